From an optimization exercise on the open Yosys and OpenROAD flow, aimed at small area; shortcuts taken in it are not production practice.
In this exercise RTL edits were held to simulation tests only and were not proved equivalent to the original.
Order is by start time. A run may have started before the one above it ended, and the first run may already hold edits.
Not every run is shown, and edits may drop behaviour that the tests do not exercise.
The clock port is modelled as an ideal driver, which makes a skipped or thinned clock tree look cheaper than it is; a real chip needs a root buffer or a tree.

$ cat flow/design.v
`timescale 1ns / 1ps
module clock_divider(clk, rst, clk_div);
parameter n=25;
input clk;
input rst;
output clk_div;
reg [n-1:0] num;
wire [n-1:0] next_num;
always @(posedge clk, posedge rst) begin
    if (rst)
        num <= 0;
    else
        num <= next_num;
    end
assign next_num = num+1;
assign clk_div = num[n-1];
endmodule
`timescale 1ns / 1ps
module lab3_3(clk, rst, en, speed ,led);
input clk;
input rst;
input en;
input speed;
output [15:0] led;
reg [15:0] ledM1A;
reg [15:0] ledM1B;
reg [15:0] ledM3;
reg [15:0] led_nextM1A;
reg [15:0] led_nextM1B;
reg [15:0] led_nextM3 ;
reg flag, n_flag;
reg dirA,n_dirA, n_dirB, dirB, dirC, n_dirC;
wire clk_div23;                     
wire clk_div25;
wire tmp_clock1, tmp_clock2;
clock_divider #(12) clkdiv1(.clk(clk), .rst(rst), .clk_div(clk_div25));
clock_divider #(10) clkdiv2(.clk(clk), .rst(rst), .clk_div(clk_div23));
assign tmp_clock1 = (speed == 0)? clk_div25: clk_div23;
assign tmp_clock2 = (speed == 0)? clk_div23: clk_div25;
reg tmp_clock1_q, tmp_clock2_q;
wire tick1 = tmp_clock1 & ~tmp_clock1_q;
wire tick2 = tmp_clock2 & ~tmp_clock2_q;
always @(posedge clk, posedge rst) begin
            if(rst) begin
                tmp_clock1_q <= 0;
                tmp_clock2_q <= 0;
            end
            else begin
                tmp_clock1_q <= tmp_clock1;
                tmp_clock2_q <= tmp_clock2;
            end
end
always @(posedge clk, posedge rst) begin
            if(rst) begin
                ledM3 <= 16'b0000111000000000;
                dirC <= 0;
            end
            else if(tick1) begin
                ledM3 <= led_nextM3;
                dirC <= n_dirC;
            end
end
always @(posedge clk, posedge rst) begin
            if(rst) begin
                ledM1A <= 16'b1000000000000000;
                dirA <=1;
            end
            else if(tick2) begin
                ledM1A <= led_nextM1A;
                dirA <= n_dirA;
            end
end
always @(posedge clk, posedge rst) begin
             if(rst) begin
                ledM1B <= 16'b0000000000000001;
                dirB <=0;
            end
            else if(tick2) begin
                ledM1B <= led_nextM1B;
                  dirB <= n_dirB;
            end
end
always@(*) begin
        led_nextM3 = ledM3;
        led_nextM1A = ledM1A;
        led_nextM1B = ledM1B;
        n_dirC = dirC;
        n_dirB = dirB;
        n_dirA = dirA;
    if(en ==1 ) begin
      if(dirA == 0)begin
         if(ledM1A == 16'b1000_0000_0000_0000) begin
                led_nextM1A =  ledM1A>> 1;
                n_dirA = 1;
            end
        else if(ledM1A != 16'b1000000000000000 ) begin
                 led_nextM1A =  ledM1A << 1;
                 n_dirA = dirA;
           end
     end
    else if(dirA == 1) begin
      if(ledM1A + ledM3 == 16'b0001111000000000 || ((ledM1A & ledM3) != 0) || ledM1A + ledM3 == 16'b0000111100000000 ||  ledM1A + ledM3 == 16'b0000111100000000 || ledM1A + ledM3 == 16'b0000001111000000  || ledM1A + ledM3 == 16'b0000000111100000 || ledM1A + ledM3 == 16'b0000000011110000) begin
               led_nextM1A =    ledM1A << 1;
               n_dirA = 0;
               end
      else begin
                 led_nextM1A =   ledM1A >> 1;  
                  n_dirA = dirA;
                 end
       end
      if(dirB == 1)begin
        if(ledM1B == 16'b0000000000000001) begin
            led_nextM1B =  ledM1B<< 1;
            n_dirB = 0;
            end
        else if(ledM1B != 16'b0000000000000001 ) begin
              led_nextM1B = ledM1B >> 1;
               n_dirB = dirB;
              end
      end
     else if(dirB == 0) begin
      if(ledM1B + ledM3 == 16'b0000000001111000 || ((ledM1B & ledM3) != 0) || ledM1B + ledM3 == 16'b0000111100000000 ||  ledM1B + ledM3 == 16'b0000011110000000 || ledM1B + ledM3 == 16'b0000001111000000  || ledM1B + ledM3 == 16'b0000000111100000 || ledM1B + ledM3 == 16'b0000000011110000) begin
               led_nextM1B =    ledM1B >> 1;
               n_dirB = 1;
               end
      else begin
                 led_nextM1B =   ledM1B << 1;  
                 n_dirB = dirB;
                 end
            end
           if(dirC == 0)begin
            if(ledM3 == 16'b0000111000000000) begin
                 led_nextM3 =  ledM3 >> 1;
                 n_dirC =1;
            end
            else if(ledM3 != 16'b0000111000000000) begin
                 led_nextM3 =  ledM3 << 1;
                 n_dirC = dirC;
            end
        end
       else if(dirC == 1)begin
            if(ledM3 == 16'b0000000001110000) begin
                 led_nextM3 =  ledM3 << 1;
                n_dirC = 0;
            end
        else if(ledM3 != 16'b0000000001110000) begin
              led_nextM3 =  ledM3 >> 1;
              n_dirC = dirC;
         end
        end
        end
end
assign led = ledM1A | ledM1B | ledM3;
endmodule
$ cat flow/run.sh
#!/bin/bash
# synth_recipe.tcl (not shown) runs the flow's synth.tcl, then flattens the netlist and writes it again
# the make line also repeats each setting of config.mk as NAME=value (left out here)
make -C /OpenROAD-flow-scripts/flow DESIGN_CONFIG=/design/flow/config.mk WORK_HOME=/design/flow/orfs CLKGATE_MAP_FILE= SYNTH_SCRIPT=/design/flow/synth_recipe.tcl finish
$ cat flow/config.mk
export PLATFORM = sky130hd
export DESIGN_NAME = lab3_3
export DESIGN_NICKNAME = lab3_3
export VERILOG_FILES = /design/flow/design.v
export SDC_FILE = /design/flow/constraint.sdc
export NUM_CORES = 4
export LEC_CHECK = 0
export CAP_MARGIN = 20
export CORE_MARGIN = 2
export CORE_UTILIZATION = 40
export SLEW_MARGIN = 20
$ cat flow/constraint.sdc
create_clock -name core_clock -period 5.0 [get_ports {clk}]
set_input_delay 1.0000 -clock core_clock [delete_from_list [all_inputs] [get_ports {clk}]]
set_output_delay 1.0000 -clock core_clock [all_outputs]
set_load 0.01 [all_outputs]
==> impl_metrics.ini, run 1 <==
[clock_network]
cts_setup_buffers = 0
insertion_delay_ns = 0.34
cts.hold.buffers_added = 0
cts_root_buf = clkbuf_16
clk_pin_slew_ns = 0.06
tritoncts = yes
cts.path.max_buffers = 2
cts_resized = 0
cts_max_level = 3
numClockSinks = 75
cts_buffers = 9

[place]
place_area_um2 = 5850
port_buffers = 19
place_hpwl_um = 10100
gp_congestion = 0.854

[routing]
first_pass_iters = 5
wl_per_cell_um = 17.3
drtIter0Drc = 309
wl_um = 13700
drc_errors = 0
vias_per_cell = 5.77
via_count = 4591
ant_nets = 0

[global_routing]
grt.busiest_layer = met2
overflow = 0
grt_use_met2 = 0.311
grt_max_degree = 49
track_usage = 0.199
grtUsageMet1 = 0.285
grt_pass1_wl_um = 23400
first_global_vias = 4479
met3_usage = 0.0398
antenna_found_initial = 0

[sta]
min_period_ns = 4.24
setup_viol = 0
fin_tns_setup_ns = 0
slew_violations = 0
rsz0062_at_grt = no
fin_crit_sh = 0.848
final_hold_viol_count = 0
worst_pin_slew_ns = 0.861
max_freq_ghz = 0.236
skew_ns = 0.00963
relSlewSlack = 0.422

[synth]
synth_top_flop_cell = dfrtp_1
synth_fa_ha_area_frac = 0.0835
synth_mux_area_frac = 0.0810
synth_compound_area_frac = 0.180
synth-edff-count = 0
synthSimpleGateAreaFrac = 0.197
synth-async-reset-ratio = 1.00
ys_ff_latch = 75
yosysWarnings = 3
ys_types = 77
syn_inst = 596
yosys-top-cells-area = dfrtp_1, ha_1, mux2i_1, xnor2_1, nand2_1
syn-num-nets = 636
yosysTopAreaCell = dfrtp_1
syn-cell-area_um2 = 5580
synth_top_area_frac = 0.310
postSynthAreaPerCell_um2 = 9.36
ys_seq_area_frac = 0.338
synthXorXnorAreaFrac = 0.0731
synth_top_family_by_area = simple AND/OR/NAND/NOR gates

[hold_path]
hold_path.class = reg2reg

[worst_setup_path]
crit_path_end_kind = flop
cpPeakStageDelay_ns = 0.56
cpLargestDelayFamily = compound AO/OA/AOI/OAI gates
critPathKind = reg2reg
worstPathArrival_ns = 4.43
cp_cell_sequence = ha_1, fa_1, a21o_2, a221o_1, or4b_4, nand4b_4, mux2_4, a2111oi_4, a22oi_2, o21ai_4, mux2i_1, a21oi_1
worst_path_max_delay_cell = o21ai_4
required_ns = 5.20
cp_max_fo = 17
crit_path_start_kind = flop
path_buf_inv = 0

[floorplanning]
ios = 20
die_height_um = 122
num_rows = 43
coreArea_um2 = 13800
start_util = 0.405
dieArea_um2 = 14900
die_w_um = 122

[cells_and_area]
final_cell_area_um2 = 6200
area.sequential_um2 = 1880
diodes = 0
syn_to_final_growth_pct = 11.2
nets = 651
drive_above_1_share = 0.0909
multi_input_area_um2 = 3430
nFillCells = 1341

[outcome]
status = no timing/DRC/antenna violations

[run]
cap_violations = 0
==> path summary, 6_finish.rpt <==
path | from | cells past startpoint | endpoint | slack (ns)
setup / recovery | ledM1A[0] | 12 | ledM1A[5] | 0.76
hold / removal | clkdiv1.num[8] | 1 | clkdiv1.num[8] | 0.47
setup reg to reg | ledM1A[0] | 12 | ledM1A[5] | 0.76
hold reg to reg | clkdiv1.num[8] | 1 | clkdiv1.num[8] | 0.47
max in group asynchronous | rst | 3 | dirA | 3.20
min in group asynchronous | rst | 2 | clkdiv2.num[8] | 1.00
==> registers in the layout (all words and copies together) (netlist names), 10 cells and up <==
signal / count
clkdiv2.num: 10
ledM1A: 16
clkdiv1.num: 12
ledM3: 16
ledM1B: 16
==> per-layer routing <==
metal / share of wire / vias to the layer above
li1: - / 2234
met1: 0.50 / 2248
met2: 0.46 / 98
met3: 0.036 / 11
met4: 0.011 / 0
met5: 0 / -
==> cells in the mapped netlist (6+ instances only) <==
cell type  number
ha_1           34
or3_1          18
a21oi_1        37
dfrtp_1        69
o21ai_1         9
a31oi_1         9
inv_1          23
nand2_1        55
xnor2_1        27
nor4_1         11
nand3_1        21
nor2_1         35
nor3_1         10
nand4_1        10
o21ai_0        30
a21o_1          6
o21a_1          8
and3_1          8
o31ai_1         6
xor2_1         17
dfstp_2         6
mux2i_1        38
clkbuf_1       12
==> metrics by stage <==
step           hold WS [ns]  utilization  instances  setup slack [ns]
2_1_floorplan         0.434            -        596              1.18
3_3_place_gp          0.452        0.425        777             0.890
3_5_place_dp          0.452        0.425        777             0.795
4_1_cts               0.468        0.447        793             0.774
5_1_grt               0.487        0.450        796             0.553
6_report              0.467        0.450        796             0.762
==> cell families after synthesis <==
group	after synthesis
compound gates	145
mux	44
simple gates	205
fa+ha+maj	36
buf+inv	46
flops	75
xor+xnor	45
==> cells in the final DEF, fill, tap and decap left out, types with 9 or more instances in the layout <==
| master | instances |
|---|---|
| dfrtp_1 | 69 |
| nand2_1 | 55 |
| mux2i_1 | 38 |
| a21oi_1 | 37 |
| nor2_1 | 35 |
| ha_1 | 34 |
| o21ai_0 | 30 |
| xnor2_1 | 27 |
| inv_1 | 22 |
| nand3_1 | 21 |
| clkdlybuf4s50_1 | 19 |
| or3_1 | 18 |
| xor2_1 | 17 |
| nor4_1 | 11 |
| nand4_1 | 10 |
| nor3_1 | 10 |
| a31oi_1 | 9 |
| o21ai_1 | 9 |
| clkbuf_16 | 9 |
==> final cells by class <==
type                       count  area share
multi-input combinational    475       0.552
sequential                    75       0.304
timing repair buffer          27      0.0442
clock buffer                   9      0.0363
tap                          180      0.0363
inverter                      23      0.0139
clock inverter                 7      0.0131
Power of run 1 is not shown: the default activity estimate is doubtful for this run.
==> run 2, diff against run 1 <==
==> flow/design.v (replaced) <==
module clock_divider(clk, rst, cnt);
parameter n=12;
input clk;
input rst;
output reg [n-1:0] cnt;
always @(posedge clk, posedge rst) begin
    if (rst)
        cnt <= 0;
    else
        cnt <= cnt + 1'b1;
end
endmodule
module lab3_3(clk, rst, en, speed, led);
input clk;
input rst;
input en;
input speed;
output [15:0] led;
wire [11:0] S;
clock_divider #(12) clkdiv(.clk(clk), .rst(rst), .cnt(S));
wire sel1 = speed ? S[9]  : S[11];
wire sel2 = speed ? S[11] : S[9];
reg p1, p2;
always @(posedge clk) begin
    p1 <= sel1;
    p2 <= sel2;
end
wire step3 = sel1 & ~p1 & en;
wire step1 = sel2 & ~p2 & en;
reg [2:0] m;      
reg dirC;         
wire m_p4 = ~m[0] & ~m[2];
wire m_p9 = ~m[1] &  m[2];
wire [15:0] M3;
assign M3[3:0]   = 4'b0;
assign M3[4]     = m_p4;
assign M3[5]     = ~m[1] & ~m[2];
assign M3[6]     = ~m[2];
assign M3[7]     =  m[0];
assign M3[8]     =  m[1];
assign M3[9]     =  m[2];
assign M3[10]    = ~m[0] & m[2];
assign M3[11]    = m_p9;
assign M3[15:12] = 4'b0;
wire [9:4] P;
assign P[4] = m_p4;
assign P[5] =  m[0] & ~m[1];
assign P[6] =  m[1] & ~m[2];
assign P[7] =  m[0] &  m[2];
assign P[8] = ~m[0] &  m[1];
assign P[9] = m_p9;
wire m_up = dirC ? m_p4 : ~m_p9;
always @(posedge clk, posedge rst) begin
    if (rst) begin
        m <= 3'b100;    
        dirC <= 1'b0;
    end else if (step3) begin
        m <= m_up ? {m[1], m[0], ~m[2]} : {~m[0], m[2], m[1]};
        dirC <= dirC ? ~m_p4 : m_p9;
    end
end
reg [3:0] a;
reg dirA;        
reg aliveA;
wire [15:0] A1 = aliveA ? (16'd1 << a) : 16'd0;
wire collA = ((A1 & M3) != 0)
           | (P[9] & (A1[12] | A1[8]))
           | (P[8] & A1[11])
           | (P[7] & A1[6])
           | (P[6] & (A1[9] | A1[5]))
           | (P[5] & (A1[8] | A1[4]))
           | (P[4] & A1[7]);
wire a_up = dirA ? collA : (a != 4'd15);
always @(posedge clk, posedge rst) begin
    if (rst) begin
        a <= 4'd15;
        dirA <= 1'b1;
        aliveA <= 1'b1;
    end else if (step1 & aliveA) begin
        if (dirA & ~collA & (a == 4'd0))
            aliveA <= 1'b0;
        else begin
            a <= a_up ? a + 1'b1 : a - 1'b1;
            dirA <= ~a_up;
        end
    end
end
reg [3:0] b;
reg dirB;        
reg aliveB;
wire [15:0] B1 = aliveB ? (16'd1 << b) : 16'd0;
wire collB = ((B1 & M3) != 0)
           | (P[4] & (B1[3] | B1[7]))
           | (P[9] & B1[8])
           | (P[8] & (B1[11] | B1[7]))
           | (P[7] & (B1[10] | B1[6]))
           | (P[6] & (B1[9] | B1[5]))
           | (P[5] & (B1[8] | B1[4]));
wire b_up = dirB ? (b == 4'd0) : ~collB;
always @(posedge clk, posedge rst) begin
    if (rst) begin
        b <= 4'd0;
        dirB <= 1'b0;
        aliveB <= 1'b1;
    end else if (step1 & aliveB) begin
        if (~dirB & ~collB & (b == 4'd15))
            aliveB <= 1'b0;
        else begin
            b <= b_up ? b + 1'b1 : b - 1'b1;
            dirB <= ~b_up;
        end
    end
end
assign led = A1 | B1 | M3;
endmodule
==> run 2 against run 1 <==
Clock skew shrank 0.0010 ns. Utilization increased by 2.6 points. Clock-buffer cell count down 2. Setup slack better by 1.0 ns. Register-to-register slack improved by 1.3 ns. Global-route usage shrank 2.7 points. Die area fell by 61%. Critical path type is now reg2out. Highest routed layer unchanged.
==> impl_metrics.ini, run 2 <==
[synth]
synth_top_area_frac = 0.240
postSynthAreaPerCell_um2 = 8.85
syn-num-nets = 247
ys_seq_area_frac = 0.359
synthTopCellsByCount = nand2_1, dfrtp_1, inv_1, nor2_1, o21ai_0
synth-edff-count = 0
synth_top_flop_cell = dfrtp_1
syn_inst = 236
synth.most_common_cell = nand2_1
ys_types = 60
ys_ff_latch = 30
syn-cell-area_um2 = 2090
yosysTopAreaCell = dfrtp_1
yosysWarnings = 2
synth-async-reset-ratio = 0.933
yosys-top-cells-area = dfrtp_1, dfstp_2, xnor2_1, nand2_1, o21ai_0

[clock_network]
cts_buffers = 5
cts_root_buf = clkbuf_8
cts_resized = 0
cts_max_level = 2
numClockSinks = 30
cts.path.max_buffers = 2
cts_setup_buffers = 0
insertion_delay_ns = 0.28
tritoncts = yes
cts.hold.buffers_added = 0
clk_pin_slew_ns = 0.06

[floorplanning]
die_w_um = 76.3
die_height_um = 76.3
dieArea_um2 = 5810
coreArea_um2 = 5070
num_rows = 26
ios = 20
start_util = 0.411

[cells_and_area]
top_regs = clkdiv.cnt (12), a (4), b (4)
largest_register_ffs = 12
post-route-util = 0.477
diodes = 0
drive_above_1_share = 0.0956
largest_register = clkdiv.cnt
syn_to_final_growth_pct = 15.8
mostFrequentLayoutCell = nand2_1
layout_common_cells = nand2_1, dfrtp_1, clkdlybuf4s50_1
nFillCells = 514
nets = 261

[routing]
drtIter0Drc = 166
vias_per_cell = 5.44
via_count = 1745
wl_um = 4640
drc_errors = 0
ant_nets = 0
wl_per_cell_um = 14.5
first_pass_iters = 4

[global_routing]
met3_usage = 0.0332
first_global_vias = 1676
track_usage = 0.173
grtUsageMet1 = 0.255
grt_pass1_wl_um = 8250
grt_max_degree = 29
antenna_found_initial = 0
grt.busiest_layer = met1
overflow = 0
grt_use_met2 = 0.247

[worst_setup_path]
worstPathArrival_ns = 2.23
cp_max_fo = 16
crit_path_start_kind = flop
crit_path_end_kind = output pin
critPathKind = reg2out
required_ns = 4.00

[sta]
fin_tns_setup_ns = 0
fin_crit_sh = 0.645
min_period_ns = 3.23
rsz0062_at_grt = no
worst_pin_slew_ns = 0.449
setup_viol = 0
max_freq_ghz = 0.310
relSlewSlack = 0.699
final_hold_viol_count = 0
slew_violations = 0
skew_ns = 0.00860

[outcome]
status = no timing/DRC/antenna violations

[place]
place_hpwl_um = 3310
gp_congestion = 0.844
port_buffers = 19

[run]
cap_violations = 0

[hold_path]
hold_path.class = reg2reg
[run 2: cell types whose count changed after synthesis, moves of 17 or more]
cell     change
a21oi_1     -29
nor2_1      -21
mux2i_1     -38
or3_1       -17
dfrtp_1     -49
ha_1        -29
nand2_1     -31
[run 2: cell type report]
type / instances / area [um2] / share of cell area
well taps: 70 / 87.6 / 0.0362
repair buffers: 20 / 198 / 0.0817
clock buffers: 7 / 76.3 / 0.0316
inverters: 14 / 52.6 / 0.0217
flip-flops and latches: 30 / 751 / 0.310
clock inverters: 1 / 30.0 / 0.0124
multi-input cells: 179 / 1220 / 0.506
[run 2: path summary, 6_finish.rpt]
path                                     from            end  slack [ns]  cells after the start
worst max-delay path                     a[1]        led[10]        1.77                      4
worst min-delay path            clkdiv.cnt[8]  clkdiv.cnt[8]        0.46                      1
worst max register to register           a[1]           a[3]        2.03                     11
worst min register to register  clkdiv.cnt[8]  clkdiv.cnt[8]        0.46                      1
max in group asynchronous                 rst           a[0]        3.60                      3
min in group asynchronous                 rst           dirB        1.08                      3
[run 2: critical path, stage by stage (launching register included)]
cell	delay, ns
dfstp_2	0.73
nand3_2	0.17
or3_1	0.37
o211ai_1	0.11
clkdlybuf4s50_1	0.56
[run 2: metal layers]
| layer | vias to the layer above | wire [um] |
|---|---|---|
| met5 | - | 0 |
| met4 | 0 | 43 |
| met3 | 4 | 230 |
| met2 | 44 | 1950 |
| met1 | 812 | 2420 |
| li1 | 885 | - |
[run 2: metrics by stage]
| stage | hold slack [ns] | std cells | cell area, um2 | setup slack (ns) |
|---|---|---|---|---|
| 2_1_floorplan | 0.434 | 236 | 2090 | 2.23 |
| 3_3_place_gp | 0.449 | 313 | 2310 | 2.03 |
| 3_5_place_dp | 0.450 | 313 | 2310 | 2.05 |
| 4_1_cts | 0.463 | 321 | 2420 | 1.78 |
| 5_1_grt | 0.473 | 321 | 2420 | 1.65 |
| 6_report | 0.459 | 321 | 2420 | 1.77 |
[run 2: logic make-up after synthesis]
group / after synthesis / synth area share
buf+inv: 27 / 0.0545
simple gates: 84 / 0.219
compound gates: 68 / 0.226
xor+xnor: 14 / 0.0587
mux: 6 / 0.0324
flops: 30 / 0.359
fa+ha+maj: 7 / 0.0491
Power of run 2 is not shown: the default activity estimate is doubtful for this run.
==> run 3, diff against run 2 <==
==> flow/design.v (replaced) <==
module clock_divider(clk, rst, cnt);
input clk;
input rst;
output reg [2:0] cnt;
reg [8:0] lo;
wire lo_z8 = (lo[7:0] == 8'd0);
wire wrap = lo[8] & lo_z8;       
always @(posedge clk, posedge rst) begin
    if (rst) begin
        lo <= 9'd0;
        cnt <= 3'd0;
    end else begin
        lo <= {lo[7:0], lo[8] ^ lo[4] ^ lo_z8};
        if (wrap)
            cnt <= cnt + 1'b1;
    end
end
endmodule
module lab3_3(clk, rst, en, speed, led);
input clk;
input rst;
input en;
input speed;
output [15:0] led;
wire [2:0] S;    
clock_divider clkdiv(.clk(clk), .rst(rst), .cnt(S));
wire sel1 = speed ? S[0] : S[2];
wire sel2 = speed ? S[2] : S[0];
reg p1, p2;
always @(posedge clk) begin
    p1 <= sel1;
    p2 <= sel2;
end
wire step3 = sel1 & ~p1 & en;
wire step1 = sel2 & ~p2 & en;
reg [2:0] m;
reg dirC;         
wire [9:4] P;     
assign P[4] = ~m[0] & ~m[2];
assign P[5] =  m[0] & ~m[1];
assign P[6] =  m[1] & ~m[2];
assign P[7] =  m[0] &  m[2];
assign P[8] = ~m[0] &  m[1];
assign P[9] = ~m[1] &  m[2];
wire [15:0] M3;
assign M3[3:0]   = 4'b0;
assign M3[4]     = P[4];
assign M3[5]     = ~m[1] & ~m[2];
assign M3[6]     = ~m[2];
assign M3[7]     =  m[0];
assign M3[8]     =  m[1];
assign M3[9]     =  m[2];
assign M3[10]    = ~m[0] & m[2];
assign M3[11]    = P[9];
assign M3[15:12] = 4'b0;
wire m_up = dirC ? P[4] : ~P[9];
always @(posedge clk, posedge rst) begin
    if (rst) begin
        m <= 3'b100;
        dirC <= 1'b0;
    end else if (step3) begin
        m <= m_up ? {m[1], m[0], ~m[2]} : {~m[0], m[2], m[1]};
        dirC <= ~m_up;
    end
end
reg [3:0] a;
reg dirA;         
wire a0 = (a == 4'd0);
wire a15 = (a == 4'd15);
wire collA = P[4] & (a >= 4'd4) & (a <= 4'd7)
           | P[5] & (a >= 4'd4) & (a <= 4'd8)
           | P[6] & (a >= 4'd5) & (a <= 4'd9)
           | P[7] & (a >= 4'd6) & (a <= 4'd9)
           | P[8] & (a >= 4'd8) & (a <= 4'd11)
           | P[9] & (a >= 4'd8) & (a <= 4'd12);
wire a_up = dirA ? collA : ~a15;
wire a_hold = ~dirA & a0;            
wire a_die = dirA & ~collA & a0;     
always @(posedge clk, posedge rst) begin
    if (rst) begin
        a <= 4'd15;
        dirA <= 1'b1;
    end else if (step1 & ~a_hold) begin
        if (a_die)
            dirA <= 1'b0;
        else begin
            a <= a_up ? a + 1'b1 : a - 1'b1;
            dirA <= ~a_up;
        end
    end
end
wire [15:0] A1 = {(16'd1 << a)} & {15'h7fff, dirA};
reg [3:0] b;
reg dirB;         
wire b0 = (b == 4'd0);
wire b15 = (b == 4'd15);
wire collB = P[4] & (b >= 4'd3) & (b <= 4'd7)
           | P[5] & (b >= 4'd4) & (b <= 4'd8)
           | P[6] & (b >= 4'd5) & (b <= 4'd9)
           | P[7] & (b >= 4'd6) & (b <= 4'd10)
           | P[8] & (b >= 4'd7) & (b <= 4'd11)
           | P[9] & (b >= 4'd8) & (b <= 4'd11);
wire b_up = dirB ? b0 : ~collB;
wire b_hold = dirB & b15;            
wire b_die = ~dirB & ~collB & b15;   
always @(posedge clk, posedge rst) begin
    if (rst) begin
        b <= 4'd0;
        dirB <= 1'b0;
    end else if (step1 & ~b_hold) begin
        if (b_die)
            dirB <= 1'b1;
        else begin
            b <= b_up ? b + 1'b1 : b - 1'b1;
            dirB <= ~b_up;
        end
    end
end
wire [15:0] B1 = {(16'd1 << b)} & {~dirB, 15'h7fff};
assign led = A1 | B1 | M3;
endmodule
==> run 3 against run 2 <==
Still clean. Sequential share of layout area is 4.2 points higher. First-iteration DRC count is 16% higher. Clock-buffer cell count is 4 lower. Synthesized cell count is 25% lower. Register-to-register slack better by 0.30 ns. Non-clock buffer count is 1 lower. Critical path type unchanged.
==> impl_metrics.ini, run 3 <==
[sta]
final_hold_viol_count = 0
min_period_ns = 3.49
worst_pin_slew_ns = 0.898
skew_ns = 0.0165
relSlewSlack = 0.398
whs_ns = 0.372
rsz0062_at_grt = no
fin_tns_setup_ns = 0
setup_viol = 0
slew_violations = 0
max_freq_ghz = 0.287
fin_crit_sh = 0.697

[synth]
syn-num-nets = 187
synth_top_family_by_area = compound AO/OA/AOI/OAI gates
synth_top_flop_cell = dfrtp_1
synthXorXnorAreaFrac = 0.0455
synth_fa_ha_area_frac = 0.0404
synth_compound_area_frac = 0.221
yosysWarnings = 2
synth_mux_area_frac = 0.0397
synthSimpleGateAreaFrac = 0.181
synth_top_area_frac = 0.289
synth-edff-count = 0
synth-async-reset-ratio = 0.929
ys_types = 55
ys_ff_latch = 28
syn_inst = 178
syn-cell-area_um2 = 1730
ys_seq_area_frac = 0.403
postSynthAreaPerCell_um2 = 9.74
synthTopCellsByCount = dfrtp_1, o21ai_0, nand2_1, nor2_1, inv_1
synth.most_common_cell = dfrtp_1
yosysTopAreaCell = dfrtp_1
yosys-top-cells-area = dfrtp_1, dfstp_2, o21ai_0, xnor2_1, buf_6

[clock_network]
insertion_delay_ns = 0.28
clk_pin_slew_ns = 0.11
cts_resized = 0
cts.hold.buffers_added = 0
cts_max_level = 1
cts_root_buf = clkbuf_8
cts_setup_buffers = 0
tritoncts = yes
numClockSinks = 28
cts.path.max_buffers = 2
cts_buffers = 3

[global_routing]
grt_max_degree = 27
grt_pass1_wl_um = 6600
track_usage = 0.164
first_global_vias = 1398
antenna_found_initial = 0
overflow = 0

[cells_and_area]
largest_register = clkdiv.lo
syn_to_final_growth_pct = 14.3
drive_above_1_share = 0.156
largest_register_ffs = 9
instances_no_fill = 242
mostFrequentLayoutCell = dfrtp_1
nets = 202
final_cell_area_um2 = 1980
diodes = 0
top_regs = clkdiv.lo (9), a (4), b (4)
layout_common_cells = dfrtp_1, clkdlybuf4s50_1, o21ai_0

[worst_setup_path]
crit_path_end_kind = output pin
required_ns = 4.00
worstPathArrival_ns = 2.49
crit_path_start_kind = flop
critPathKind = reg2out
cp_max_fo = 8

[floorplanning]
die_w_um = 69.8
start_util = 0.424
die_height_um = 69.8
ios = 20
dieArea_um2 = 4870
num_rows = 23
coreArea_um2 = 4090

[hold_path]
hold_path.class = reg2reg

[place]
place_hpwl_um = 2800
dpl.cell_count = 238
port_buffers = 19
gp_congestion = 0.931
place_area_um2 = 1910

[routing]
drc_errors = 0
drtIter0Drc = 192
via_count = 1383
wl_um = 3800
vias_per_cell = 5.71
first_pass_iters = 4
ant_nets = 0
wl_per_cell_um = 15.7

[outcome]
status = no timing/DRC/antenna violations

[run]
cap_violations = 0
-- run 3: cell types whose count changed in the layout (fill, tap and decap cells not counted), moves of 3 or more --
cell,change
and3_1,-4
nand3_1,-5
a31oi_1,-6
nand2_1,-12
and2_1,-3
mux2_1,-3
inv_1,-5
xnor2_1,-4
nand4_1,-3
a21o_1,-3
-- run 3: path summary, 6_finish.rpt --
path	from	end	slack, ns	cells after the start
max in group asynchronous	rst	clkdiv.lo[1]	3.48	2
worst min register to register	clkdiv.lo[3]	clkdiv.lo[4]	0.37	0
worst max register to register	m[2]	b[3]	2.33	10
worst max-delay path	a[3]	led[0]	1.51	7
worst min-delay path	clkdiv.lo[3]	clkdiv.lo[4]	0.37	0
min in group asynchronous	rst	clkdiv.cnt[0]	1.09	2
-- run 3: cells by family after synthesis --
group / count (synthesis)
AND/OR/NAND/NOR: 56
AO/OA/AOI/OAI: 53
flip-flops: 28
buffers and inverters: 21
XOR/XNOR: 9
multiplexers: 6
adder cells (fa/ha/maj): 5
-- run 3: through the flow --
step | util | worst slack, ns
6_report | 0.485 | 1.51
5_1_grt | 0.485 | 1.32
3_3_place_gp | 0.467 | 1.89
2_1_floorplan | - | 2.42
3_5_place_dp | 0.467 | 1.83
4_1_cts | 0.485 | 1.51
-- run 3: critical path, stage by stage, from the launching register on --
cell and delay, ns:
dfstp_2 0.60, nand2b_1 0.27, o22a_1 0.20, o221ai_1 0.12, a21oi_2 0.24, inv_1 0.06
o21ai_0 0.14, clkdlybuf4s50_1 0.56
-- run 3: cell type report --
cell class	count	area [um2]
Fill cell	396	2110
Clock inverter	1	30.0
Clock buffer	3	41.3
Multi-Input combinational cell	129	913
Tap cell	50	62.6
Timing Repair Buffer	19	190
Sequential cell	28	698
Inverter	12	45.0
-- run 3: metal layers --
metal | share of wire | up-vias | global-route usage
li1 | - | 666 | -
met1 | 0.46 | 664 | 0.224
met2 | 0.46 | 49 | 0.258
met3 | 0.066 | 4 | 0.0436
met4 | 0.010 | 0 | 0.0449
met5 | 0 | - | 0
Power of run 3 is not shown: the default activity estimate is doubtful for this run.
==> run 4, diff against run 3 <==
==> flow/flow/run.sh (new file) <==
#!/bin/bash
# Own layout flow: the standard synthesis, then its combinational logic
# re-mapped for area (flip-flops untouched), then the standard ORFS layout
# steps with 1x port buffers and a single-level clock tree.
set -euo pipefail
W=$PWD
R=$W/orfs/results/$FLOW_PLATFORM/lab3_3/base
export LIB_FILE=$FLOW_HOME/platforms/$FLOW_PLATFORM/lib/sky130_fd_sc_hd__tt_025C_1v80.lib
export DONT_USE_CELLS="$(sed -n '/^export DONT_USE_CELLS/,/^$/p' $FLOW_HOME/platforms/$FLOW_PLATFORM/config.mk | tr -d '\\' | sed 's/export DONT_USE_CELLS += //' | tr -s ' \n' ' ')"
export TOP=$FLOW_TOP

# 1. standard synthesis (netlist only)
bash standard.sh $R/1_2_yosys.v > $W/synth_standard.log 2>&1
cp $R/1_2_yosys.v $W/netlist_standard.v

# 2. re-map the logic with a few ABC area scripts, keep the smallest
best=""; best_area=""
for s in $W/flow/abc_*.script; do
  n=$(basename $s .script)
  if IN_V=$W/netlist_standard.v OUT_V=$W/netlist_$n.v ABC_SCRIPT=$s \
       yosys -c $W/flow/remap.tcl > $W/remap_$n.log 2>&1; then
    a=$(sed -n "s/.*Chip area for top module.*: *//p" $W/netlist_$n.v.stat)
    echo "$n $a" >> $W/remap_areas.txt
    if [[ -z "$best" ]] || awk "BEGIN{exit !($a < $best_area)}"; then best=$n; best_area=$a; fi
  fi
done
a0=$(grep -h "Chip area" $W/orfs/reports/$FLOW_PLATFORM/lab3_3/base/synth_stat.txt | head -1 | sed 's/.*: *//')
echo "standard $a0 best $best $best_area" >> $W/remap_areas.txt
if [[ -n "$best" ]] && awk "BEGIN{exit !($best_area < $a0)}"; then
  cp $W/netlist_$best.v $R/1_2_yosys.v
fi

# 3. layout
bash standard.sh finish \
  "BUFFER_PORTS_ARGS=-buffer_cell sky130_fd_sc_hd__buf_1" \
  > $W/layout_standard.log 2>&1
==> flow/flow/abc_a.script (new file) <==
strash
dch -f
amap
topo
==> flow/flow/abc_b.script (new file) <==
&get -n
&st
&dch -f
&nf -R 1000
&put
==> flow/flow/abc_c.script (new file) <==
strash
dch -f
map -a -B 0
topo
==> flow/flow/remap.tcl (new file) <==
# Re-map the combinational logic of the standard synthesis netlist for area.
# The flip-flops (and tie cells) are kept as they are, with their names and
# cell types; only the logic between them is re-synthesised by ABC.
yosys -import
set lib $::env(LIB_FILE)
read_liberty -ignore_miss_func $lib
read_verilog $::env(IN_V)
hierarchy -top $::env(TOP)
setattr -mod -set keep_hierarchy 1 sky130_fd_sc_hd__df* sky130_fd_sc_hd__conb*
flatten
opt_clean -purge
set du {}
foreach c $::env(DONT_USE_CELLS) { lappend du -dont_use $c }
abc -liberty $lib -script $::env(ABC_SCRIPT) {*}$du
opt_clean -purge
hilomap -singleton -hicell sky130_fd_sc_hd__conb_1 HI -locell sky130_fd_sc_hd__conb_1 LO
tee -o $::env(OUT_V).stat stat -liberty $lib
blackbox sky130_fd_sc_hd__*
write_verilog -noattr -nohex -nodec $::env(OUT_V)
==> flow/standard.sh (new file) <==
#!/bin/bash
# synth_recipe.tcl (not shown) runs the flow's synth.tcl, then flattens the netlist and writes it again
# the make line also repeats each setting of config.mk as NAME=value (left out here)
make -C /OpenROAD-flow-scripts/flow DESIGN_CONFIG=/design/flow/config.mk WORK_HOME=/design/flow/orfs CLKGATE_MAP_FILE= SYNTH_SCRIPT=/design/flow/synth_recipe.tcl "${@:-finish}"
--- a/flow/config.mk
+++ b/flow/config.mk
@@ -8,4 +8,6 @@
 export CAP_MARGIN = 20
 export CORE_MARGIN = 2
 export CORE_UTILIZATION = 40
+export CTS_CLUSTER_DIAMETER = 500
+export CTS_CLUSTER_SIZE = 40
 export SLEW_MARGIN = 20
removed: flow/run.sh
==> run 4 against run 3 <==
Non-clock buffer count grew 1. Cell count is 8.3% higher. Synthesized cell count increased by 6.7%. Area after synthesis down 13%. Global-route usage is 1.1 points higher. Critical endpoint unchanged.
==> impl_metrics.ini, run 4 <==
[routing]
wl_per_cell_um = 13.5
drc_errors = 0
ant_nets = 0
first_pass_iters = 6
drtIter0Drc = 221
wl_um = 3530
vias_per_cell = 5.66
via_count = 1484

[sta]
fin_tns_setup_ns = 0
worst_pin_slew_ns = 0.916
relSlewSlack = 0.385
min_period_ns = 3.25
rsz0062_at_grt = no
slew_violations = 0
final_hold_viol_count = 0
fin_crit_sh = 0.650
skew_ns = 0.00600
max_freq_ghz = 0.308
setup_ws_ns = 1.75
setup_viol = 0

[global_routing]
antenna_found_initial = 0
first_global_vias = 1344
track_usage = 0.175
overflow = 0
grt_max_degree = 27
grt_pass1_wl_um = 5890

[worst_setup_path]
cp_max_fo = 8
critPathKind = reg2out
cpPeakStageDelay_ns = 0.58
worst_path_max_delay_cell = dfstp_2
worstPathArrival_ns = 2.25
crit_path_end_kind = output pin
cp_cell_sequence = clkinv_1, nand2_1, a211oi_1, nor4_1, o31ai_1, o32ai_1, buf_1
required_ns = 4.00
crit_path_start_kind = flop

[floorplanning]
ios = 20
dieArea_um2 = 4280
coreArea_um2 = 3630
num_rows = 22
die_w_um = 65.4
die_height_um = 65.4
start_util = 0.415

[clock_network]
numClockSinks = 28
cts_root_buf = clkbuf_8
tritoncts = yes
cts_resized = 0
clk_pin_slew_ns = 0.10
cts_buffers = 3
cts_setup_buffers = 0
cts.hold.buffers_added = 0
cts_max_level = 1
insertion_delay_ns = 0.28
cts.path.max_buffers = 2

[synth]
syn-num-nets = 194
yosysWarnings = 2
syn-cell-area_um2 = 1510
syn_inst = 190
postSynthAreaPerCell_um2 = 7.94

[cells_and_area]
layout_common_cells = nor2_1, clkinv_1, dfrtp_1
largest_register_ffs = 9
nets = 219
mostFrequentLayoutCell = nor2_1
largest_register = clkdiv.lo
syn_to_final_growth_pct = 13.6
drive_above_1_share = 0.0514
top_regs = clkdiv.lo (9), a (4), b (4)
diodes = 0

[run]
cap_violations = 0

[place]
place_ws_ns = 2.10
port_buffers = 19
place_hpwl_um = 2700
gp_congestion = 0.941

[outcome]
status = no timing/DRC/antenna violations

[hold_path]
hold_path.class = reg2reg
-- run 4: final timing paths --
check | cells past startpoint | endpoint | slack (ns) | from
min reg2reg | 0 | clkdiv.lo[1] | 0.38 | clkdiv.lo[0]
max reg2reg | 12 | a[2] | 2.16 | a[3]
max in group asynchronous | 2 | clkdiv.lo[3] | 3.80 | rst
max | 7 | led[0] | 1.75 | a[0]
min | 0 | clkdiv.lo[1] | 0.38 | clkdiv.lo[0]
min in group asynchronous | 2 | clkdiv.cnt[1] | 0.77 | rst
-- run 4: through the flow --
step	util	instance area (um2)	instances	hold WS [ns]
after CTS	0.471	1710	262	0.384
after global placement	0.453	1650	258	0.362
after global routing	0.471	1710	262	0.395
after floorplan	-	1510	190	0.346
final	0.471	1710	262	0.379
after detailed placement	0.453	1650	258	0.365
-- run 4: worst max-delay path: cells and delay by family, from the launching register on --
family / cells / cell delay, ns
buffers and inverters: 2 / 0.32
AO/OA/AOI/OAI: 3 / 0.56
AND/OR/NAND/NOR: 2 / 0.52
flip-flops: 1 / 0.58
-- run 4: layout make-up --
cell class	instances	area, um2
fillers	389	1920
flip-flops and latches	28	698
multi-input cells	129	686
inverters	33	124
repair buffers	20	78.8
clock buffers	4	66.3
well taps	48	60.1
-- run 4: routing by layer --
| metal | vias to the layer above | track usage | share of wire | wire, um |
|---|---|---|---|---|
| met5 | - | 0 | 0 | 0 |
| met2 | 58 | 0.297 | 0.46 | 1640 |
| met3 | 8 | 0.0325 | 0.061 | 215 |
| met4 | 0 | 0.0781 | 0.018 | 65 |
| met1 | 691 | 0.216 | 0.46 | 1620 |
| li1 | 727 | - | - | - |
Power of run 4 is not shown: the default activity estimate is doubtful for this run.
==> run 5, diff against run 4 <==
--- a/flow/flow/run.sh
+++ b/flow/flow/run.sh
@@ -17,12 +17,17 @@
 best=""; best_area=""
 for s in $W/flow/abc_*.script; do
   n=$(basename $s .script)
-  if IN_V=$W/netlist_standard.v OUT_V=$W/netlist_$n.v ABC_SCRIPT=$s \
-       yosys -c $W/flow/remap.tcl > $W/remap_$n.log 2>&1; then
-    a=$(sed -n "s/.*Chip area for top module.*: *//p" $W/netlist_$n.v.stat)
-    echo "$n $a" >> $W/remap_areas.txt
-    if [[ -z "$best" ]] || awk "BEGIN{exit !($a < $best_area)}"; then best=$n; best_area=$a; fi
-  fi
+  IN_V=$W/netlist_standard.v OUT_V=$W/netlist_$n.v ABC_SCRIPT=$s \
+    yosys -c $W/flow/remap.tcl > $W/remap_$n.log 2>&1 &
+done
+wait
+for s in $W/flow/abc_*.script; do
+  n=$(basename $s .script)
+  [[ -s $W/netlist_$n.v.stat ]] || continue
+  a=$(sed -n "s/.*Chip area for top module.*: *//p" $W/netlist_$n.v.stat)
+  [[ -n "$a" ]] || continue
+  echo "$n $a" >> $W/remap_areas.txt
+  if [[ -z "$best" ]] || awk "BEGIN{exit !($a < $best_area)}"; then best=$n; best_area=$a; fi
 done
 a0=$(grep -h "Chip area" $W/orfs/reports/$FLOW_PLATFORM/lab3_3/base/synth_stat.txt | head -1 | sed 's/.*: *//')
 echo "standard $a0 best $best $best_area" >> $W/remap_areas.txt
@@ -33,4 +38,5 @@
 # 3. layout
 bash standard.sh finish \
   "BUFFER_PORTS_ARGS=-buffer_cell sky130_fd_sc_hd__buf_1" \
+  "CTS_ARGS=-sink_clustering_enable -repair_clock_nets -dont_use_dummy_load -sink_clustering_size 64 -sink_clustering_max_diameter 500 -buf_list sky130_fd_sc_hd__clkbuf_8 -root_buf sky130_fd_sc_hd__clkbuf_8" \
   > $W/layout_standard.log 2>&1
==> flow/flow/abc_d1.script (new file) <==
strash
&get -n
&deepsyn -T 15 -S 1
&put
dch -f
amap
==> flow/flow/abc_d2.script (new file) <==
strash
&get -n
&deepsyn -T 15 -S 2
&put
dch -f
amap
==> flow/flow/abc_d3.script (new file) <==
strash
&get -n
&deepsyn -T 15 -S 3
&put
dch -f
amap
==> flow/flow/abc_d4.script (new file) <==
strash
&get -n
&deepsyn -T 15 -S 4
&put
dch -f
amap
==> flow/flow/abc_s01.script (new file) <==
strash
dch -f
amap
==> flow/flow/abc_s21.script (new file) <==
strash
dch -f
amap
strash
dch -f
amap
strash
dch -f
amap
--- a/flow/config.mk
+++ b/flow/config.mk
@@ -8,6 +8,4 @@
 export CAP_MARGIN = 20
 export CORE_MARGIN = 2
 export CORE_UTILIZATION = 40
-export CTS_CLUSTER_DIAMETER = 500
-export CTS_CLUSTER_SIZE = 40
 export SLEW_MARGIN = 20
removed: flow/flow/abc_a.script
removed: flow/flow/abc_b.script
removed: flow/flow/abc_c.script
==> run 5 against run 4 <==
Setup slack better by 0.17 ns. Hold slack worse by 0.0094 ns. Sequential cell count stayed put. Area after synthesis is 6.6% lower. Register-to-register slack better by 0.47 ns.
==> impl_metrics.ini, run 5 <==
[clock_network]
cts_setup_buffers = 0
cts_buffers = 3
insertion_delay_ns = 0.28
clk_pin_slew_ns = 0.10
cts_root_buf = clkbuf_8
cts_max_level = 1
tritoncts = yes
cts.path.max_buffers = 2
numClockSinks = 28
cts_resized = 0
cts.hold.buffers_added = 0

[synth]
syn-num-nets = 175
postSynthAreaPerCell_um2 = 8.23
yosysWarnings = 2
syn-cell-area_um2 = 1410
syn_inst = 171

[hold_path]
holdPathStages = 0
hold_path.startpoint = clkdiv.lo[2]
hold_path.class = reg2reg

[cells_and_area]
drive_above_1_share = 0.0466
largest_register_ffs = 9
layout_common_cells = nor2_1, clkinv_1, nand2_1
diodes = 0
syn_to_final_growth_pct = 12.1
top_regs = clkdiv.lo (9), a (4), b (4)
nets = 199
mostFrequentLayoutCell = nor2_1
largest_register = clkdiv.lo

[sta]
fin_tns_setup_ns = 0
setup_viol = 0
worst_pin_slew_ns = 0.891
max_freq_ghz = 0.325
whs_ns = 0.370
final_hold_viol_count = 0
skew_ns = 0.0181
rsz0062_at_grt = no
slew_violations = 0
min_period_ns = 3.08
relSlewSlack = 0.402
fin_crit_sh = 0.616

[global_routing]
track_usage = 0.176
antenna_found_initial = 0
grt_max_degree = 27
overflow = 0
first_global_vias = 1261
grt_pass1_wl_um = 5640

[routing]
first_pass_iters = 5
via_count = 1363
wl_um = 3290
drc_errors = 0
drtIter0Drc = 178
ant_nets = 0
wl_per_cell_um = 13.8
vias_per_cell = 5.70

[floorplanning]
die_w_um = 63.3
start_util = 0.419
dieArea_um2 = 4010
ios = 20
coreArea_um2 = 3360
die_height_um = 63.3
num_rows = 21

[worst_setup_path]
crit_path_start_kind = flop
worstPathArrival_ns = 2.08
timing.rr.start = m[2]
critPathKind = reg2out
worstRegToRegCells = 11
crit_path_end_kind = output pin
startpoint = m[2]
required_ns = 4.00
cp_max_fo = 9

[place]
port_buffers = 19
place_hpwl_um = 2560
gp_congestion = 1.07

[outcome]
status = no timing/DRC/antenna violations

[run]
cap_violations = 0
[run 5: cell count changes in the layout (fill, tap and decap cells not counted), moves of 3 or more]
| cell | previous run | this run |
|---|---|---|
| nor2_1 | 38 | 28 |
| clkinv_1 | 33 | 25 |
| a21oi_1 | 12 | 6 |
| nand2_1 | 18 | 24 |
| o21ai_0 | 15 | 18 |
| o32ai_1 | 5 | 2 |
[run 5: area by class of cell]
type | count | area (um2)
tap | 46 | 57.6
fill | 348 | 1790
clock buffer | 3 | 41.3
timing repair buffer | 19 | 71.3
sequential | 28 | 698
multi-input combinational | 118 | 616
inverter | 25 | 93.8
[run 5: worst max-delay path, stage by stage (launching register included)]
cell and delay [ns]:
dfstp_2 0.63, clkinv_1 0.15, nand2_1 0.15, nor2_1 0.06, nor3_1 0.18, o21ai_0 0.10, a31oi_1 0.23, nand2_1 0.09
nand2_1 0.07, buf_1 0.15
[run 5: layer usage]
layer,global-route usage,share of wire,vias up
li1,-,-,649
met5,0,0,-
met3,0.0393,0.085,8
met4,0.0842,0.012,0
met1,0.223,0.45,636
met2,0.283,0.46,70
[run 5: path summary, 6_finish.rpt]
path                            slack [ns]           end
worst max register to register        2.63          a[2]
worst max-delay path                  1.92        led[0]
max in group asynchronous             3.80          b[3]
worst min register to register        0.37  clkdiv.lo[3]
min in group asynchronous             0.77  clkdiv.lo[3]
worst min-delay path                  0.37  clkdiv.lo[3]
[run 5: through the flow]
| step | util | cells | setup WS [ns] | instance area [um2] |
|---|---|---|---|---|
| 6_report | 0.469 | 239 | 1.92 | 1580 |
| 3_3_place_gp | 0.457 | 236 | 2.33 | 1540 |
| 4_1_cts | 0.469 | 239 | 1.96 | 1580 |
| 3_5_place_dp | 0.457 | 236 | 2.28 | 1540 |
| 2_1_floorplan | - | 171 | 2.56 | 1410 |
| 5_1_grt | 0.469 | 239 | 1.68 | 1580 |
Power of run 5 is not shown: the default activity estimate is doubtful for this run.
==> run 6, diff against run 5 <==
--- a/flow/design.v
+++ b/flow/design.v
@@ -33,7 +33,8 @@
 end
 wire step3 = sel1 & ~p1 & en;
 wire step1 = sel2 & ~p2 & en;
-reg [2:0] m;
+reg [2:0] mr;      
+wire [2:0] m = mr ^ 3'b100;
 reg dirC;         
 wire [9:4] P;     
 assign P[4] = ~m[0] & ~m[2];
@@ -56,15 +57,17 @@
 wire m_up = dirC ? P[4] : ~P[9];
 always @(posedge clk, posedge rst) begin
     if (rst) begin
-        m <= 3'b100;
+        mr <= 3'b000;
         dirC <= 1'b0;
     end else if (step3) begin
-        m <= m_up ? {m[1], m[0], ~m[2]} : {~m[0], m[2], m[1]};
+        mr <= (m_up ? {m[1], m[0], ~m[2]} : {~m[0], m[2], m[1]}) ^ 3'b100;
         dirC <= ~m_up;
     end
 end
-reg [3:0] a;
-reg dirA;         
+reg [3:0] na;     
+reg ndirA;        
+wire [3:0] a = ~na;
+wire dirA = ~ndirA;   
 wire a0 = (a == 4'd0);
 wire a15 = (a == 4'd15);
 wire collA = P[4] & (a >= 4'd4) & (a <= 4'd7)
@@ -78,14 +81,14 @@
 wire a_die = dirA & ~collA & a0;     
 always @(posedge clk, posedge rst) begin
     if (rst) begin
-        a <= 4'd15;
-        dirA <= 1'b1;
+        na <= 4'd0;
+        ndirA <= 1'b0;
     end else if (step1 & ~a_hold) begin
         if (a_die)
-            dirA <= 1'b0;
+            ndirA <= 1'b1;
         else begin
-            a <= a_up ? a + 1'b1 : a - 1'b1;
-            dirA <= ~a_up;
+            na <= ~(a_up ? a + 1'b1 : a - 1'b1);
+            ndirA <= a_up;
         end
     end
 end
==> run 6 against run 5 <==
Still clean. Register-to-register slack got worse by 0.80 ns. Critical path depth increased by 5. Non-clock buffer count increased by 1. Cell count decreased by 1.7%. Synthesized cell count decreased by 2.9%. Clock-buffer cell count unchanged.
==> impl_metrics.ini, run 6 <==
[routing]
vias_per_cell = 5.58
wl_um = 3330
wl_per_cell_um = 14.2
first_pass_iters = 4
drc_errors = 0
drtIter0Drc = 94
via_count = 1312
ant_nets = 0

[hold_path]
holdPathStages = 0
hold_path.class = reg2reg
hold_path.startpoint = clkdiv.lo[3]
min_to = clkdiv.lo[4]

[floorplanning]
ios = 20
start_util = 0.417
die_height_um = 63.0
dieArea_um2 = 3960
die_w_um = 63.0
coreArea_um2 = 3340
num_rows = 21

[place]
gp_congestion = 0.925
place_hpwl_um = 2570
port_buffers = 19

[worst_setup_path]
cp_cell_sequence = buf_1, clkinv_1, o22ai_1, nor3_1, clkinv_1, a31oi_1, o21ai_0, a2111oi_0, nor2_1, a21oi_1, a21oi_1, nand2_1, nor2_1, o21ai_0
worstRegToRegCells = 12
r2r_setup_slack_ns = 1.83
worst_path_max_delay_cell = a2111oi_0
rr_endpoint = b[3]
path_buf_inv = 3
crit_path_start_kind = input port
cpPeakStageDelay_ns = 0.81
required_ns = 5.21
crit_path_end_kind = flop
critPathKind = in2reg
cpLargestDelayFamily = compound AO/OA/AOI/OAI gates
worstPathArrival_ns = 3.80
cp_max_fo = 6
startpoint = speed
timing.rr.start = clkdiv.cnt[0]

[clock_network]
cts_buffers = 3
cts_resized = 0
cts_root_buf = clkbuf_8
tritoncts = yes
cts.hold.buffers_added = 0
cts_setup_buffers = 0
cts.path.max_buffers = 2
clk_pin_slew_ns = 0.10
cts_max_level = 1
numClockSinks = 28
insertion_delay_ns = 0.28

[outcome]
status = no timing/DRC/antenna violations

[sta]
worst_pin_slew_ns = 1.04
min_period_ns = 3.60
fin_crit_sh = 0.719
slew_violations = 0
rsz0062_at_grt = no
setup_viol = 0
fin_tns_setup_ns = 0
whs_ns = 0.369
max_freq_ghz = 0.278
relSlewSlack = 0.291
skew_ns = 0.0183
final_hold_viol_count = 0

[cells_and_area]
largest_register_ffs = 9
mostFrequentLayoutCell = dfrtp_1
layout_common_cells = dfrtp_1, clkinv_1, nor2_1
drive_above_1_share = 0.0212
diodes = 0
top_regs = clkdiv.lo (9), b (4), na (4)
nets = 195
largest_register = clkdiv.lo
syn_to_final_growth_pct = 13.3

[global_routing]
antenna_found_initial = 0
overflow = 0
grt_max_degree = 27
first_global_vias = 1305
grt_pass1_wl_um = 5930
track_usage = 0.186

[synth]
yosysWarnings = 2
syn-num-nets = 170
postSynthAreaPerCell_um2 = 8.37
syn-cell-area_um2 = 1390
syn_inst = 166

[run]
cap_violations = 0
-- run 6: changes by cell type in the layout (fill, tap and decap cells not counted), sizes merged, moves of 3 or more --
cell | previous run | this run
o21ai | 18 | 15
dfrtp | 20 | 26
nor2 | 28 | 23
dfstp | 6 | 0
-- run 6: how the worst max path moves through the flow --
stage	cells after the start	slack [ns]	to
2_1_floorplan	12	1.79	b[3]
3_3_place_gp	13	1.39	b[3]
3_5_place_dp	12	1.15	b[3]
4_1_cts	14	1.44	b[3]
5_1_grt	14	0.85	b[3]
6_report	14	1.40	b[3]
-- run 6: worst reg2reg max path, cell delays in order (launching register included) --
cell	delay [ns]
dfrtp_1	0.40
o22ai_1	0.13
nor3_1	0.52
clkinv_1	0.20
a31oi_1	0.22
o21ai_0	0.10
a2111oi_0	0.81
nor2_1	0.12
a21oi_1	0.25
a21oi_1	0.08
nand2_1	0.09
nor2_1	0.04
o21ai_0	0.14
-- run 6: stage by stage --
stage | std cells | utilization | setup slack [ns] | instance area [um2]
2_1_floorplan | 166 | - | 1.79 | 1390
3_3_place_gp | 231 | 0.455 | 1.39 | 1520
3_5_place_dp | 231 | 0.455 | 1.15 | 1520
4_1_cts | 234 | 0.468 | 1.44 | 1560
5_1_grt | 235 | 0.472 | 0.850 | 1580
6_report | 235 | 0.472 | 1.40 | 1580
-- run 6: final cells by class --
cell class / instances / area [um2]
Tap cell: 46 / 57.6
Fill cell: 356 / 1760
Inverter: 25 / 93.8
Clock buffer: 3 / 41.3
Multi-Input combinational cell: 113 / 606
Sequential cell: 28 / 691
Timing Repair Buffer: 20 / 86.3
-- run 6: routing by layer --
| metal | vias up | track usage | share of wire |
|---|---|---|---|
| met3 | 7 | 0.0324 | 0.053 |
| met2 | 38 | 0.295 | 0.46 |
| li1 | 649 | - | - |
| met1 | 618 | 0.247 | 0.47 |
| met5 | - | 0 | 0 |
| met4 | 0 | 0.0861 | 0.019 |
Power of run 6 is not shown: the default activity estimate is doubtful for this run.
==> run 7, diff against run 6 <==
--- a/flow/config.mk
+++ b/flow/config.mk
@@ -5,7 +5,7 @@
 export SDC_FILE = /design/flow/constraint.sdc
 export NUM_CORES = 4
 export LEC_CHECK = 0
-export CAP_MARGIN = 20
+export CAP_MARGIN = 0
 export CORE_MARGIN = 2
 export CORE_UTILIZATION = 40
-export SLEW_MARGIN = 20
+export SLEW_MARGIN = 0
==> run 7 against run 6 <==
Still clean on timing, DRC and antenna. Utilization decreased by 0.45 points. Die area unchanged. Non-clock buffer count decreased by 1. Synthesized cell count unchanged. Fmax increased by 0.70%. Setup slack improved by 0.025 ns. Critical path depth unchanged. Sequential cell count unchanged. Clock-buffer cell count unchanged. Register-to-register slack improved by 0.02 ns.
==> impl_metrics.ini, run 7 <==
[cells_and_area]
post-route-util = 0.468
layout_common_cells = dfrtp_1, clkinv_1, nor2_1
drive_above_1_share = 0.0160
largest_register_ffs = 9
nets = 194
top_regs = clkdiv.lo (9), b (4), na (4)
syn_to_final_growth_pct = 12.2
diodes = 0
largest_register = clkdiv.lo
mostFrequentLayoutCell = dfrtp_1
nFillCells = 358

[worst_setup_path]
required_ns = 5.21
cp_max_fo = 6
crit_path_end_kind = flop
worstPathArrival_ns = 3.78
critPathKind = in2reg
crit_path_start_kind = input port

[sta]
rsz0062_at_grt = no
fin_crit_sh = 0.714
relSlewSlack = 0.305
worst_pin_slew_ns = 1.02
slew_violations = 0
final_hold_viol_count = 0
setup_viol = 0
min_period_ns = 3.57
max_freq_ghz = 0.280
skew_ns = 0.0173
fin_tns_setup_ns = 0

[synth]
postSynthAreaPerCell_um2 = 8.37
syn-num-nets = 170
yosysWarnings = 2
syn-cell-area_um2 = 1390
syn_inst = 166

[global_routing]
grt_pass1_wl_um = 5930
track_usage = 0.186
first_global_vias = 1305
overflow = 0
antenna_found_initial = 0
grt_max_degree = 27

[clock_network]
cts_resized = 0
insertion_delay_ns = 0.28
cts.hold.buffers_added = 0
cts.path.max_buffers = 2
cts_max_level = 1
cts_root_buf = clkbuf_8
tritoncts = yes
cts_buffers = 3
clk_pin_slew_ns = 0.10
cts_setup_buffers = 0
numClockSinks = 28

[outcome]
status = no timing/DRC/antenna violations

[routing]
drtIter0Drc = 83
drc_errors = 0
wl_um = 3320
first_pass_iters = 4
via_count = 1332
vias_per_cell = 5.69
ant_nets = 0
wl_per_cell_um = 14.2

[floorplanning]
die_height_um = 63.0
die_w_um = 63.0
start_util = 0.417
dieArea_um2 = 3960
ios = 20
num_rows = 21
coreArea_um2 = 3340

[place]
place_hpwl_um = 2570
gp_congestion = 0.925
port_buffers = 19

[hold_path]
hold_path.class = reg2reg

[run]
cap_violations = 0
==> run 7: final cells by class <==
| cell class | instances | area, um2 | share of cell area |
|---|---|---|---|
| Sequential cell | 28 | 691 | 0.443 |
| Multi-Input combinational cell | 113 | 606 | 0.388 |
| Inverter | 25 | 93.8 | 0.0601 |
| Timing Repair Buffer | 19 | 71.3 | 0.0457 |
| Tap cell | 46 | 57.6 | 0.0369 |
| Clock buffer | 3 | 41.3 | 0.0265 |
==> run 7: path summary, 6_finish.rpt <==
kind	startpoint	to	slack (ns)	depth (start not counted)
min	clkdiv.lo[3]	clkdiv.lo[4]	0.37	0
max reg2reg	clkdiv.cnt[0]	b[3]	1.85	12
min reg2reg	clkdiv.lo[3]	clkdiv.lo[4]	0.37	0
max in group asynchronous	rst	clkdiv.lo[1]	3.79	2
min in group asynchronous	rst	clkdiv.lo[5]	0.77	2
max	speed	b[3]	1.43	14
==> run 7: per-layer routing <==
| metal | global-route usage | wire (um) |
|---|---|---|
| met5 | 0 | 0 |
| met3 | 0.0324 | 229 |
| met4 | 0.0861 | 70 |
| met2 | 0.295 | 1510 |
| met1 | 0.247 | 1520 |
==> run 7: stage by stage <==
step           hold slack, ns  cell area (um2)  setup slack, ns  cells
6_report                0.371             1560             1.43    234
5_1_grt                 0.381             1560            0.850    234
4_1_cts                 0.377             1560             1.44    234
3_5_place_dp            0.356             1520             1.15    231
3_3_place_gp            0.361             1520             1.39    231
2_1_floorplan           0.346             1390             1.79    166
==> run 7: critical path, cell delays in order <==
cell       delay, ns
buf_1           0.10
clkinv_1        0.06
o22ai_1         0.08
nor3_1          0.52
clkinv_1        0.20
a31oi_1         0.21
o21ai_0         0.10
a2111oi_0       0.79
nor2_1          0.12
a21oi_1         0.24
a21oi_1         0.08
nand2_1         0.09
nor2_1          0.04
o21ai_0         0.14
Power of run 7 is not shown: the default activity estimate is doubtful for this run.
==> run 8, diff against run 7 <==
==> flow/flow/run.sh (replaced) <==
#!/bin/bash
# Own layout flow: the standard synthesis, then its combinational logic
# re-mapped for area (flip-flops untouched), then the standard ORFS layout
# steps with 1x port buffers and a single-level clock tree.
set -euo pipefail
W=$PWD
R=$W/orfs/results/$FLOW_PLATFORM/lab3_3/base
export LIB_FILE=$FLOW_HOME/platforms/$FLOW_PLATFORM/lib/sky130_fd_sc_hd__tt_025C_1v80.lib
export DONT_USE_CELLS="$(sed -n '/^export DONT_USE_CELLS/,/^$/p' $FLOW_HOME/platforms/$FLOW_PLATFORM/config.mk | tr -d '\\' | sed 's/export DONT_USE_CELLS += //' | tr -s ' \n' ' ')"
export TOP=$FLOW_TOP

# 1. standard synthesis (netlist only)
bash standard.sh $R/1_2_yosys.v > $W/synth_standard.log 2>&1
cp $R/1_2_yosys.v $W/netlist_standard.v

a0=$(grep -h "Chip area" $W/orfs/reports/$FLOW_PLATFORM/lab3_3/base/synth_stat.txt | head -1 | sed 's/.*: *//')
best_v=$W/netlist_standard.v; best_area=$a0
echo "standard $a0" >> $W/remap_areas.txt
for round in 1 2 3; do
  src=$best_v; improved=0
  for s in $W/flow/abc_*.script; do
    n=r${round}_$(basename $s .script)
    IN_V=$src OUT_V=$W/netlist_$n.v ABC_SCRIPT=$s \
      yosys -c $W/flow/remap.tcl > $W/remap_$n.log 2>&1 &
  done
  wait
  for s in $W/flow/abc_*.script; do
    n=r${round}_$(basename $s .script)
    [[ -s $W/netlist_$n.v.stat ]] || continue
    a=$(sed -n "s/.*Chip area for top module.*: *//p" $W/netlist_$n.v.stat)
    [[ -n "$a" ]] || continue
    echo "$n $a" >> $W/remap_areas.txt
    if awk "BEGIN{exit !($a < $best_area)}"; then best_v=$W/netlist_$n.v; best_area=$a; improved=1; fi
  done
  [[ $improved == 1 ]] || break
done
echo "best $best_v $best_area" >> $W/remap_areas.txt
cp $best_v $R/1_2_yosys.v

# 3. layout
bash standard.sh finish \
  "BUFFER_PORTS_ARGS=-buffer_cell sky130_fd_sc_hd__buf_1" \
  "CTS_ARGS=-sink_clustering_enable -repair_clock_nets -dont_use_dummy_load -sink_clustering_size 64 -sink_clustering_max_diameter 500 -buf_list sky130_fd_sc_hd__clkbuf_8 -root_buf sky130_fd_sc_hd__clkbuf_8" \
  > $W/layout_standard.log 2>&1
==> flow/flow/abc_d5.script (new file) <==
strash
&get -n
&deepsyn -T 15 -S 5
&put
dch -f
amap
==> flow/flow/abc_d6.script (new file) <==
strash
&get -n
&deepsyn -T 15 -S 6
&put
dch -f
amap
==> run 8 against run 7 <==
First-iteration DRC count is 61% higher. Fmax is 23% higher. Final area is 0.96% lower. Register-to-register slack better by 0.66 ns. Largest cell class unchanged.
==> impl_metrics.ini, run 8 <==
[outcome]
status = no timing/DRC/antenna violations

[synth]
syn-num-nets = 171
yosysWarnings = 2
syn_inst = 167
postSynthAreaPerCell_um2 = 8.23
syn-cell-area_um2 = 1380

[place]
gp_congestion = 0.924
place_hpwl_um = 2550
port_buffers = 19

[clock_network]
tritoncts = yes
insertion_delay_ns = 0.27
cts_setup_buffers = 0
cts.hold.buffers_added = 0
cts_buffers = 3
cts_root_buf = clkbuf_8
cts.path.max_buffers = 2
cts_max_level = 1
cts_resized = 0
clk_pin_slew_ns = 0.09
numClockSinks = 28

[cells_and_area]
syn_to_final_growth_pct = 12.4
nFillCells = 355
layout_common_cells = clkinv_1, nand2_1, dfrtp_1
drive_above_1_share = 0.0159
area.sequential_um2 = 691
largest_register_ffs = 9
largest_register = clkdiv.lo
post-route-util = 0.467
nets = 195
top_regs = clkdiv.lo (9), b (4), na (4)
diodes = 0
multi_input_area_um2 = 587

[hold_path]
hold_path.class = reg2reg

[sta]
worst_pin_slew_ns = 0.933
min_period_ns = 2.91
setup_viol = 0
skew_ns = 0.00848
max_freq_ghz = 0.343
fin_crit_sh = 0.582
final_hold_viol_count = 0
fin_tns_setup_ns = 0
relSlewSlack = 0.372
rsz0062_at_grt = no
slew_violations = 0

[global_routing]
overflow = 0
antenna_found_initial = 0
grt_pass1_wl_um = 5690
grt_max_degree = 27
track_usage = 0.180
first_global_vias = 1251

[routing]
drtIter0Drc = 134
ant_nets = 0
wl_per_cell_um = 14.0
wl_um = 3280
via_count = 1305
drc_errors = 0
first_pass_iters = 4
vias_per_cell = 5.55

[floorplanning]
start_util = 0.415
coreArea_um2 = 3310
num_rows = 21
die_w_um = 62.6
ios = 20
die_height_um = 62.6
dieArea_um2 = 3920

[worst_setup_path]
worstPathArrival_ns = 3.07
crit_path_start_kind = input port
cp_max_fo = 5
required_ns = 5.15
cpPeakStageDelay_ns = 0.34
worst_path_max_delay_cell = nor3_1
cp_cell_sequence = buf_1, clkinv_1, o22ai_1, nand2_1, a31oi_1, o221ai_1, nor3_1, clkinv_1, o22ai_1, and3_1, nand2_1, nor2_1, o32ai_1
crit_path_end_kind = flop
critPathKind = in2reg

[run]
cap_violations = 0
-- run 8: changes by cell type in the layout (fill, tap and decap cells not counted), moves of 2 or more --
| cell | before | now |
|---|---|---|
| a21oi_1 | 8 | 11 |
| nand2_1 | 22 | 26 |
| nand3_1 | 3 | 1 |
| o21a_1 | 4 | 1 |
| o21ai_0 | 15 | 13 |
| o22ai_1 | 8 | 11 |
-- run 8: routing by layer --
metal	routed length [um]	track usage	share of wire	up-vias
met5	0	0	0	-
li1	-	-	-	644
met1	1530	0.238	0.47	606
met2	1510	0.298	0.46	48
met3	184	0.0324	0.056	7
met4	53	0.0639	0.016	0
-- run 8: final timing paths --
| check | end | startpoint | slack (ns) | cells after the start |
|---|---|---|---|---|
| max | b[3] | speed | 2.09 | 13 |
| min | clkdiv.lo[8] | clkdiv.lo[7] | 0.38 | 0 |
| max reg2reg | na[2] | mr[2] | 2.51 | 9 |
| min reg2reg | clkdiv.lo[8] | clkdiv.lo[7] | 0.38 | 0 |
| max in group asynchronous | clkdiv.lo[7] | rst | 3.79 | 2 |
| min in group asynchronous | clkdiv.lo[2] | rst | 0.78 | 2 |
-- run 8: per-stage QoR --
step           cell area (um2)  instances  setup WS (ns)  hold slack, ns
4_1_cts                   1550        235           2.06           0.385
6_report                  1550        235           2.09           0.378
5_1_grt                   1550        235           1.81           0.391
2_1_floorplan             1380        167           2.27           0.346
3_5_place_dp              1500        232           1.79           0.366
3_3_place_gp              1500        232           1.99           0.361
-- run 8: cell type report --
type,instances,area share
sequential,28,0.447
multi-input combinational,113,0.380
inverter,26,0.0632
timing repair buffer,19,0.0462
tap,46,0.0372
clock buffer,3,0.0267
-- run 8: worst max-delay path, delay by kind of cell --
| kind | cells | cell delay, ns |
|---|---|---|
| buffers and inverters | 3 | 0.35 |
| AND/OR/NAND/NOR | 5 | 0.88 |
| AO/OA/AOI/OAI | 5 | 0.83 |
Power of run 8 is not shown: the default activity estimate is doubtful for this run.
==> run 9, diff against run 8 <==
--- a/flow/flow/run.sh
+++ b/flow/flow/run.sh
@@ -37,8 +37,12 @@
 echo "best $best_v $best_area" >> $W/remap_areas.txt
 cp $best_v $R/1_2_yosys.v
 
-# 3. layout
-bash standard.sh finish \
-  "BUFFER_PORTS_ARGS=-buffer_cell sky130_fd_sc_hd__buf_1" \
-  "CTS_ARGS=-sink_clustering_enable -repair_clock_nets -dont_use_dummy_load -sink_clustering_size 64 -sink_clustering_max_diameter 500 -buf_list sky130_fd_sc_hd__clkbuf_8 -root_buf sky130_fd_sc_hd__clkbuf_8" \
-  > $W/layout_standard.log 2>&1
+# 3. layout: standard steps up to CTS, then the clock tree collapsed into
+# one buffer, then the rest of the standard steps
+LAYOUT_ARGS=(
+  "BUFFER_PORTS_ARGS=-buffer_cell sky130_fd_sc_hd__buf_1"
+  "CTS_ARGS=-sink_clustering_enable -repair_clock_nets -dont_use_dummy_load -sink_clustering_size 64 -sink_clustering_max_diameter 500 -buf_list sky130_fd_sc_hd__clkbuf_8 -root_buf sky130_fd_sc_hd__clkbuf_8"
+)
+bash standard.sh $R/4_cts.odb "${LAYOUT_ARGS[@]}" > $W/layout_standard_cts.log 2>&1
+RESULTS=$R ROOT_BUF=sky130_fd_sc_hd__clkbuf_16 openroad -no_init -exit $W/flow/onebuf.tcl > $W/onebuf.log 2>&1
+bash standard.sh finish "${LAYOUT_ARGS[@]}" > $W/layout_standard.log 2>&1
==> flow/flow/onebuf.tcl (new file) <==
# Collapse the clock tree that CTS built into its root buffer alone, sized
# up: all clock sinks then hang off one clkbuf_16 that the clock port drives.
set R $::env(RESULTS)
read_db $R/4_cts.odb
set db [ord::get_db]
set block [ord::get_db_block]
set root [$block findInst clkbuf_0_clk]
set rootnet [[$root findITerm X] getNet]
set n 0
foreach inst [$block getInsts] {
  set nm [$inst getName]
  if {$inst ne $root && ([string match clkbuf_* $nm] || [string match clkload* $nm])} {
    set onet [[$inst findITerm X] getNet]
    if {$onet ne "NULL"} {
      foreach it [$onet getITerms] {
        if {[$it getInst] ne $inst} { $it disconnect; $it connect $rootnet }
      }
    }
    odb::dbInst_destroy $inst
    if {$onet ne "NULL"} { odb::dbNet_destroy $onet }
    incr n
  }
}
puts "removed $n clock buffers"
$root swapMaster [$db findMaster $::env(ROOT_BUF)]
detailed_placement
check_placement
write_db $R/4_cts.odb
==> run 9 against run 8 <==
Still clean on timing, DRC and antenna. Critical path depth stayed put. Setup slack worse by 0.12 ns. Fmax is 4.1% lower. Sequential share of layout area is 0.48 points higher. Non-clock buffer count stayed put. Area after synthesis stayed put. Synthesized cell count stayed put. Die area stayed put. Global-route usage is 2.4 points higher.
==> impl_metrics.ini, run 9 <==
[routing]
route.met3.wl_um = 254
vias_per_cell = 5.56
wl_per_cell_um = 14.1
via_count = 1295
wl_met2_um = 1520
routed.top_layer = met4
ant_nets = 0
drt-met1-wl_um = 1470
wl_um = 3290
drtIter0Drc = 245
first_pass_iters = 4
drc_errors = 0

[sta]
fin_tns_setup_ns = 0
min_period_ns = 3.04
worst_pin_slew_ns = 0.938
max_freq_ghz = 0.329
rsz0062_at_grt = no
relSlewSlack = 0.369
fin_crit_sh = 0.607
final_hold_viol_count = 0
slew_violations = 0
setup_viol = 0
skew_ns = 0.00420

[cells_and_area]
syn_to_final_growth_pct = 11.2
largest_register_ffs = 9
nets = 193
top_regs = clkdiv.lo (9), b (4), na (4)
diodes = 0
layout_common_cells = clkinv_1, nand2_1, dfrtp_1
drive_above_1_share = 0.00535
nFillCells = 357
largest_register = clkdiv.lo

[floorplanning]
die_height_um = 62.6
num_rows = 21
ios = 20
coreArea_um2 = 3310
die_w_um = 62.6
start_util = 0.415
dieArea_um2 = 3920

[worst_setup_path]
r2r_setup_slack_ns = 2.52
timing.rr.start = mr[2]
required_ns = 5.05
crit_path_end_kind = flop
worstPathArrival_ns = 3.09
rr_endpoint = na[2]
crit_path_start_kind = input port
cp_max_fo = 5
critPathKind = in2reg
worstRegToRegCells = 9

[run]
cap_violations = 0

[place]
place_hpwl_um = 2550
port_buffers = 19
gp_congestion = 0.924

[outcome]
status = no timing/DRC/antenna violations

[synth]
syn-cell-area_um2 = 1380
syn-num-nets = 171
yosysWarnings = 2
postSynthAreaPerCell_um2 = 8.23
syn_inst = 167

[global_routing]
overflow = 0
grt_pass1_wl_um = 5700
grt_max_degree = 29
track_usage = 0.205
antenna_found_initial = 0
first_global_vias = 1248

[clock_network]
cts_setup_buffers = 0
clk_pin_slew_ns = 0.10
cts_resized = 0
cts.hold.buffers_added = 0
insertion_delay_ns = 0.16
numClockSinks = 28

[hold_path]
min_to = clkdiv.lo[6]
holdPathStages = 0
hold_path.class = reg2reg
hold_path.startpoint = clkdiv.lo[5]
[run 9: cell types whose count changed in the layout (fill, tap and decap cells not counted), sizes merged]
cell | before | now
clkbuf | 3 | 1
[run 9: critical path, stage by stage]
cell	delay, ns
buf_1	0.12
clkinv_1	0.09
o22ai_1	0.18
nand2_1	0.18
a31oi_1	0.24
o221ai_1	0.16
nor3_1	0.34
clkinv_1	0.15
o22ai_1	0.19
and3_1	0.21
nand2_1	0.07
nor2_1	0.09
o32ai_1	0.07
[run 9: cell type report]
class / instances / area (um2) / share of cell area
Sequential cell: 28 / 691 / 0.452
Clock buffer: 1 / 25.0 / 0.0164
Tap cell: 46 / 57.6 / 0.0376
Inverter: 26 / 97.6 / 0.0638
Timing Repair Buffer: 19 / 71.3 / 0.0466
Multi-Input combinational cell: 113 / 587 / 0.384
[run 9: stage by stage]
| step | setup WS, ns | hold slack (ns) | area, um2 | instances | util |
|---|---|---|---|---|---|
| after floorplan | 2.27 | 0.346 | 1380 | 167 | - |
| after global placement | 1.99 | 0.361 | 1500 | 232 | 0.454 |
| after detailed placement | 1.79 | 0.366 | 1500 | 232 | 0.454 |
| after CTS | 2.06 | 0.385 | 1550 | 235 | 0.467 |
| after global routing | 1.71 | 0.402 | 1530 | 233 | 0.462 |
| final | 1.96 | 0.385 | 1530 | 233 | 0.462 |
[run 9: worst max-delay path by stage]
stage	start	to	cells past startpoint
4_1_cts	speed	b[3]	13
3_3_place_gp	speed	b[3]	13
2_1_floorplan	speed	b[3]	12
5_1_grt	speed	b[3]	13
3_5_place_dp	speed	b[3]	13
6_report	speed	b[3]	13
[run 9: metal layers]
metal  vias up  global-route usage
met5         -                   0
met4         0              0.0389
met3         6              0.0324
met2        60               0.349
met1       588               0.278
li1        641                   -
Power of run 9 is not shown: the default activity estimate is doubtful for this run.

port drivers added, routing unchanged:
In the flow no input, the clock included, has a driving cell. The finished layouts below were timed again as built, in two steps. Step 1: set_driving_cell puts a clkbuf_16 on clk and a buf_2 on each other input, an assumption about the parent block. Step 2 moves the port delays by t, midway between the first and last clock arrival at a register: inputs arrive t later, outputs are due t later. That takes back most of the time a late clock gives input paths. a / b / c = no drivers / after step 1 / after step 2; a / b = the first two.
run	t, ns	setup WS [ns]	hold WS [ns]	worst setup path at the end	cell pins on the clock port's net
run 1	0.376	0.762 / 0.762 / 0.762	0.467 / 0.467 / 0.467	register to register	1
run 2	0.305	1.773 / 1.747 / 2.027	0.459 / 0.459 / 0.459	register to register	1
run 3	0.300	1.514 / 1.489 / 1.789	0.372 / 0.372 / 0.372	register to output	1
run 4	0.298	1.748 / 1.726 / 2.024	0.379 / 0.379 / 0.379	register to output	1
run 5	0.294	1.922 / 1.896 / 2.190	0.370 / 0.370 / 0.370	register to output	1
run 6	0.294	1.404 / 1.405 / 1.111	0.369 / 0.369 / 0.369	input to register	1
run 7	0.295	1.429 / 1.431 / 1.136	0.371 / 0.371 / 0.371	input to register	1
run 8	0.292	2.088 / 2.085 / 1.799	0.378 / 0.378 / 0.378	input to register	1
run 9	0.191	1.964 / 1.971 / 1.780	0.385 / 0.385 / 0.385	input to register	1
After both steps setup and hold are still met in every run listed.
